Background: an optimization exercise with open tools, aiming at small area and a short achievable clock period. Do not read the settings as production practice. In this exercise RTL edits were held to simulation tests only and were not proved equivalent to the original. Order is by start time. A run may have started before the one above it ended, and the first run may already hold edits. Not every run is shown, and edits may drop behaviour that the tests do not exercise. The clock input has no modelled driver; a real chip could not lean on it and would need a root buffer or a full tree. Power and IR drop assume default switching activity.

**flow/run.sh**
```bash
#!/bin/bash
# synth_recipe.tcl (not shown) runs the flow's synth.tcl, then flattens the netlist and writes it again
# the make line also repeats each setting of config.mk as NAME=value (left out here)
make -C /OpenROAD-flow-scripts/flow DESIGN_CONFIG=/design/flow/config.mk WORK_HOME=/design/flow/orfs CLKGATE_MAP_FILE= SYNTH_SCRIPT=/design/flow/synth_recipe.tcl finish
```
**flow/config.mk**
```make
export PLATFORM = sky130hd
export DESIGN_NAME = FIFO
export DESIGN_NICKNAME = FIFO
export VERILOG_FILES = /design/flow/design.v
export SDC_FILE = /design/flow/constraint.sdc
export NUM_CORES = 4
export LEC_CHECK = 0
export CAP_MARGIN = 20
export CORE_MARGIN = 2
export CORE_UTILIZATION = 40
export PLACE_DENSITY = 0.6
export SLEW_MARGIN = 20
```
**flow/constraint.sdc**
```tcl
create_clock -name core_clock -period 4.2 [get_ports {clk}]
set_input_delay 0.8400 -clock core_clock [delete_from_list [all_inputs] [get_ports {clk}]]
set_output_delay 0.8400 -clock core_clock [all_outputs]
set_load 0.01 [all_outputs]
```
**flow/design.v**
```verilog
module CounterParameter
#(
	parameter Maximum_Value = 9,
	parameter NBitsForCounter = CeilLog2(Maximum_Value)
)
(
	input clk,
	input reset,
	input enable,
	input SyncReset,
	output Flag,
	output[NBitsForCounter-1:0] Counting 
);
bit MaxValue_Bit;
logic [NBitsForCounter-1 : 0] Counting_logic;
	always_ff@(posedge clk or negedge reset) begin
		if (reset == 1'b0)
			Counting_logic <= {NBitsForCounter{1'b0}};
		else begin
				if(enable == 1'b1) begin
					if(SyncReset == 0)
						Counting_logic <= Counting + 1'b1;
					else
						Counting_logic <= 0;
				end
		end
	end
always_comb
	if(Counting_logic == Maximum_Value-1)
		MaxValue_Bit = 1;
	else
		MaxValue_Bit = 0;
assign Flag = MaxValue_Bit;
assign Counting = Counting_logic;
     function integer CeilLog2;
       input integer data;
       integer i,result;
       begin
          for(i=0; 2**i < data; i=i+1)
             result = i + 1;
          CeilLog2 = result;
       end
    endfunction
endmodule
module CounterParameterUpDown
#(
	parameter Maximum_Value = 9,
	parameter NBitsForCounter = CeilLog2(Maximum_Value)
)
(
	input clk,
	input reset,
	input up,
	input down,
	input SyncReset,
	output Flag,
	output[NBitsForCounter-1:0] Counting
);
bit MaxValue_Bit;
logic [NBitsForCounter-1 : 0] Counting_logic;
	always_ff@(posedge clk or negedge reset) begin
		if (reset == 1'b0)
			Counting_logic <= {NBitsForCounter{1'b0}};
		else begin
			if(SyncReset == 1'b1)
				Counting_logic <= 0;
			else if(up == 1'b1 && down == 1'b0)
				Counting_logic <= Counting_logic + 1'b1;
			else if(up == 1'b0 && down == 1'b1)
				Counting_logic <= Counting_logic - 1'b1;
		end
	end
always_comb
	if(Counting_logic == Maximum_Value-1)
		MaxValue_Bit = 1;
	else
		MaxValue_Bit = 0;
assign Flag = MaxValue_Bit;
assign Counting = Counting_logic;
     function integer CeilLog2;
       input integer data;
       integer i,result;
       begin
          for(i=0; 2**i < data; i=i+1)
             result = i + 1;
          CeilLog2 = result;
       end
    endfunction
endmodule
module simple_dual_port_ram_single_clock
#(parameter DATA_WIDTH=8, parameter ADDR_WIDTH=6)
(
	input [(DATA_WIDTH-1):0] data,
	input [(ADDR_WIDTH-1):0] read_addr, write_addr,
	input we, clk,
	output [(DATA_WIDTH-1):0] q
);
	logic [DATA_WIDTH-1:0] ram[2**ADDR_WIDTH-1:0];
	always_ff @ (posedge clk)
	begin
		if (we)
			ram[write_addr] <= data;
	end
	assign q = ram[read_addr];
endmodule
module FIFO
#(parameter WORDLENGHT = 16, Mem_lenght = 32)
(
	input [WORDLENGHT-1:0]data_input  ,
	input push,
	input pop,
	input clk,
	input reset,
	input synch_rst,
	output [WORDLENGHT-1:0]data_out,
	output full_out,
	output empty_out
);
bit POP_counter_enable_wire  ;
bit PUSH_counter_enable_wire  ;
bit [CeilLog2(Mem_lenght)-1:0] POP_counter_out_wire  ;
bit [CeilLog2(Mem_lenght)-1:0] PUSH_counter_out_wire  ;
bit [CeilLog2(Mem_lenght):0] DATA_counter_wire;
bit POP_SYNC_RST_WIRE;
bit PUSH_SYNC_RST_WIRE;
bit  Flag_full_wire;
assign POP_counter_enable_wire = (~empty_out) && pop;
CounterParameter
#(	.Maximum_Value(Mem_lenght) )    POP_module
(
	.clk(clk),
	.reset(reset),
	.enable(synch_rst | POP_counter_enable_wire),
	.SyncReset(synch_rst||POP_SYNC_RST_WIRE),
	.Flag(POP_SYNC_RST_WIRE),
	.Counting(POP_counter_out_wire)
);
assign PUSH_counter_enable_wire = (~Flag_full_wire) & push;
CounterParameter
#(	.Maximum_Value(Mem_lenght) )       PUSH_module
(
	.clk(clk),
	.reset(reset),
	.enable(synch_rst | PUSH_counter_enable_wire),
	.SyncReset(synch_rst || PUSH_SYNC_RST_WIRE),
	.Flag(PUSH_SYNC_RST_WIRE),
	.Counting(PUSH_counter_out_wire)
);
CounterParameterUpDown
#(
	.Maximum_Value(Mem_lenght+1)
)
DATA_module
(
	.clk(clk),
	.reset(reset),
	.up(PUSH_counter_enable_wire),
	.down(POP_counter_enable_wire),
	.SyncReset(synch_rst),
	.Flag(Flag_full_wire),
	.Counting(DATA_counter_wire)
);
simple_dual_port_ram_single_clock
#(
	.DATA_WIDTH(WORDLENGHT),
	.ADDR_WIDTH(CeilLog2(Mem_lenght))
  )
  MEMORY
(
	.data(data_input),
	.read_addr(POP_counter_out_wire),
	.write_addr(PUSH_counter_out_wire),
	.we(PUSH_counter_enable_wire),
	.clk(clk),
	.q(data_out)
);
assign empty_out = ~(|DATA_counter_wire);
assign full_out = Flag_full_wire;
     function integer CeilLog2;
       input integer data;
       integer i,result;
       begin
          for(i=0; 2**i < data; i=i+1)
             result = i + 1;
          CeilLog2 = result;
       end
    endfunction
endmodule
```
==> results.cfg, run 1 <==
[worst_setup_path]
cp_cell_sequence = buf_4 -> buf_12 -> buf_12 -> mux2i_1 -> a22o_1 -> nor3_1 -> a31oi_1 -> o221ai_1 -> clkdlybuf4s50_1
crit_required_ns = 3.36
path_class = register to output port
arrival_ns = 3.26
slowest_delay_ns = 0.62
start_kind = register
r2r-end = DATA_module.Counting_logic[5]
startpoint = POP_module.Counting_logic[0]
critPathBufInv = 4
setup.worst_path.end = data_out[6]
cp_max_fo = 24
reg2reg_depth = 9
end_kind = output port
r2r_slack_ns = 0.77
r2r-start = DATA_module.Counting_logic[0]
cpMostUsedCell = buf_12
crit_slowest_cell = clkdlybuf4s50_1
path_depth = 9
crit_family = buffers and inverters

[final_layout]
synthToLayoutAreaGrowth_pct = 17.0
final_cell_mix = edfxtp_1 (512), mux2i_1 (162), mux4_2 (64)
insertedDiodeCount = 0
layout_commonest_cell = edfxtp_1
fin_area_um2 = 24400
drive_gt1_frac = 0.199
nets = 1231

[timing]
post-route-period-util = 0.975
relSlewSlack = 0.436
max_freq_mhz = 244
setup_tns_ns = 0
worst_pin_slew_ns = 0.843
min_period_ns = 4.10
slew_viol_final = 0
worst_hold_slack_ns = 0.599
finalHoldViolCount = 0
finalWorstSetupSlack_ns = 0.104
grt_setup_unrepaired = false
fin_worst_skew_ns = 0.0114
setup_viol = 0

[pwr]
seqPwrFrac = 0.451
comb_power_share = 0.183
p_int_mw = 9.87
netSwitchingPower_mw = 3.27
power_density_nw_per_um2 = 538
p_sw_frac = 0.249
ir_drop_mv = 0.415
clkPwrFrac = 0.366
p_leak_nw = 7.74

[die]
io_pins = 39
die_area_um2 = 54100
die_h_um = 233
die_w_um = 233
core_um2 = 51500
rows = 83
start_util = 0.405

[detailed_routing]
via_per_inst = 5.47
dr_total_vias = 10500
wl_per_cell_um = 24.6
routed_wl_um = 47200
firstDrtPassIters = 5
drc = 0
ant_nets = 0
drtIter0Drc = 777

[global_route]
grt.busiest_layer = met2
grt.met3_usage = 0.0290
use_met2 = 0.278
met1_usage = 0.252
first_global_vias = 10600
antenna_found_initial = 1
grt_pass1_wl_um = 69700
grt_usage = 0.178
grt_max_degree = 67
gr-total-overflow = 0

[clocking]
clk_pin_slew_ns = 0.06
numCtsBuffers = 53
root_buffer = clkbuf_16
clockBufferDepth = 3
htreeDepth = 2
clock_sinks = 528
cts_tree = yes
insertion_delay_ns = 0.59

[job]
maxCapViolCount = 0

[run_status]
run_status = complete, no violations

[synthesis]
synth_cell_type_count = 50
yosys.area.top_type = edfxtp_1
syn-num-nets = 1120
synth-main-ff-cell = edfxtp_1
synth_top_area_frac = 0.736
synth_area_um2 = 20900
synth_edf_count = 512
synthArstFlopShare = 0.0303
ys_warn_count = 3
ys_seq_area_frac = 0.755
synth-seq-cells = 528
syn_inst = 1087
netlist_top_cells_area = edfxtp_1 (74%), mux2i_1 (7.8%), mux4_2 (6.9%)
avgSynthCellArea_um2 = 19.2

[place]
hpwl_um = 26600
gp_congestion = 0.778
dpl_cell_area_um2 = 22600
portBuffers = 38
dp_slack_ns = 0.572

[worst_hold_path]
worst_hold_path_type = register to register
hold_path_startpoint = DATA_module.Counting_logic[2]
[logic make-up (layout without fill, tap and decap cells)]
family          count (synthesis)  count (layout)  share of synthesized area
xor+xnor                        3               3                    0.00216
flops                         528             528                      0.755
compound gates                125             125                     0.0435
simple gates                  126             126                     0.0298
buf+inv                        65             219                     0.0141
fa+ha+maj                      12              12                    0.00755
mux                           228             228                      0.148
[worst reg2reg max path, stage by stage, from the launching register on]
cell and delay [ns]:
dfrtp_1 0.45, or4_4 0.58, o31ai_4 0.58, nand2_2 0.24, ha_1 0.35, a211oi_1 0.24, o21bai_1 0.10, a21oi_1 0.21
mux2i_1 0.23, mux2_1 0.33
[cell usage after synthesis, types with 3 or more instances]
library cell / n
nand2_1: 25
nor2_1: 47
and3_1: 5
clkbuf_1: 29
a21oi_1: 30
nand3_1: 3
a31oi_1: 17
nor2b_1: 4
nor3_1: 16
inv_1: 4
o21ai_0: 6
mux4_2: 64
nand3b_1: 6
o221ai_1: 16
mux2i_1: 163
a22o_1: 39
buf_1: 6
buf_2: 21
ha_1: 11
dfrtp_1: 16
a22oi_1: 9
edfxtp_1: 512
[stage by stage]
stage,power (mW),std cells,utilization
after CTS,13.3,1921,0.474
after detailed placement,8.43,1818,0.439
after floorplan,7.52,1087,-
after global placement,8.41,1818,0.439
after global routing,13.6,1921,0.474
final,13.1,1921,0.474
[per-layer routing]
| layer | part of all wire | vias to the layer above | routed length, um |
|---|---|---|---|
| li1 | - | 4659 | - |
| met1 | 0.43 | 5456 | 20300 |
| met2 | 0.47 | 331 | 22200 |
| met3 | 0.065 | 68 | 3080 |
| met4 | 0.034 | 0 | 1620 |
| met5 | 0 | - | 0 |
[worst min-delay path by stage]
stage	to	slack [ns]	cells past startpoint
finish	DATA_module.Counting_logic[2]	0.60	2
global route	DATA_module.Counting_logic[3]	0.63	2
CTS	DATA_module.Counting_logic[3]	0.61	2
detailed placement	DATA_module.Counting_logic[2]	0.59	2
global placement	DATA_module.Counting_logic[2]	0.58	2
floorplan	PUSH_module.Counting_logic[3]	0.50	2
[power groups by stage]
stage / Sequential, mW / Combinational, mW / Clock, mW
2_1_floorplan: 6.02 / 1.51 / 0
3_3_place_gp: 6.06 / 2.35 / 0
3_5_place_dp: 6.06 / 2.36 / 0
4_1_cts: 5.93 / 2.43 / 4.90
5_1_grt: 5.94 / 2.58 / 5.10
6_report: 5.93 / 2.41 / 4.80
[final cells by class]
| class | instances | area [um2] |
|---|---|---|
| timing repair buffer | 116 | 1150 |
| clock inverter | 33 | 363 |
| clock buffer | 65 | 1410 |
| fill | 4325 | 27100 |
| tap | 680 | 851 |
| multi-input combinational | 494 | 4850 |
| sequential | 528 | 15800 |
| inverter | 5 | 20.0 |
[sequential cells by signal (all words and copies together), names as in the netlist]
signal and cells:
MEMORY.ram 512, DATA_module.Counting_logic 6, POP_module.Counting_logic 5, PUSH_module.Counting_logic 5
[timing repair]
action | 4_1_cts | 5_1_grt
setup endpoints to repair | 6 | 2
hold buffers | 0 | 0
pin swaps | 0 | 0
gates cloned | 0 | 0
gates resized for setup | 1 | 1
buffers inserted | 5 | 0
==> run 2, diff against run 1 <==
--- a/flow/design.v
+++ b/flow/design.v
@@ -108,3 +108,3 @@
 (
-	input [WORDLENGHT-1:0]data_input  ,
+	input [WORDLENGHT-1:0]data_input,
 	input push,
@@ -118,71 +118,44 @@
 );
-bit POP_counter_enable_wire  ;
-bit PUSH_counter_enable_wire  ;
-bit [CeilLog2(Mem_lenght)-1:0] POP_counter_out_wire  ;
-bit [CeilLog2(Mem_lenght)-1:0] PUSH_counter_out_wire  ;
-bit [CeilLog2(Mem_lenght):0] DATA_counter_wire;
-bit POP_SYNC_RST_WIRE;
-bit PUSH_SYNC_RST_WIRE;
-bit  Flag_full_wire;
-assign POP_counter_enable_wire = (~empty_out) && pop;
-CounterParameter
-#(	.Maximum_Value(Mem_lenght) )    POP_module
-(
-	.clk(clk),
-	.reset(reset),
-	.enable(synch_rst | POP_counter_enable_wire),
-	.SyncReset(synch_rst||POP_SYNC_RST_WIRE),
-	.Flag(POP_SYNC_RST_WIRE),
-	.Counting(POP_counter_out_wire)
-);
-assign PUSH_counter_enable_wire = (~Flag_full_wire) & push;
-CounterParameter
-#(	.Maximum_Value(Mem_lenght) )       PUSH_module
-(
-	.clk(clk),
-	.reset(reset),
-	.enable(synch_rst | PUSH_counter_enable_wire),
-	.SyncReset(synch_rst || PUSH_SYNC_RST_WIRE),
-	.Flag(PUSH_SYNC_RST_WIRE),
-	.Counting(PUSH_counter_out_wire)
-);
-CounterParameterUpDown
-#(
-	.Maximum_Value(Mem_lenght+1)
-)
-DATA_module
-(
-	.clk(clk),
-	.reset(reset),
-	.up(PUSH_counter_enable_wire),
-	.down(POP_counter_enable_wire),
-	.SyncReset(synch_rst),
-	.Flag(Flag_full_wire),
-	.Counting(DATA_counter_wire)
-);
-simple_dual_port_ram_single_clock
-#(
-	.DATA_WIDTH(WORDLENGHT),
-	.ADDR_WIDTH(CeilLog2(Mem_lenght))
-  )
-  MEMORY
-(
-	.data(data_input),
-	.read_addr(POP_counter_out_wire),
-	.write_addr(PUSH_counter_out_wire),
-	.we(PUSH_counter_enable_wire),
-	.clk(clk),
-	.q(data_out)
-);
-assign empty_out = ~(|DATA_counter_wire);
-assign full_out = Flag_full_wire;
-     function integer CeilLog2;
-       input integer data;
-       integer i,result;
-       begin
-          for(i=0; 2**i < data; i=i+1)
-             result = i + 1;
-          CeilLog2 = result;
-       end
-    endfunction
+localparam W = WORDLENGHT;
+localparam D = Mem_lenght - 1;      
+logic [W*D-1:0] sr;
+logic [W-1:0]   dout;
+logic [4:0]     ridx;
+logic           e, f;
+wire inc = push & ~f;               
+wire dec = pop & ~e;                
+always_ff @(posedge clk)
+	if (inc)
+		sr <= {sr[W*(D-1)-1:0], data_input};
+logic [W-1:0] nxt;
+always_comb begin
+	nxt = (e | (ridx == 5'd31)) ? data_input : {W{1'b0}};
+	for (int i = 0; i < D; i++)
+		if (ridx == i[4:0] && !(i == D-1 && e))
+			nxt = nxt | sr[W*i +: W];
+end
+always_ff @(posedge clk)
+	if (e | pop)
+		dout <= nxt;
+always_ff @(posedge clk or negedge reset)
+	if (!reset) begin
+		ridx <= 5'd30;
+		e    <= 1'b1;
+		f    <= 1'b0;
+	end else if (synch_rst) begin
+		ridx <= 5'd30;
+		e    <= 1'b1;
+		f    <= 1'b0;
+	end else if (inc & ~dec) begin
+		ridx <= ridx + 5'd1;
+		e    <= 1'b0;
+		f    <= (ridx == 5'd29);
+	end else if (dec & ~inc) begin
+		ridx <= ridx - 5'd1;
+		e    <= (ridx == 5'd31);
+		f    <= 1'b0;
+	end
+assign data_out  = dout;
+assign empty_out = e;
+assign full_out  = f;
 endmodule
==> run 2 against run 1 <==
  * Largest cell class unchanged
  * Routed wire length is 12% higher
  * Combinational power fell by 51%
  * Clock power fell by 4%
  * Critical path depth decreased by 1
  * Critical endpoint is now dout[2]
  * Clock skew up 0.0092 ns
==> results.cfg, run 2 <==
[final_layout]
regMostFlops = sr
reg_top3 = sr x496, dout x16, ridx x5
layout.area.seq_um2 = 15600
multi_input_area_um2 = 3690
fin_area_um2 = 22400
fin_cells = 1804
fillers = 4028
largest_register_ffs = 496
synthToLayoutAreaGrowth_pct = 15.2
nets = 1175
final_cell_mix = edfxtp_1 (512), a22oi_1 (94), clkbuf_16 (52)
drive_gt1_frac = 0.130
post-route-util = 0.468
layout_commonest_cell = edfxtp_1
insertedDiodeCount = 0

[synthesis]
synth-main-ff-cell = edfxtp_1
synth_edf_count = 512
synth-seq-cells = 519
synth_cell_type_count = 58
synth_common_cells = edfxtp_1 (512), a22oi_1 (94), mux2i_1 (47)
synth.most_common_cell = edfxtp_1
ys_seq_area_frac = 0.798
syn-num-nets = 1109
avgSynthCellArea_um2 = 18.0
synthArstFlopShare = 0.0135
synth_area_um2 = 19500
syn_inst = 1081
yosys.area.top_type = edfxtp_1
synth_top_area_frac = 0.789
ys_warn_count = 1
netlist_top_cells_area = edfxtp_1 (79%), a22oi_1 (3.6%), mux2i_1 (2.4%)

[timing]
relSlewSlack = 0.347
post-route-period-util = 0.760
grt_setup_unrepaired = false
worst_hold_slack_ns = 0.441
worst_pin_slew_ns = 0.977
min_period_ns = 3.19
finalHoldViolCount = 0
setup_viol = 0
fin_worst_skew_ns = 0.0206
max_freq_mhz = 313
slew_viol_final = 0

[worst_hold_path]
hold_path_startpoint = sr[293]
worst_hold_path_type = register to register
min_to = sr[309]
min_path_cells = 0

[die]
start_util = 0.406
die_area_um2 = 50500
die_h_um = 225
die_w_um = 225
rows = 80
io_pins = 39
core_um2 = 47900

[worst_setup_path]
crit_slowest_cell = dfstp_2
crit_required_ns = 4.53
start_kind = register
slowest_delay_ns = 0.59
r2r_slack_ns = 1.01
r2r-end = dout[2]
critPathBufInv = 2
path_class = register to register
end_kind = register
r2r-start = ridx[1]
reg2reg_depth = 8
cp_max_fo = 15
crit_family = compound AO/OA/AOI/OAI gates
arrival_ns = 3.52
cp_cell_sequence = inv_1 -> ha_1 -> and4_1 -> buf_4 -> a222oi_1 -> o211ai_1 -> a211oi_1 -> nand4_1

[pwr]
p_leak_nw = 7.59
power_density_nw_per_um2 = 551
ir_drop_mv = 0.318

[detailed_routing]
drtIter0Drc = 1778
drc = 0
via_per_inst = 6.20
dr_total_vias = 11200
wl_per_cell_um = 29.2
ant_nets = 0
routed_wl_um = 52600
firstDrtPassIters = 6

[run_status]
run_status = complete, no violations

[global_route]
antenna_found_initial = 0
grt_usage = 0.208
gr-total-overflow = 0
grt_max_degree = 134
first_global_vias = 11100
grt_pass1_wl_um = 75400

[place]
portBuffers = 38
hpwl_um = 29800
dp.cells = 1709
gp_congestion = 0.794
dpl_cell_area_um2 = 20800

[clocking]
clk_pin_slew_ns = 0.06
clock_sinks = 519
htreeDepth = 2
clockBufferDepth = 3
cts_hold_buffers = 0
numCtsBuffers = 51
cts_setup_buffers = 0
ctsResizeCount = 0
root_buffer = clkbuf_16
insertion_delay_ns = 0.61
cts_tree = yes

[job]
maxCapViolCount = 0
[run 2: cell type report]
type / instances / area share
Sequential cell: 519 / 0.693
Tap cell: 615 / 0.0343
Multi-Input combinational cell: 492 / 0.165
Clock inverter: 32 / 0.0139
Timing Repair Buffer: 76 / 0.0319
Clock buffer: 63 / 0.0607
Inverter: 7 / 0.00134
[run 2: kinds of logic (layout without fill, tap and decap cells)]
family | count (synthesis) | count (layout) | share of synthesized area
XOR/XNOR | 3 | 3 | 0.00135
adder cells (fa/ha/maj) | 7 | 7 | 0.00449
buffers and inverters | 70 | 178 | 0.0164
AND/OR/NAND/NOR | 165 | 165 | 0.0443
AO/OA/AOI/OAI | 252 | 252 | 0.101
multiplexers | 65 | 65 | 0.0345
flip-flops | 519 | 519 | 0.798
[run 2: power breakdown]
group	total, mW	switching [mW]	internal [mW]
Clock	4.63	1.95	2.67
Sequential	6.55	0.309	6.24
Combinational	1.19	0.758	0.435
[run 2: metal layers]
layer / part of all wire / GRT usage / up-vias
met3: 0.10 / 0.0509 / 126
met4: 0.037 / 0.0808 / 0
li1: - / - / 4638
met5: 0 / 0 / -
met2: 0.45 / 0.316 / 684
met1: 0.41 / 0.290 / 5738
[run 2: worst max path at each step]
stage          startpoint       end  slack, ns  depth (start not counted)
4_1_cts           ridx[1]   dout[2]       1.01                          8
6_report          ridx[1]   dout[2]       1.01                          8
3_5_place_dp      ridx[1]   dout[2]       1.06                          8
3_3_place_gp      ridx[4]  dout[13]        1.0                          6
2_1_floorplan        push     sr[0]      -4.58                          2
5_1_grt           ridx[0]  dout[14]       0.90                          8
[run 2: worst reg2reg max path: cells and delay by family (launching register included)]
family | cells | cell delay, ns
simple gates | 2 | 0.66
buf+inv | 2 | 0.40
compound gates | 3 | 0.86
fa+ha+maj | 1 | 0.43
flops | 1 | 0.59
[run 2: per-stage QoR]
stage               TNS (ns)  power [mW]  worst slack, ns
floorplan           -2293.03        7.24            -4.58
global placement           0        7.79            0.998
detailed placement         0        7.82             1.06
CTS                        0        12.4             1.01
global route               0        12.7            0.901
finish                     0        12.4             1.01
==> run 3, diff against run 2 <==
--- a/flow/config.mk
+++ b/flow/config.mk
@@ -9,4 +9,5 @@
 export CORE_MARGIN = 2
-export CORE_UTILIZATION = 40
-export PLACE_DENSITY = 0.6
+export CORE_UTILIZATION = 55
+export PLACE_DENSITY = 0.7
+export SETUP_SLACK_MARGIN = 2.1
 export SLEW_MARGIN = 20
==> run 3 against run 2 <==
  * Still clean on timing, DRC and antenna
  * Utilization rose by 19 points
  * Worst hold slack improved by 0.0059 ns
  * Non-clock buffer count increased by 53
  * Via count grew 2.8%
  * Clock skew rose by 0.0020 ns
  * Routed wire length is 4.5% lower
  * Fmax increased by 28%
  * Global-route usage grew 6.9 points
  * Critical path depth rose by 1
  * Die area shrank 27%
  * Setup slack improved by 0.70 ns
  * Count of clock-buffer cells in the layout shrank 3
  * Critical endpoint is now dout[9]
  * Largest cell class unchanged
==> results.cfg, run 3 <==
[die]
rows = 68
die_area_um2 = 37000
die_h_um = 192
core_um2 = 34700
die_w_um = 192
io_pins = 39
start_util = 0.561

[synthesis]
synth-main-ff-cell = edfxtp_1
netlist_top_cells_area = edfxtp_1 (79%), a22oi_1 (3.6%), mux2i_1 (2.4%)
synth-compound-area-share = 0.101
synth.most_common_cell = edfxtp_1
ys_warn_count = 1
synthXorXnorAreaFrac = 0.00135
synth_edf_count = 512
synth-seq-cells = 519
syn-num-nets = 1109
synthSimpleGateAreaFrac = 0.0443
avgSynthCellArea_um2 = 18.0
synth_top_area_frac = 0.789
syn_inst = 1081
synth_common_cells = edfxtp_1 (512), a22oi_1 (94), mux2i_1 (47)
ys_seq_area_frac = 0.798
synth_cell_type_count = 58
yosys.area.top_type = edfxtp_1
synthAdderAreaFrac = 0.00449
synthArstFlopShare = 0.0135
synth_area_um2 = 19500
synthMuxAreaShare = 0.0345
synth_top_family_by_area = compound AO/OA/AOI/OAI gates

[detailed_routing]
wl_per_cell_um = 29.7
via_per_inst = 6.79
dr_total_vias = 11500
drc = 0
routed_wl_um = 50300
firstDrtPassIters = 7
drtIter0Drc = 1948
ant_nets = 0

[final_layout]
synthToLayoutAreaGrowth_pct = 17.9
reg_top3 = sr x496, dout x16, ridx x5
nets = 1227
layout_commonest_cell = edfxtp_1
post-route-util = 0.662
insertedDiodeCount = 0
regMostFlops = sr
final_cell_mix = edfxtp_1 (512), a22oi_1 (94), buf_4 (65)
drive_gt1_frac = 0.195
largest_register_ffs = 496

[clocking]
cts_tree = yes
clock_sinks = 519
numCtsBuffers = 50
clk_pin_slew_ns = 0.06
htreeDepth = 2
clockBufferDepth = 3
root_buffer = clkbuf_16
insertion_delay_ns = 0.59

[worst_hold_path]
worst_hold_path_type = register to register

[global_route]
first_global_vias = 11400
met1_usage = 0.388
grt_usage = 0.277
grt_max_degree = 86
grt.met3_usage = 0.0627
gr-total-overflow = 0
grt_pass1_wl_um = 73500
antenna_found_initial = 1
use_met2 = 0.420
grt.busiest_layer = met2

[timing]
grt_setup_unrepaired = true
setup_viol = 0
slew_viol_final = 0
worst_pin_slew_ns = 0.753
post-route-period-util = 0.593
fin_worst_skew_ns = 0.0226
relSlewSlack = 0.498
worst_hold_slack_ns = 0.447
finalHoldViolCount = 0
min_period_ns = 2.49
max_freq_mhz = 401

[worst_setup_path]
cpMostUsedCell = ha_4
cp_cell_sequence = ha_4 -> and3_4 -> ha_4 -> or2_4 -> buf_12 -> a222oi_1 -> o211ai_1 -> a211oi_2 -> nand4_1
start_kind = register
critPathBufInv = 1
path_class = register to register
crit_slowest_cell = dfrtp_2
end_kind = register
slowest_delay_ns = 0.44
crit_required_ns = 4.53
cp_max_fo = 8
crit_family = compound AO/OA/AOI/OAI gates
arrival_ns = 2.82

[pwr]
power_density_nw_per_um2 = 540
p_leak_nw = 8.00
ir_drop_mv = 0.444

[place]
portBuffers = 38
hpwl_um = 28400
gp_congestion = 0.867

[job]
maxCapViolCount = 0

[run_status]
run_status = complete, no violations
-- run 3: cell counts after synthesis --
Identical to the previous run, type by type.
-- run 3: timing repair --
action / CTS / global route
setup endpoints to repair: 324 / 21
endpoints found under the hold margin: 0 / 0
hold buffers: 0 / 0
cloned: 2 / 0
setup buffers: 42 / 6
resized for setup: 92 / 9
pin swaps: 21 / 12
-- run 3: where the power goes --
part | switching (mW) | total, mW | internal, mW
combinational | 0.822 | 1.34 | 0.520
sequential | 0.272 | 6.51 | 6.24
clock | 1.93 | 4.55 | 2.63
total | 3.02 | 12.4 | 9.38
-- run 3: path summary, 6_finish.rpt --
path                            slack [ns]    start  cells past startpoint       to
worst min register to register        0.45  sr[191]                      0  sr[207]
worst min-delay path                  0.45  sr[191]                      0  sr[207]
min in group asynchronous             0.53    reset                      1        f
worst max-delay path                  1.71  ridx[0]                      9  dout[9]
max in group asynchronous             3.37    reset                      1  ridx[1]
worst max register to register        1.71  ridx[0]                      9  dout[9]
-- run 3: stage by stage --
step | TNS [ns] | setup slack [ns] | total power, mW | area, um2 | cells
floorplan | -2293.03 | -4.58 | 7.26 | 19600 | 1081
global placement | 0 | 1.30 | 7.73 | 20600 | 1552
detailed placement | 0 | 1.24 | 7.76 | 20600 | 1552
CTS | 0 | 1.77 | 12.4 | 22900 | 1687
global route | 0 | 1.69 | 12.7 | 23000 | 1693
finish | 0 | 1.71 | 12.4 | 23000 | 1693
-- run 3: logic make-up (layout without fill, tap and decap cells) --
| logic type | count (synthesis) | in the layout |
|---|---|---|
| flops | 519 | 519 |
| compound gates | 252 | 252 |
| simple gates | 165 | 165 |
| buf+inv | 70 | 227 |
| mux | 65 | 65 |
| fa+ha+maj | 7 | 7 |
| xor+xnor | 3 | 3 |
-- run 3: worst register-to-register path, stage by stage, from the launching register on --
cell and delay, ns:
dfrtp_2 0.44, ha_4 0.17, and3_4 0.19, ha_4 0.15, or2_4 0.33, buf_12 0.17
a222oi_1 0.28, o211ai_1 0.20, a211oi_2 0.20, nand4_1 0.11
-- run 3: area by class of cell --
cell class,count,area (um2)
clock buffer,60,1290
clock inverter,31,350
fill,2256,11700
inverter,7,33.8
multi-input combinational,492,3840
sequential,519,15600
tap,455,569
timing repair buffer,129,1330
-- run 3: routing by layer --
layer,vias to the layer above,part of all wire
met3,172,0.12
li1,4731,-
met2,905,0.45
met1,5693,0.38
met4,0,0.045
met5,-,0
==> run 4, diff against run 3 <==
--- a/flow/design.v
+++ b/flow/design.v
@@ -122,3 +122,4 @@
 logic [W-1:0]   dout;
-logic [4:0]     ridx;
+logic [3:0]     lo;                 
+logic [7:0]     hi;                 
 logic           e, f;
@@ -126,2 +127,4 @@
 wire dec = pop & ~e;                
+wire up  = inc & ~dec;
+wire dn  = dec & ~inc;
 always_ff @(posedge clk)
@@ -129,7 +132,8 @@
 		sr <= {sr[W*(D-1)-1:0], data_input};
+wire use_in = e | (lo[3] & hi[7]);
 logic [W-1:0] nxt;
-always_comb begin
-	nxt = (e | (ridx == 5'd31)) ? data_input : {W{1'b0}};
+always @* begin
+	nxt = use_in ? data_input : {W{1'b0}};
 	for (int i = 0; i < D; i++)
-		if (ridx == i[4:0] && !(i == D-1 && e))
+		if (lo[i%4] & hi[i/4] & ~(i == D-1 && e))
 			nxt = nxt | sr[W*i +: W];
@@ -141,17 +145,21 @@
 	if (!reset) begin
-		ridx <= 5'd30;
-		e    <= 1'b1;
-		f    <= 1'b0;
+		lo <= 4'b0100;
+		hi <= 8'b1000_0000;
+		e  <= 1'b1;
+		f  <= 1'b0;
 	end else if (synch_rst) begin
-		ridx <= 5'd30;
-		e    <= 1'b1;
-		f    <= 1'b0;
-	end else if (inc & ~dec) begin
-		ridx <= ridx + 5'd1;
-		e    <= 1'b0;
-		f    <= (ridx == 5'd29);
-	end else if (dec & ~inc) begin
-		ridx <= ridx - 5'd1;
-		e    <= (ridx == 5'd31);
-		f    <= 1'b0;
+		lo <= 4'b0100;
+		hi <= 8'b1000_0000;
+		e  <= 1'b1;
+		f  <= 1'b0;
+	end else if (up) begin
+		lo <= {lo[2:0], lo[3]};
+		if (lo[3]) hi <= {hi[6:0], hi[7]};
+		e  <= 1'b0;
+		f  <= lo[1] & hi[7];        
+	end else if (dn) begin
+		lo <= {lo[0], lo[3:1]};
+		if (lo[0]) hi <= {hi[0], hi[7:1]};
+		e  <= lo[3] & hi[7];        
+		f  <= 1'b0;
 	end
==> run 4 against run 3 <==
  * Die area decreased by 0.33%
  * Register-to-register slack improved by 0.37 ns
  * Non-clock buffer count fell by 22
  * Global-route usage fell by 1.5 points
  * Sequential cell count is 7 higher
  * Clock skew is 0.0046 ns lower
  * First-iteration DRC count down 4.6%
  * Design area decreased by 2.6%
  * Count of clock-buffer cells in the layout grew 6
  * Synthesized cell count increased by 0.56%
  * Still clean
  * Largest power group unchanged
  * Sequential power fell by 1%
==> results.cfg, run 4 <==
[clocking]
insertion_delay_ns = 0.57
root_buffer = clkbuf_16
numCtsBuffers = 50
clockBufferDepth = 3
clock_sinks = 526
cts_tree = yes
clk_pin_slew_ns = 0.07
cts_hold_buffers = 0
htreeDepth = 2

[synthesis]
synth-seq-cells = 526
ys_warn_count = 1
netlist_top_cells_area = edfxtp_1 (79%), a22oi_1 (6.7%), a222oi_1 (1.8%)
yosys.area.top_type = edfxtp_1
synth-main-ff-cell = edfxtp_1
avgSynthCellArea_um2 = 17.9
synthArstFlopShare = 0.0266
syn-num-nets = 1108
synth_cell_type_count = 48
synth_common_cells = edfxtp_1 (512), a22oi_1 (173), a21oi_1 (50)
synth_top_area_frac = 0.792
synth_area_um2 = 19400
synth.most_common_cell = edfxtp_1
syn_inst = 1087
synth_edf_count = 512
ys_seq_area_frac = 0.810

[final_layout]
largest_register_ffs = 496
layout_commonest_cell = edfxtp_1
drive_gt1_frac = 0.157
nets = 1191
reg_top3 = sr x496, dout x16, hi x8
final_cell_mix = edfxtp_1 (512), a22oi_1 (172), clkbuf_16 (54)
fin_area_um2 = 22400
regMostFlops = sr
synthToLayoutAreaGrowth_pct = 15.3
fillers = 2347

[worst_setup_path]
path_class = register to register
critPathBufInv = 1
crit_required_ns = 4.49
slowest_delay_ns = 0.62
cp_max_fo = 22
crit_family = flip-flops
end_kind = register
cp_cell_sequence = buf_4 -> a222oi_1 -> o22ai_1 -> nor3_1 -> nand4_1
start_kind = register
arrival_ns = 2.42
r2r_slack_ns = 2.07
crit_slowest_cell = dfrtp_4

[place]
dpl_cell_area_um2 = 20300
hpwl_um = 24600
portBuffers = 38
gp_congestion = 0.792

[run_status]
run_status = complete, no violations

[detailed_routing]
drtIter0Drc = 1859
routed_wl_um = 47900
firstDrtPassIters = 8
drc = 0
ant_nets = 0
wl_per_cell_um = 28.8
dr_total_vias = 11600
via_per_inst = 6.98

[global_route]
gr-total-overflow = 0
grt_usage = 0.262
first_global_vias = 11000
grt_pass1_wl_um = 69900
grt_max_degree = 151
antenna_found_initial = 0

[die]
rows = 68
start_util = 0.561
io_pins = 39
die_h_um = 192
die_w_um = 192
core_um2 = 34600
die_area_um2 = 36800

[timing]
max_freq_mhz = 470
post-route-period-util = 0.506
relSlewSlack = 0.492
min_period_ns = 2.13
worst_pin_slew_ns = 0.761
finalHoldViolCount = 0
setup_tns_ns = 0
slew_viol_final = 0
fin_worst_skew_ns = 0.0180
setup_viol = 0
grt_setup_unrepaired = true

[pwr]
ir_drop_mv = 0.377
p_leak_nw = 7.38
power_density_nw_per_um2 = 518

[worst_hold_path]
worst_hold_path_type = register to register

[job]
maxCapViolCount = 0
==> run 4: changes by cell type after synthesis, moves of 10 or more <==
cell,before,now
mux2i_1,47,1
and3_1,18,1
buf_1,7,23
nor2_1,36,25
a222oi_1,17,34
a21oi_1,3,50
o211ai_1,15,1
mux2_2,18,0
nand4_1,21,11
nand2_1,33,18
nand3_1,9,29
a211oi_1,15,1
a221oi_1,29,10
a22oi_1,94,173
==> run 4: layout make-up <==
class	count	area (um2)	area share
clock inverter	25	164	0.00732
sequential	526	15800	0.704
clock buffer	66	1380	0.0614
timing repair inverter	3	26.3	0.00117
antenna	1	2.50	0.000112
multi-input combinational	469	3310	0.148
inverter	13	83.8	0.00374
tap	455	569	0.0254
timing repair buffer	107	1100	0.0493
==> run 4: worst reg2reg max path: stages (launching register included) <==
cell and delay [ns]:
dfrtp_4 0.62, buf_4 0.31, a222oi_1 0.40, o22ai_1 0.13
nor3_1 0.25, nand4_1 0.14
==> run 4: stage by stage <==
| stage | hold slack (ns) | util | instances | total power [mW] | setup slack, ns |
|---|---|---|---|---|---|
| 2_1_floorplan | 0.419 | - | 1087 | 6.89 | 1.35 |
| 3_3_place_gp | 0.427 | 0.585 | 1528 | 7.28 | 1.18 |
| 3_5_place_dp | 0.433 | 0.585 | 1528 | 7.29 | 1.16 |
| 4_1_cts | 0.439 | 0.641 | 1652 | 11.6 | 1.95 |
| 5_1_grt | 0.456 | 0.647 | 1664 | 11.9 | 2.07 |
| 6_report | 0.437 | 0.647 | 1665 | 11.6 | 2.07 |
==> run 4: power breakdown <==
group	total [mW]	internal (mW)	switching (mW)
combinational	0.888	0.325	0.563
sequential	6.42	6.20	0.226
clock	4.28	2.42	1.86
==> run 4: cells by family after synthesis <==
group / count (synthesis) / share of synthesized area
DFF: 526 / 0.810
AOI/OAI and AO/OA: 347 / 0.133
and+or+nand+nor: 113 / 0.0287
buffers and inverters: 92 / 0.0217
muxes: 8 / 0.00593
xor gates and xnor gates: 1 / 0.000451
==> run 4: path summary, 6_finish.rpt <==
path                       depth (start not counted)      end     from
max reg2reg                                        5  dout[5]    hi[4]
max                                                5  dout[5]    hi[4]
min in group asynchronous                          1    hi[2]    reset
min reg2reg                                        0  sr[138]  sr[122]
max in group asynchronous                          1    hi[6]    reset
min                                                0  sr[138]  sr[122]
==> run 4: layer usage <==
| layer | track usage | wire, um |
|---|---|---|
| met1 | 0.403 | 19300 |
| met3 | 0.0630 | 6180 |
| met2 | 0.371 | 21000 |
| met4 | 0.0891 | 1390 |
| met5 | 0 | 0 |
==> run 4: what timing repair did <==
action | CTS | global route
gates cloned | 3 | 1
pin swaps | 1 | 3
gates resized for setup | 65 | 24
buffers inserted | 30 | 11
setup endpoints to repair | 466 | 235
==> run 5, diff against run 4 <==
--- a/flow/design.v
+++ b/flow/design.v
@@ -119,12 +119,11 @@
 localparam W = WORDLENGHT;
-localparam D = Mem_lenght - 1;      
+localparam N = Mem_lenght;          
+localparam D = N - 1;               
 logic [W*D-1:0] sr;
 logic [W-1:0]   dout;
-logic [3:0]     lo;                 
-logic [7:0]     hi;                 
-logic           e, f;
+logic [N:0]     occ;                
+logic           ne, fo;
+wire e = occ[0];
+wire f = occ[N];
 wire inc = push & ~f;               
-wire dec = pop & ~e;                
-wire up  = inc & ~dec;
-wire dn  = dec & ~inc;
 always_ff @(posedge clk)
@@ -132,38 +131,43 @@
 		sr <= {sr[W*(D-1)-1:0], data_input};
-wire use_in = e | (lo[3] & hi[7]);
 logic [W-1:0] nxt;
 always @* begin
-	nxt = use_in ? data_input : {W{1'b0}};
+	nxt = (occ[0] | occ[1]) ? data_input : {W{1'b0}};
 	for (int i = 0; i < D; i++)
-		if (lo[i%4] & hi[i/4] & ~(i == D-1 && e))
-			nxt = nxt | sr[W*i +: W];
+		nxt = nxt | (sr[W*i +: W] & {W{occ[i+2]}});
 end
+wire take = pop | e;
 always_ff @(posedge clk)
-	if (e | pop)
-		dout <= nxt;
+	dout <= ({W{take}} & nxt) | ({W{~take}} & dout);
+logic [N:0] occ_pp, occ_p, occ_q;
+always @* begin
+	occ_pp = occ;
+	occ_pp[0] = 1'b0;
+	occ_pp[1] = occ[1] | occ[0];
+	occ_pp[N] = 1'b0;
+	occ_pp[N-1] = occ[N-1] | occ[N];
+	occ_p = {occ[N] | occ[N-1], occ[N-2:0], 1'b0};
+	occ_q = {1'b0, occ[N:2], occ[1] | occ[0]};
+end
 always_ff @(posedge clk or negedge reset)
 	if (!reset) begin
-		lo <= 4'b0100;
-		hi <= 8'b1000_0000;
-		e  <= 1'b1;
-		f  <= 1'b0;
+		occ <= {{N{1'b0}}, 1'b1};
+		ne  <= 1'b0;
+		fo  <= 1'b0;
 	end else if (synch_rst) begin
-		lo <= 4'b0100;
-		hi <= 8'b1000_0000;
-		e  <= 1'b1;
-		f  <= 1'b0;
-	end else if (up) begin
-		lo <= {lo[2:0], lo[3]};
-		if (lo[3]) hi <= {hi[6:0], hi[7]};
-		e  <= 1'b0;
-		f  <= lo[1] & hi[7];        
-	end else if (dn) begin
-		lo <= {lo[0], lo[3:1]};
-		if (lo[0]) hi <= {hi[0], hi[7:1]};
-		e  <= lo[3] & hi[7];        
-		f  <= 1'b0;
+		occ <= {{N{1'b0}}, 1'b1};
+		ne  <= 1'b0;
+		fo  <= 1'b0;
+	end else begin
+		case ({push, pop})
+			2'b11: occ <= occ_pp;
+			2'b10: occ <= occ_p;
+			2'b01: occ <= occ_q;
+			default: ;
+		endcase
+		ne <= (ne | push) & ~(occ[1] & pop & ~push);
+		fo <= (fo & ~pop) | (occ[N-1] & push & ~pop);
 	end
 assign data_out  = dout;
-assign empty_out = e;
-assign full_out  = f;
+assign empty_out = ~ne;
+assign full_out  = fo;
 endmodule
==> flow/flow/run.sh (new file) <==
#!/bin/bash
# Standard ORFS layout, with the port buffers made from buf_4 cells instead
# of the slow delay-buffer cells buffer_ports picks by default.
set -euo pipefail
export BUFFER_PORTS_ARGS="-buffer_cell sky130_fd_sc_hd__buf_4"
bash standard.sh > standard.log 2>&1
==> flow/standard.sh (new file) <==
#!/bin/bash
# synth_recipe.tcl (not shown) runs the flow's synth.tcl, then flattens the netlist and writes it again
# the make line also repeats each setting of config.mk as NAME=value (left out here)
make -C /OpenROAD-flow-scripts/flow DESIGN_CONFIG=/design/flow/config.mk WORK_HOME=/design/flow/orfs CLKGATE_MAP_FILE= SYNTH_SCRIPT=/design/flow/synth_recipe.tcl "${@:-finish}"
--- a/flow/config.mk
+++ b/flow/config.mk
@@ -10,4 +10,6 @@
 export CORE_UTILIZATION = 55
+export CTS_CLUSTER_DIAMETER = 100
+export CTS_CLUSTER_SIZE = 30
 export PLACE_DENSITY = 0.7
-export SETUP_SLACK_MARGIN = 2.1
+export SETUP_SLACK_MARGIN = 2.35
 export SLEW_MARGIN = 20
removed: flow/run.sh
==> run 5 against run 4 <==
  * Fmax grew 8.3%
  * Still clean on timing, DRC and antenna
  * Synthesized cell count decreased by 0.55%
  * Count of clock-buffer cells in the layout decreased by 27
  * Clock power shrank 38%
  * Via count is 1.9% lower
  * Register-to-register slack improved by 0.27 ns
  * Routed wire length is 6.8% higher
  * Sequential share of layout area rose by 2.5 points
  * Highest routed layer unchanged
==> results.cfg, run 5 <==
[clocking]
insertion_delay_ns = 0.56
numCtsBuffers = 22
clock_sinks = 547
cts_hold_buffers = 0
root_buffer = clkbuf_16
clockBufferDepth = 3
cts_tree = yes
clk_pin_slew_ns = 0.11
htreeDepth = 1

[synthesis]
syn_inst = 1081
syn-num-nets = 1105
synth_common_cells = edfxtp_1 (512), a22oi_1 (220), nand2_1 (47)
avgSynthCellArea_um2 = 18.5
synth_cell_type_count = 40
synthArstFlopShare = 0.0640
synthMuxAreaShare = 0
synthXorXnorAreaFrac = 0
ys_warn_count = 1
synth_top_area_frac = 0.768
synth-main-ff-cell = edfxtp_1
synth-seq-cells = 547
yosys.area.top_type = edfxtp_1
synthSimpleGateAreaFrac = 0.0319
synth.most_common_cell = edfxtp_1
synth_area_um2 = 20000
netlist_top_cells_area = edfxtp_1 (77%), a22oi_1 (8.2%), dfrtp_1 (4.2%)
synthAdderAreaFrac = 0.00187
synth_top_family_by_area = compound AO/OA/AOI/OAI gates
synth-compound-area-share = 0.126
ys_seq_area_frac = 0.812
synth_edf_count = 512

[detailed_routing]
ant_nets = 0
firstDrtPassIters = 8
dr_wl_met3_um = 5290
highest_layer = met4
drt-met1-wl_um = 20000
drtIter0Drc = 1872
drc = 0
wl_met2_um = 24200
routed_wl_um = 51100
dr_total_vias = 11400
wl_per_cell_um = 31.4
via_per_inst = 6.98

[timing]
setup_viol = 0
worst_pin_slew_ns = 0.725
post-route-period-util = 0.467
finalHoldViolCount = 0
slew_viol_final = 0
grt_setup_unrepaired = true
fin_worst_skew_ns = 0.0283
max_freq_mhz = 509
relSlewSlack = 0.517
setup_tns_ns = 0
min_period_ns = 1.96

[die]
rows = 69
die_area_um2 = 38000
start_util = 0.560
die_h_um = 195
core_um2 = 35700
io_pins = 39
die_w_um = 195

[final_layout]
final_cell_mix = edfxtp_1 (512), a22oi_1 (199), buf_4 (71)
reg_top3 = sr x496, occ x33
synthToLayoutAreaGrowth_pct = 11.6
post-route-util = 0.626
multi_input_area_um2 = 3540
regMostFlops = sr
largest_register_ffs = 496
layout.area.seq_um2 = 16300
nets = 1178
insertedDiodeCount = 0
drive_gt1_frac = 0.194
layout_commonest_cell = edfxtp_1
fillers = 2502

[run_status]
run_status = complete, no violations

[global_route]
gr-total-overflow = 0
antenna_found_initial = 0
first_global_vias = 10800
grt_usage = 0.264
grt_pass1_wl_um = 72700
grt_max_degree = 107

[worst_setup_path]
start_kind = register
path_class = register to output port
end_kind = output port
cp_max_fo = 2
crit_required_ns = 3.36
arrival_ns = 1.12

[place]
portBuffers = 38
hpwl_um = 28400
gp_congestion = 0.828

[pwr]
ir_drop_mv = 0.413
power_density_nw_per_um2 = 445
finalPower_mw = 9.95
p_leak_nw = 7.33

[worst_hold_path]
worst_hold_path_type = input pin to asynchronous set/reset pin

[job]
maxCapViolCount = 0
==> run 5: cell count changes after synthesis, sizes merged, moves of 14 or more <==
cell / previous run / this run
nand2: 18 / 47
o21ai: 7 / 29
nand4: 11 / 32
dfrtp: 11 / 34
a222oi: 34 / 16
a22oi: 173 / 222
a21oi: 50 / 5
clkbuf: 27 / 12
nor2: 26 / 6
o22ai: 23 / 0
and3: 1 / 16
a2111oi: 2 / 16
==> run 5: repair_timing <==
action | 4_1_cts | 5_1_grt
gates cloned | 2 | 4
gates resized for setup | 72 | 58
endpoints found under the setup margin | 487 | 63
buffers inserted | 27 | 16
pin swaps | 16 | 37
==> run 5: where the power goes <==
group          total (mW)  internal [mW]  switching [mW]
Sequential           6.77           6.51           0.256
Clock                2.66           1.06            1.60
Combinational       0.520          0.187           0.333
Total                9.95           7.76            2.19
==> run 5: worst paths after layout <==
kind | start | to | slack [ns] | cells past startpoint
max | ne | empty_out | 2.24 | 2
min | reset | occ[6] | 0.21 | 1
max reg2reg | occ[1] | register | 2.34 | 4
min reg2reg | sr[285] | sr[301] | 0.43 | 0
max in group asynchronous | reset | occ[4] | 3.63 | 1
min in group core_clock | sr[285] | sr[301] | 0.43 | 0
==> run 5: metal layers <==
layer  up-vias  global-route usage
li1       4653                   -
met1      5842               0.387
met2       783               0.414
met3       112              0.0448
met4         0              0.0783
met5         -                   0
==> run 5: layout make-up <==
class / instances / share of cell area
inverter: 4 / 0.00123
clock inverter: 1 / 0.00134
tap: 461 / 0.0258
timing repair buffer: 121 / 0.0560
sequential: 547 / 0.729
multi-input combinational: 458 / 0.158
clock buffer: 39 / 0.0284
==> run 5: cell families after synthesis <==
family	Yosys count
buffers and inverters	81
adder cells (fa/ha/maj)	3
AO/OA/AOI/OAI	325
flip-flops	547
AND/OR/NAND/NOR	125
==> run 5: worst max-delay path, cell delays in order (launching register included) <==
cell	delay, ns
dfrtp_1	0.41
inv_2	0.06
buf_6	0.09
==> run 5: per-stage QoR <==
stage | cells | hold slack [ns] | setup WS [ns] | area (um2)
3_3_place_gp | 1542 | 0.430 | 1.44 | 20700
2_1_floorplan | 1081 | 0.426 | -4.40 | 20100
6_report | 1631 | 0.211 | 2.24 | 22400
4_1_cts | 1611 | 0.207 | 2.21 | 21900
5_1_grt | 1631 | 0.228 | 2.18 | 22400
3_5_place_dp | 1542 | 0.434 | 1.36 | 20700
==> run 6, diff against run 5 <==
--- a/flow/design.v
+++ b/flow/design.v
@@ -131,21 +131,54 @@
 		sr <= {sr[W*(D-1)-1:0], data_input};
+wire s_in = occ[0] | occ[1];
 logic [W-1:0] nxt;
-always @* begin
-	nxt = (occ[0] | occ[1]) ? data_input : {W{1'b0}};
-	for (int i = 0; i < D; i++)
-		nxt = nxt | (sr[W*i +: W] & {W{occ[i+2]}});
-end
+genvar b, g;
+generate
+	for (b = 0; b < W; b++) begin : RD
+		wire [10:0] t;              
+		wire [3:0]  p;              
+		wire [1:0]  q;              
+		for (g = 0; g < 10; g++) begin : T3
+			FIFO_aoi222 A (
+				.a1(occ[3*g+2]), .a2(sr[W*(3*g)+b]),
+				.b1(occ[3*g+3]), .b2(sr[W*(3*g+1)+b]),
+				.c1(occ[3*g+4]), .c2(sr[W*(3*g+2)+b]),
+				.y(t[g])
+			);
+		end
+		FIFO_aoi22 A10 (
+			.a1(occ[32]), .a2(sr[W*30+b]),
+			.b1(s_in),    .b2(data_input[b]),
+			.y(t[10])
+		);
+		for (g = 0; g < 3; g++) begin : P
+			FIFO_nand3 N (.a(t[3*g]), .b(t[3*g+1]), .c(t[3*g+2]), .y(p[g]));
+		end
+		FIFO_nand2 N3 (.a(t[9]), .b(t[10]), .y(p[3]));
+		FIFO_nor2  R0 (.a(p[0]), .b(p[1]), .y(q[0]));
+		FIFO_nor2  R1 (.a(p[2]), .b(p[3]), .y(q[1]));
+		FIFO_nand2 O  (.a(q[0]), .b(q[1]), .y(nxt[b]));
+	end
+endgenerate
 wire take = pop | e;
 always_ff @(posedge clk)
-	dout <= ({W{take}} & nxt) | ({W{~take}} & dout);
-logic [N:0] occ_pp, occ_p, occ_q;
-always @* begin
-	occ_pp = occ;
-	occ_pp[0] = 1'b0;
-	occ_pp[1] = occ[1] | occ[0];
-	occ_pp[N] = 1'b0;
-	occ_pp[N-1] = occ[N-1] | occ[N];
-	occ_p = {occ[N] | occ[N-1], occ[N-2:0], 1'b0};
-	occ_q = {1'b0, occ[N:2], occ[1] | occ[0]};
-end
+	if (take)
+		dout <= nxt;
+wire dec = pop & ~e;                
+wire up = ~synch_rst & inc & ~dec;
+wire dn = ~synch_rst & dec & ~inc;
+wire hd = ~synch_rst & (inc ~^ dec);
+logic [N:0] occ_n;
+genvar k;
+generate
+	for (k = 1; k < N; k++) begin : OC
+		FIFO_ao222 S (
+			.a1(up), .a2(occ[k-1]),
+			.b1(dn), .b2(occ[k+1]),
+			.c1(hd), .c2(occ[k]),
+			.y(occ_n[k])
+		);
+	end
+endgenerate
+assign occ_n[0] = synch_rst | (dn & occ[1]) | (hd & occ[0]);
+assign occ_n[N] = (up & occ[N-1]) | (hd & occ[N]);
 always_ff @(posedge clk or negedge reset)
@@ -155,15 +188,6 @@
 		fo  <= 1'b0;
-	end else if (synch_rst) begin
-		occ <= {{N{1'b0}}, 1'b1};
-		ne  <= 1'b0;
-		fo  <= 1'b0;
 	end else begin
-		case ({push, pop})
-			2'b11: occ <= occ_pp;
-			2'b10: occ <= occ_p;
-			2'b01: occ <= occ_q;
-			default: ;
-		endcase
-		ne <= (ne | push) & ~(occ[1] & pop & ~push);
-		fo <= (fo & ~pop) | (occ[N-1] & push & ~pop);
+		occ <= occ_n;
+		ne  <= ~synch_rst & (ne | push) & ~(occ[1] & pop & ~push);
+		fo  <= ~synch_rst & ((fo & ~pop) | (occ[N-1] & push & ~pop));
 	end
@@ -173 +197,19 @@
 endmodule
+module FIFO_aoi222 (input a1, a2, b1, b2, c1, c2, output y);
+	assign y = ~((a1 & a2) | (b1 & b2) | (c1 & c2));
+endmodule
+module FIFO_aoi22 (input a1, a2, b1, b2, output y);
+	assign y = ~((a1 & a2) | (b1 & b2));
+endmodule
+module FIFO_ao222 (input a1, a2, b1, b2, c1, c2, output y);
+	assign y = (a1 & a2) | (b1 & b2) | (c1 & c2);
+endmodule
+module FIFO_nand3 (input a, b, c, output y);
+	assign y = ~(a & b & c);
+endmodule
+module FIFO_nor2 (input a, b, output y);
+	assign y = ~(a | b);
+endmodule
+module FIFO_nand2 (input a, b, output y);
+	assign y = ~(a & b);
+endmodule
--- a/flow/config.mk
+++ b/flow/config.mk
@@ -15 +15,4 @@
 export SLEW_MARGIN = 20
+export SYNTH_HIERARCHICAL = 1
+export SYNTH_MINIMUM_KEEP_SIZE = 0
+export TNS_END_PERCENT = 0
==> run 6 against run 5 <==
  * Sequential cell count did not move
  * Still clean on timing, DRC and antenna
  * Global-route usage down 4.5 points
  * Non-clock buffer count is 73 lower
  * Critical path type unchanged
==> results.cfg, run 6 <==
[run_status]
run_status = complete, no violations

[final_layout]
layout_commonest_cell = edfxtp_1
synthToLayoutAreaGrowth_pct = 8.99
reg_top3 = sr x496, occ x33, dout x16
drive_gt1_frac = 0.121
largest_register_ffs = 496
insertedDiodeCount = 0
nets = 1010
fillers = 2452
regMostFlops = sr
fin_cells = 1453
final_cell_mix = edfxtp_1 (512), a222oi_1 (191), nand3_1 (48)

[timing]
relSlewSlack = 0.373
post-route-period-util = 0.478
fin_worst_skew_ns = 0.0399
setup_tns_ns = 0
slew_viol_final = 0
setup_viol = 0
grt_setup_unrepaired = true
min_period_ns = 2.01
finalHoldViolCount = 0
max_freq_mhz = 498
worst_pin_slew_ns = 0.941

[place]
dp.cells = 1419
portBuffers = 38
hpwl_um = 22500
gp_congestion = 0.750

[synthesis]
yosys.area.top_type = edfxtp_1
synth_edf_count = 512
syn_inst = 917
ys_warn_count = 7
synth.most_common_cell = edfxtp_1
synth_top_area_frac = 0.806
ys_seq_area_frac = 0.852
synth-main-ff-cell = edfxtp_1
synthArstFlopShare = 0.0640
synth-seq-cells = 547
synth_common_cells = edfxtp_1 (512), a222oi_1 (191), nand3_1 (48)
synth_area_um2 = 19100
syn-num-nets = 938
avgSynthCellArea_um2 = 20.8
netlist_top_cells_area = edfxtp_1 (81%), a222oi_1 (10%), dfrtp_1 (4.5%)
synth_cell_type_count = 18

[worst_setup_path]
crit_slowest_cell = dfrtp_1
start_kind = register
cp_cell_sequence = inv_1 -> buf_6
crit_required_ns = 3.36
cp_max_fo = 2
arrival_ns = 1.17
slowest_delay_ns = 0.42
end_kind = output port
path_class = register to output port

[detailed_routing]
wl_per_cell_um = 27.3
ant_nets = 0
firstDrtPassIters = 12
routed_wl_um = 39700
via_per_inst = 6.84
drtIter0Drc = 2268
drc = 0
dr_total_vias = 9935

[clocking]
clock_sinks = 547
cts_hold_buffers = 0
clk_pin_slew_ns = 0.12
clockBufferDepth = 3
numCtsBuffers = 22
insertion_delay_ns = 0.57
cts_setup_buffers = 0
cts_tree = yes
root_buffer = clkbuf_16
htreeDepth = 1

[pwr]
comb_power_share = 0.030
clkPwrFrac = 0.278
netSwitchingPower_mw = 1.92
seqPwrFrac = 0.692
p_leak_nw = 7.19
finalPower_mw = 9.34
p_int_mw = 7.43
ir_drop_mv = 0.309
power_density_nw_per_um2 = 449
p_sw_frac = 0.205

[die]
die_h_um = 190
core_um2 = 34400
die_w_um = 190
die_area_um2 = 36200
io_pins = 39
start_util = 0.555
rows = 68

[global_route]
grt_max_degree = 165
first_global_vias = 9506
gr-total-overflow = 0
grt_usage = 0.219
grt_pass1_wl_um = 59400
antenna_found_initial = 2

[worst_hold_path]
worst_hold_path_type = input pin to asynchronous set/reset pin

[job]
maxCapViolCount = 0
run 6: cells by family (layout without fill, tap and decap cells):
logic type	count (synthesis)	in the layout	share of synthesized area
AO/OA/AOI/OAI	212	212	0.112
AND/OR/NAND/NOR	124	124	0.0289
XOR/XNOR	1	1	0.000459
buffers and inverters	33	114	0.00649
flip-flops	547	547	0.852
run 6: metrics by stage:
stage	setup slack [ns]	hold slack (ns)	area, um2	util
after global routing	2.17	0.240	20800	0.605
final	2.19	0.212	20800	0.605
after global placement	1.82	0.426	20100	0.584
after detailed placement	1.78	0.432	20100	0.584
after CTS	2.20	0.215	20700	0.603
after floorplan	1.79	0.425	19100	-
run 6: worst max-delay path: cells and delay by family (launching register included):
family,cells,cell delay (ns)
buffers and inverters,2,0.18
flip-flops,1,0.42
run 6: routing by layer:
metal	wire [um]	vias up	global-route usage
li1	-	4260	-
met1	16400	5143	0.330
met2	18900	481	0.344
met3	3410	51	0.0269
met4	945	0	0.0593
met5	0	-	0
run 6: final timing paths:
path | start | endpoint | slack (ns) | cells past startpoint
worst max-delay path | ne | empty_out | 2.19 | 2
worst min-delay path | reset | ne | 0.21 | 1
worst max register to register | occ[25] | dout[0] | 2.24 | 4
worst min register to register | sr[85] | sr[101] | 0.43 | 0
max in group asynchronous | reset | occ[13] | 3.63 | 1
min in group core_clock | sr[85] | sr[101] | 0.43 | 0
run 6: repair_timing:
item / CTS / global route
hold endpoints to repair: 0 / 0
endpoints found under the setup margin: 371 / 389
cloned: 0 / 1
pin swaps: 0 / 2
gates resized for setup: 13 / 16
run 6: final cells by class:
type | instances | area, um2 | share of cell area
Multi-Input combinational cell | 337 | 2710 | 0.131
Clock inverter | 1 | 30.0 | 0.00144
Inverter | 33 | 150 | 0.00722
Sequential cell | 547 | 16300 | 0.783
Tap cell | 455 | 569 | 0.0274
Timing Repair Buffer | 48 | 434 | 0.0209
Clock buffer | 32 | 609 | 0.0293
run 6: per-module statistics from Yosys (local to each module, per instance):
module / copies in the design / cells inside / flops+latches
FIFO: 1 / 567 / 547
FIFO_nor2: 32 / 1 / 0
FIFO_aoi222: 160 / 1 / 0
FIFO_nand2: 32 / 1 / 0
FIFO_ao222: 31 / 2 / 0
FIFO_aoi22: 16 / 1 / 0
FIFO_nand3: 48 / 1 / 0
run 6: power groups by stage:
stage | registers, mW | clock network [mW] | logic, mW
3_3_place_gp | 6.56 | 0 | 0.271
6_report | 6.46 | 2.60 | 0.280
3_5_place_dp | 6.58 | 0 | 0.276
5_1_grt | 6.50 | 2.81 | 0.302
4_1_cts | 6.46 | 2.64 | 0.276
2_1_floorplan | 6.53 | 0 | 0.132
==> run 7, diff against run 6 <==
==> flow/flow/run.sh (replaced) <==
#!/bin/bash
# Standard ORFS layout with two changes:
#  - the port buffers are buf_4 cells instead of the slow delay-buffer cells
#    buffer_ports picks by default;
#  - after clock tree synthesis, flow/quad_clk.tcl rebuilds the top of the
#    clock tree: the clock port drives four root buffers, each driving the
#    leaf buffers of its quadrant (two buffers from port to every register).
set -euo pipefail
export BUFFER_PORTS_ARGS="-buffer_cell sky130_fd_sc_hd__buf_4"
export POST_CTS_TCL="$(pwd)/flow/quad_clk.tcl"
bash standard.sh > standard.log 2>&1
==> flow/flow/quad_clk.tcl (new file) <==
# Rebuild the top of the clock tree TritonCTS made: the clock port drives
# four root buffers (one per quadrant of leaf buffers), and each root drives
# the leaf buffers of its quadrant directly. TritonCTS's root and branch
# buffers and its dummy balancing loads are removed. Every register still
# sees exactly two buffers (a root, then its leaf), so the tree stays
# balanced.
set block [ord::get_db_block]
set old_root [$block findInst clkbuf_0_clk]
if {$old_root eq "NULL"} { puts "quad_clk: no root buffer, tree left as is"; return }
set pnet ""
foreach it [$old_root getITerms] { if {[$it isInputSignal] && [$it getNet] ne "NULL"} { set pnet [$it getNet] } }
set leaves {}
foreach i [$block getInsts] { if {[string match clkbuf_leaf_* [$i getName]]} { lappend leaves $i } }
if {[llength $leaves] < 4} { puts "quad_clk: only [llength $leaves] leaves, tree left as is"; return }
# cells to remove: old root, the branch buffers under it, dummy loads
set doomed {}
set doomed_nets {}
proc out_net {inst} { foreach it [$inst getITerms] { if {[$it isOutputSignal] && [$it getNet] ne "NULL"} { return [$it getNet] } }; return "" }
set frontier [list $old_root]
while {[llength $frontier]} {
  set b [lindex $frontier 0]; set frontier [lrange $frontier 1 end]
  lappend doomed $b
  set n [out_net $b]
  if {$n eq ""} continue
  lappend doomed_nets $n
  foreach it [$n getITerms] {
    set i [$it getInst]
    if {$i eq $b || ![$it isInputSignal]} continue
    if {[string match clkbuf_leaf_* [$i getName]]} continue
    set m [[$i getMaster] getName]
    if {[string match *clkbuf* $m] || [string match *clkinv* $m]} { lappend frontier $i } else { error "quad_clk: unexpected sink [$i getName] on [$n getName]" }
  }
}
foreach i [$block getInsts] { if {[string match clkload* [$i getName]] && [lsearch $doomed $i] < 0} { lappend doomed $i } }
# split the leaves at the median x, then each half at its median y
proc cx {i} { set b [$i getBBox]; return [expr {([$b xMin] + [$b xMax]) / 2}] }
proc cy {i} { set b [$i getBBox]; return [expr {([$b yMin] + [$b yMax]) / 2}] }
set byx [lsort -command {apply {{a b} { expr {[cx $a] - [cx $b]} }}} $leaves]
set h [expr {[llength $byx] / 2}]
set groups {}
foreach half [list [lrange $byx 0 [expr {$h - 1}]] [lrange $byx $h end]] {
  set byy [lsort -command {apply {{a b} { expr {[cy $a] - [cy $b]} }}} $half]
  set q [expr {[llength $byy] / 2}]
  lappend groups [lrange $byy 0 [expr {$q - 1}]] [lrange $byy $q end]
}
set master [[ord::get_db] findMaster sky130_fd_sc_hd__clkbuf_16]
set k 0
foreach g $groups {
  set sx 0; set sy 0
  foreach l $g { set sx [expr {$sx + [cx $l]}]; set sy [expr {$sy + [cy $l]}] }
  set x [expr {int($sx / [llength $g])}]; set y [expr {int($sy / [llength $g])}]
  set r [odb::dbInst_create $block $master clkroot_$k]
  $r setLocation $x $y
  $r setPlacementStatus PLACED
  set n [odb::dbNet_create $block clknet_root_$k]
  $n setSigType CLOCK
  [$r findITerm A] connect $pnet
  [$r findITerm X] connect $n
  foreach l $g { [$l findITerm A] disconnect; [$l findITerm A] connect $n }
  incr k
}
foreach i $doomed { odb::dbInst_destroy $i }
foreach n $doomed_nets { odb::dbNet_destroy $n }
puts "quad_clk: [llength $leaves] leaves under 4 roots, removed [llength $doomed] cells"
detailed_placement
check_placement -verbose
==> run 7 against run 6 <==
  * Still clean
  * Cell count increased by 0.21%
  * Sequential power is essentially flat
  * Synthesized cell count unchanged
  * Combinational power up 5%
  * Die area is the same
  * Via count is 0.47% higher
  * Critical path depth is 2 higher
  * First-iteration DRC count grew 2.8%
  * Setup slack improved by 0.13 ns
  * Fmax increased by 6.7%
  * Clock skew up 0.037 ns
  * Worst hold slack improved by 0.16 ns
  * Critical endpoint is now sr[110]
  * Largest cell class unchanged
==> results.cfg, run 7 <==
[synthesis]
synth_common_cells = edfxtp_1 (512), a222oi_1 (191), nand3_1 (48)
synth_edf_count = 512
synthArstFlopShare = 0.0640
synth_cell_type_count = 18
synth.most_common_cell = edfxtp_1
synth_area_um2 = 19100
synth-main-ff-cell = edfxtp_1
avgSynthCellArea_um2 = 20.8
netlist_top_cells_area = edfxtp_1 (81%), a222oi_1 (10%), dfrtp_1 (4.5%)
synth-seq-cells = 547
ys_seq_area_frac = 0.852
yosys.area.top_type = edfxtp_1
syn-num-nets = 938
ys_warn_count = 7
synth_top_area_frac = 0.806
syn_inst = 917

[global_route]
grt_usage = 0.220
first_global_vias = 9535
grt_max_degree = 165
antenna_found_initial = 2
gr-total-overflow = 0
grt_pass1_wl_um = 59400

[final_layout]
insertedDiodeCount = 0
fillers = 2434
drive_gt1_frac = 0.144
layout_commonest_cell = edfxtp_1
nets = 1024
synthToLayoutAreaGrowth_pct = 9.59
fin_area_um2 = 20900
final_cell_mix = edfxtp_1 (512), a222oi_1 (191), buf_4 (52)
layout.area.seq_um2 = 16300
reg_top3 = sr x496, occ x33, dout x16
largest_register_ffs = 496
multi_input_area_um2 = 2730
regMostFlops = sr

[timing]
fin_worst_skew_ns = 0.0765
finalWorstSetupSlack_ns = 2.32
max_freq_mhz = 531
grt_setup_unrepaired = true
setup_tns_ns = 0
min_period_ns = 1.88
finalHoldViolCount = 0
slew_viol_final = 0
setup_viol = 0
post-route-period-util = 0.448
relSlewSlack = 0.599
worst_pin_slew_ns = 0.602

[detailed_routing]
drtIter0Drc = 2332
firstDrtPassIters = 10
routed_wl_um = 40600
ant_nets = 0
wl_per_cell_um = 27.9
via_per_inst = 6.86
dr_total_vias = 9982
drc = 0

[clocking]
insertion_delay_ns = 0.35
clk_pin_slew_ns = 0.11
clock_sinks = 547

[pwr]
p_leak_nw = 7.24
seqPwrFrac = 0.700
ir_drop_mv = 0.295
clkPwrFrac = 0.269
netSwitchingPower_mw = 1.84
power_density_nw_per_um2 = 442
p_sw_frac = 0.199
comb_power_share = 0.032
p_int_mw = 7.39

[worst_setup_path]
arrival_ns = 1.88
end_kind = register
r2r_slack_ns = 2.34
start_kind = input pin
cp_max_fo = 93
path_class = input pin to register
crit_required_ns = 4.19

[place]
hpwl_um = 22500
portBuffers = 38
gp_congestion = 0.750
dp_slack_ns = 1.78
dpl_cell_area_um2 = 20100

[die]
die_h_um = 190
core_um2 = 34400
rows = 68
die_area_um2 = 36200
io_pins = 39
start_util = 0.555
die_w_um = 190

[job]
maxCapViolCount = 0

[worst_hold_path]
worst_hold_path_type = register to register

[run_status]
run_status = complete, no violations
==> run 7: cell counts after synthesis <==
Identical to the previous run, type by type.
==> run 7: routing by layer <==
layer  track usage  share of wire  up-vias
li1              -              -     4278
met3        0.0285          0.088       51
met4        0.0683          0.028        0
met2         0.342           0.47      519
met5             0              0        -
met1         0.330           0.42     5134
==> run 7: final cells by class, clock buffers not listed <==
type / count / share of cell area
repair buffers: 60 / 0.0269
plain buffers: 4 / 0.00479
inverters: 33 / 0.00718
repair inverters: 1 / 0.000539
multi-input cells: 337 / 0.130
flip-flops and latches: 547 / 0.780
well taps: 455 / 0.0272
==> run 7: stage by stage <==
step / hold slack (ns) / util / instances / total power [mW]
final: 0.376 / 0.608 / 1456 / 9.24
after global routing: 0.384 / 0.608 / 1456 / 9.49
after detailed placement: 0.432 / 0.584 / 1419 / 6.86
after global placement: 0.426 / 0.584 / 1419 / 6.83
after floorplan: 0.425 / - / 917 / 6.67
==> run 7: kinds of logic (layout without fill, tap and decap cells) <==
kind of cell | after synthesis | count (layout) | share of synthesized area
DFF | 547 | 547 | 0.852
AOI/OAI and AO/OA | 212 | 212 | 0.112
and+or+nand+nor | 124 | 124 | 0.0289
buffers and inverters | 33 | 117 | 0.00649
xor gates and xnor gates | 1 | 1 | 0.000459
==> run 7: critical path: stages <==
cell and delay (ns):
buf_4 0.11, nand2b_4 0.12, clkinv_16 0.20, buf_16 0.41
==> run 7: power groups by stage <==
stage	clock (mW)	sequential [mW]	combinational, mW
2_1_floorplan	0	6.53	0.132
6_report	2.48	6.46	0.294
3_5_place_dp	0	6.58	0.276
5_1_grt	2.67	6.50	0.316
3_3_place_gp	0	6.56	0.271
==> run 7: path summary, 6_finish.rpt <==
path / cells past startpoint / from / to
max: 4 / push / sr[110]
min: 0 / sr[85] / sr[101]
max reg2reg: 5 / occ[17] / dout[12]
min reg2reg: 0 / sr[85] / sr[101]
max in group asynchronous: 1 / reset / occ[4]
min in group asynchronous: 1 / reset / occ[23]
==> run 7: per-module statistics from Yosys, one instance, submodules excluded <==
| module | flops+latches | cell area [um2] | cells | times used |
|---|---|---|---|---|
| FIFO | 547 | 16400 | 567 | 1 |
| FIFO_ao222 | 0 | 13.8 | 2 | 31 |
| FIFO_aoi22 | 0 | 12.5 | 1 | 16 |
| FIFO_aoi222 | 0 | 10.0 | 1 | 160 |
| FIFO_nand3 | 0 | 5.00 | 1 | 48 |
| FIFO_nand2 | 0 | 3.75 | 1 | 32 |
| FIFO_nor2 | 0 | 3.75 | 1 | 32 |
==> run 8, diff against run 7 <==
--- a/flow/config.mk
+++ b/flow/config.mk
@@ -13,3 +13,3 @@
 export PLACE_DENSITY = 0.7
-export SETUP_SLACK_MARGIN = 2.35
+export SETUP_SLACK_MARGIN = 2.4
 export SLEW_MARGIN = 20
@@ -17,2 +17,2 @@
 export SYNTH_MINIMUM_KEEP_SIZE = 0
-export TNS_END_PERCENT = 0
+export TNS_END_PERCENT = 10
==> run 8 against run 7 <==
  * Still clean
  * Highest routed layer unchanged
  * Critical path type is now register to register
  * Synthesized area is the same
  * Fmax grew 3.5%
  * Sequential power hardly changed
  * Utilization is 0.74 points higher
==> results.cfg, run 8 <==
[run_status]
run_status = complete, no violations

[synthesis]
synth_area_um2 = 19100
netlist_top_cells_area = edfxtp_1 (81%), a222oi_1 (10%), dfrtp_1 (4.5%)
avgSynthCellArea_um2 = 20.8
synth.most_common_cell = edfxtp_1
syn_inst = 917
synth_edf_count = 512
synth-seq-cells = 547
synth_common_cells = edfxtp_1 (512), a222oi_1 (191), nand3_1 (48)
ys_seq_area_frac = 0.852
ys_warn_count = 7
synth_top_area_frac = 0.806
yosys.area.top_type = edfxtp_1
synth_cell_type_count = 18
synthArstFlopShare = 0.0640
syn-num-nets = 938
synth-main-ff-cell = edfxtp_1

[global_route]
grt_max_degree = 166
first_global_vias = 9671
antenna_found_initial = 2
gr-total-overflow = 0
grt_usage = 0.222
grt_pass1_wl_um = 60000

[worst_setup_path]
cp_max_fo = 7
end_kind = register
start_kind = register
path_class = register to register
arrival_ns = 1.91
crit_required_ns = 4.29

[timing]
worst_pin_slew_ns = 0.595
setup_viol = 0
fin_worst_skew_ns = 0.0769
grt_setup_unrepaired = true
relSlewSlack = 0.603
finalHoldViolCount = 0
post-route-period-util = 0.433
setup_tns_ns = 0
slew_viol_final = 0
max_freq_mhz = 550
min_period_ns = 1.82
worst_hold_slack_ns = 0.373

[pwr]
power_density_nw_per_um2 = 437
finalPower_mw = 9.24
p_leak_nw = 7.35
seqPwrFrac = 0.700
p_sw_frac = 0.199
p_int_mw = 7.40
ir_drop_mv = 0.294
netSwitchingPower_mw = 1.84
clkPwrFrac = 0.268
comb_power_share = 0.033

[detailed_routing]
via_per_inst = 6.87
dr_total_vias = 10100
firstDrtPassIters = 9
ant_nets = 0
wl_per_cell_um = 27.8
routed_wl_um = 40900
drc = 0
drtIter0Drc = 2358

[final_layout]
fin_cells = 1470
nets = 1038
multi_input_area_um2 = 2750
fillers = 2405
regMostFlops = sr
post-route-util = 0.615
largest_register_ffs = 496
insertedDiodeCount = 0
reg_top3 = sr x496, occ x33, dout x16
drive_gt1_frac = 0.162
layout.area.seq_um2 = 16300
layout_commonest_cell = edfxtp_1
synthToLayoutAreaGrowth_pct = 10.9
final_cell_mix = edfxtp_1 (512), a222oi_1 (191), buf_4 (52)

[worst_hold_path]
worst_hold_path_type = register to register

[die]
die_w_um = 190
die_area_um2 = 36200
start_util = 0.555
io_pins = 39
rows = 68
die_h_um = 190
core_um2 = 34400

[place]
hpwl_um = 22500
gp_congestion = 0.750
dp.cells = 1419
portBuffers = 38

[clocking]
clock_sinks = 547
clk_pin_slew_ns = 0.11
insertion_delay_ns = 0.35

[job]
maxCapViolCount = 0
[run 8: cell counts after synthesis]
No cell type changed its count.
[run 8: logic make-up (layout without fill, tap and decap cells)]
group	after synthesis	count (layout)	synth area share
buffers and inverters	33	131	0.00649
and+or+nand+nor	124	124	0.0289
AOI/OAI and AO/OA	212	212	0.112
DFF	547	547	0.852
xor gates and xnor gates	1	1	0.000459
[run 8: metal layers]
layer / vias up / track usage / wire [um]
li1: 4306 / - / -
met1: 5182 / 0.330 / 16300
met2: 558 / 0.346 / 19300
met3: 60 / 0.0339 / 4060
met4: 0 / 0.0695 / 1220
met5: - / 0 / 0
[run 8: power by group through the flow]
stage | Combinational (mW) | Clock [mW] | Sequential [mW]
2_1_floorplan | 0.132 | 0 | 6.53
3_3_place_gp | 0.271 | 0 | 6.56
3_5_place_dp | 0.276 | 0 | 6.58
5_1_grt | 0.326 | 2.67 | 6.50
6_report | 0.304 | 2.47 | 6.46
[run 8: cell type report, clock buffers not listed]
cell class / instances / share of cell area
Tap cell: 455 / 0.0269
Timing Repair Buffer: 74 / 0.0369
Sequential cell: 547 / 0.771
Inverter: 33 / 0.00710
Timing Repair inverter: 1 / 0.000532
Multi-Input combinational cell: 337 / 0.130
Buffer: 4 / 0.00473
[run 8: through the flow]
step	setup WS (ns)	cell area (um2)
global placement	1.82	20100
detailed placement	1.78	20100
floorplan	1.79	19100
global route	2.31	21200
finish	2.38	21200
[run 8: final timing paths]
| path | start | end | slack (ns) | cells past startpoint |
|---|---|---|---|---|
| setup / recovery | occ[2] | dout[14] | 2.38 | 6 |
| hold / removal | sr[85] | sr[101] | 0.37 | 0 |
| setup reg to reg | occ[2] | dout[14] | 2.38 | 6 |
| hold reg to reg | sr[85] | sr[101] | 0.37 | 0 |
| max in group asynchronous | reset | occ[4] | 3.40 | 1 |
| min in group asynchronous | reset | occ[19] | 0.43 | 1 |
[run 8: worst max-delay path, stage by stage, from the launching register on]
cell      delay, ns
dfrtp_4        0.51
buf_12         0.15
buf_4          0.14
a222oi_1       0.35
nand3_1        0.18
nor2_1         0.14
nand2_1        0.07
[run 8: modules after synthesis, one instance, submodules excluded, excerpt]
| module | flops+latches | cells inside | copies in the design | area (um2) |
|---|---|---|---|---|
| FIFO_ao222 | 0 | 2 | 31 | 13.8 |
| FIFO_nand2 | 0 | 1 | 32 | 3.75 |
| FIFO_aoi222 | 0 | 1 | 160 | 10.0 |
| FIFO_nand3 | 0 | 1 | 48 | 5.00 |
| FIFO_aoi22 | 0 | 1 | 16 | 12.5 |
| FIFO_nor2 | 0 | 1 | 32 | 3.75 |
==> run 9, diff against run 8 <==
--- a/flow/design.v
+++ b/flow/design.v
@@ -132,3 +132,6 @@
 wire s_in = occ[0] | occ[1];
+wire take = pop | e;
+wire take_n = ~take;
 logic [W-1:0] nxt;
+wire  [W-1:0] h;
 genvar b, g;
@@ -156,11 +159,10 @@
 		FIFO_nand2 N3 (.a(t[9]), .b(t[10]), .y(p[3]));
-		FIFO_nor2  R0 (.a(p[0]), .b(p[1]), .y(q[0]));
-		FIFO_nor2  R1 (.a(p[2]), .b(p[3]), .y(q[1]));
-		FIFO_nand2 O  (.a(q[0]), .b(q[1]), .y(nxt[b]));
+		FIFO_o21ai R0 (.a1(p[0]), .a2(p[1]), .b1(take), .y(q[0]));
+		FIFO_o21ai R1 (.a1(p[2]), .a2(p[3]), .b1(take), .y(q[1]));
+		FIFO_nand2 H  (.a(take_n), .b(dout[b]), .y(h[b]));
+		FIFO_nand3 O  (.a(q[0]), .b(q[1]), .c(h[b]), .y(nxt[b]));
 	end
 endgenerate
-wire take = pop | e;
 always_ff @(posedge clk)
-	if (take)
-		dout <= nxt;
+	dout <= nxt;
 wire dec = pop & ~e;                
@@ -206,2 +208,5 @@
 endmodule
+module FIFO_o21ai (input a1, a2, b1, output y);
+	assign y = ~((a1 | a2) & b1);
+endmodule
 module FIFO_nand3 (input a, b, c, output y);
==> run 9 against run 8 <==
  * Still clean on timing, DRC and antenna
  * Clock power about the same
  * Fmax down 0.88%
  * Critical path depth down 1
  * Via count up 1.3%
  * Worst hold slack better by 0.019 ns
  * Power up 0.20%
  * Cell count up 0.61%
  * Register-to-register slack about the same
==> results.cfg, run 9 <==
[run_status]
run_status = complete, no violations

[synthesis]
netlist_top_cells_area = edfxtp_1 (78%), a222oi_1 (10%), dfrtp_1 (4.5%)
synth_top_area_frac = 0.783
synth_common_cells = edfxtp_1 (496), a222oi_1 (191), nand3_1 (64)
ys_warn_count = 7
ys_seq_area_frac = 0.845
avgSynthCellArea_um2 = 20.4
yosys.area.top_type = edfxtp_1
synthArstFlopShare = 0.0640
synth-seq-cells = 547
syn-num-nets = 955
synth_area_um2 = 19000
synth-main-ff-cell = edfxtp_1
syn_inst = 934
synth_edf_count = 496
synth.most_common_cell = edfxtp_1
synth_cell_type_count = 19

[pwr]
finalPower_mw = 9.25
seqPwrFrac = 0.697
power_density_nw_per_um2 = 442
p_leak_nw = 7.22
ir_drop_mv = 0.298
p_int_mw = 7.39
netSwitchingPower_mw = 1.87
comb_power_share = 0.035
clkPwrFrac = 0.268
p_sw_frac = 0.202

[worst_hold_path]
min_to = sr[138]
worst_hold_path_type = register to register
min_path_cells = 0
hold_path_startpoint = sr[122]

[worst_setup_path]
slowest_delay_ns = 0.37
cp_max_fo = 73
crit_required_ns = 4.22
crit_slowest_cell = buf_12
path_class = input pin to register
cpMostUsedCell = buf_12
start_kind = input pin
r2r-start = occ[4]
arrival_ns = 1.86
r2r-end = dout[1]
end_kind = register
cp_cell_sequence = buf_4 -> nand2b_4 -> buf_12 -> clkinv_16 -> buf_12
reg2reg_depth = 4
r2r_slack_ns = 2.38

[final_layout]
largest_register_ffs = 496
fin_cells = 1479
drive_gt1_frac = 0.146
reg_top3 = sr x496, occ x33, dout x16
fin_area_um2 = 20900
insertedDiodeCount = 0
layout_commonest_cell = edfxtp_1
fillers = 2399
final_cell_mix = edfxtp_1 (496), a222oi_1 (191), nand3_1 (64)
regMostFlops = sr
nets = 1047
synthToLayoutAreaGrowth_pct = 10.0
post-route-util = 0.611

[global_route]
grt_pass1_wl_um = 60000
first_global_vias = 9751
use_met2 = 0.327
grt_usage = 0.222
grt.busiest_layer = met1
grt_max_degree = 105
grt.met3_usage = 0.0450
met1_usage = 0.342
antenna_found_initial = 1
gr-total-overflow = 0

[detailed_routing]
firstDrtPassIters = 10
wl_per_cell_um = 27.6
dr_total_vias = 10200
drc = 0
ant_nets = 0
routed_wl_um = 40800
drtIter0Drc = 2238
via_per_inst = 6.92

[die]
io_pins = 39
start_util = 0.555
die_area_um2 = 36100
die_h_um = 190
die_w_um = 190
core_um2 = 34300
rows = 68

[place]
hpwl_um = 23700
dp_slack_ns = 1.69
dp.cells = 1439
gp_congestion = 0.773
dpl_cell_area_um2 = 20100
portBuffers = 38

[timing]
worst_hold_slack_ns = 0.392
finalHoldViolCount = 0
grt_setup_unrepaired = true
setup_tns_ns = 0
worst_pin_slew_ns = 0.804
fin_worst_skew_ns = 0.0796
finalWorstSetupSlack_ns = 2.36
post-route-period-util = 0.437
relSlewSlack = 0.464
max_freq_mhz = 545
min_period_ns = 1.84
setup_viol = 0
slew_viol_final = 0

[clocking]
clk_pin_slew_ns = 0.11
clock_sinks = 547
insertion_delay_ns = 0.36

[job]
maxCapViolCount = 0
## run 9: power by group through the flow
stage                     Clock (mW)  Combinational (mW)  Sequential, mW
after global routing            2.67               0.350            6.49
final                           2.48               0.327            6.45
after floorplan                    0               0.141            6.51
after global placement             0               0.280            6.55
after detailed placement           0               0.290            6.57
## run 9: kinds of logic after synthesis
family	synth area share
buffers and inverters	0.00671
AO/OA/AOI/OAI	0.121
XOR/XNOR	0.000460
flip-flops	0.845
AND/OR/NAND/NOR	0.0266
## run 9: worst max path at each step
stage | from | to | slack (ns)
6_report | push | sr[482] | 2.36
2_1_floorplan | push | sr[0] | 1.79
3_3_place_gp | push | occ[28] | 1.54
3_5_place_dp | push | sr[265] | 1.69
5_1_grt | ne | empty_out | 2.34
## run 9: cell type report, clock buffers not listed
type	count	area, um2	area share
timing repair buffer	62	574	0.0274
buffer	4	100	0.00478
tap	455	569	0.0272
multi-input combinational	356	2910	0.139
inverter	34	158	0.00753
sequential	547	16100	0.770
timing repair inverter	2	27.5	0.00131
## run 9: metal layers
metal | wire, um | vias to the layer above
met4 | 854 | 0
li1 | - | 4380
met5 | 0 | -
met3 | 4360 | 53
met2 | 18700 | 541
met1 | 16900 | 5264
## run 9: worst max-delay path: cells and delay by family
family                 cells  cell delay [ns]
buffers and inverters      4             0.78
and+or+nand+nor            1             0.13
## run 9: modules after synthesis (local to each module, per instance)
module	times used	flops+latches	cells inside	area [um2]
FIFO	1	547	568	16200
FIFO_aoi22	16	0	1	12.5
FIFO_aoi222	160	0	1	10.0
FIFO_o21ai	32	0	1	5.00
FIFO_nand3	64	0	1	5.00
FIFO_ao222	31	0	2	13.8
FIFO_nand2	32	0	1	3.75

## port drivers added, routing unchanged
How much do the figures lean on ideal ports? The routed layouts below were timed once more, with nothing changed but the port constraints.
Step 1 (the two cells are an assumption about what drives the block):
set clk [get_ports {clk}]
set_driving_cell -lib_cell sky130_fd_sc_hd__clkbuf_16 $clk
set_driving_cell -lib_cell sky130_fd_sc_hd__buf_2 [delete_from_list [all_inputs] $clk]
Step 2 also shifts input and output timing later by t, the mid clock arrival at the registers, as if the neighbouring blocks saw the same clock.
a / b / c = ideal / step 1 / step 2; a / b = the first two.
run	t, ns	slack for setup (ns)	hold slack, ns	clock arrival spread, ns	cell pins on the clock port's net
run 1	0.642	0.104 / 0.046 / 0.688	0.599 / 0.599 / 0.599	0.013 / 0.012	1
run 2	0.647	1.010 / 1.010 / 1.010	0.441 / 0.441 / 0.441	0.025 / 0.024	1
run 3	0.633	1.708 / 1.708 / 1.561	0.447 / 0.447 / 0.447	0.027 / 0.027	1
run 4	0.612	2.073 / 2.046 / 1.627	0.437 / 0.437 / 0.437	0.019 / 0.018	1
run 5	0.603	2.237 / 2.185 / 1.782	0.211 / 0.187 / 0.428	0.034 / 0.034	1
run 6	0.600	2.190 / 2.138 / 1.791	0.212 / 0.227 / 0.435	0.040 / 0.040	1
run 7	0.424	2.317 / 2.329 / 1.973	0.376 / 0.376 / 0.376	0.084 / 0.084	4
run 8	0.419	2.380 / 2.330 / 2.041	0.373 / 0.373 / 0.373	0.082 / 0.082	4
run 9	0.423	2.364 / 2.267 / 2.022	0.392 / 0.391 / 0.392	0.082 / 0.083	4
After both steps every run listed still meets setup and hold. The setup slack of run 5, which loses most, moves by -0.052 ns with the drivers and by -0.455 ns with both steps.
